Background: an optimization exercise with open tools, aiming at small area. Do not read the settings as production practice.
RTL that was checked went through simulation tests only; none was proved equivalent to the original.
Runs are listed by start time; runs that overlapped did not see each other's results, and the first one shown may already differ from the original design.
Not every run is shown, and edits may drop behaviour that the tests do not exercise.
The RTL of run 3 was laid out without a check of its function.
In runs 8 to 10 the design's own scripts or RTL, not TritonCTS, make the clock network.
The flow treats the clock pin as an ideal source. Dropping or thinning the clock tree relies on that and would not hold on a real chip.
Power is estimated from default activity; no workload was simulated.

[design/flow/run.sh]
#!/bin/bash
# synth_recipe.tcl (not shown) runs the flow's synth.tcl, then flattens the netlist and writes it again
# the make line also repeats each setting of config.mk as NAME=value (left out here)
make -C /OpenROAD-flow-scripts/flow DESIGN_CONFIG=/design/flow/config.mk WORK_HOME=/design/flow/orfs CLKGATE_MAP_FILE= SYNTH_SCRIPT=/design/flow/synth_recipe.tcl finish
[design/flow/config.mk]
export PLATFORM = sky130hd
export DESIGN_NAME = BBqM
export DESIGN_NICKNAME = BBqM
export VERILOG_FILES = /design/flow/design.v
export SDC_FILE = /design/flow/constraint.sdc
export NUM_CORES = 4
export LEC_CHECK = 0
export CAP_MARGIN = 20
export CORE_MARGIN = 2
export CORE_UTILIZATION = 40
export SLEW_MARGIN = 20
[design/flow/constraint.sdc]
create_clock -name core_clock -period 20.0 [get_ports {CLK}]
set_input_delay 4.0000 -clock core_clock [delete_from_list [all_inputs] [get_ports {CLK}]]
set_output_delay 4.0000 -clock core_clock [all_outputs]
set_load 0.01 [all_outputs]
[design/flow/design.v]
module sevenSegments (bcd,dec);
input [3:0]bcd;
output reg [6:0] dec;
always@(bcd)
		begin 
			case(bcd)
				4'b0000 : dec = ~7'b1111110 ;  
				4'b0001 : dec = ~7'b0110000 ;  
				4'b0010 : dec = ~7'b1101101 ;  
				4'b0011 : dec = ~7'b1111001 ;  
				4'b0100 : dec = ~7'b0110011 ;  
				4'b0101 : dec = ~7'b1011011 ;  
				4'b0110 : dec = ~7'b1011111 ;  
				4'b0111 : dec = ~7'b1110000 ;  
				4'b1000 : dec = ~7'b1111111 ;  
				4'b1001 : dec = ~7'b1111011 ;  
			default : dec = ~7'b1111110 ;  
			endcase 
		end
endmodule
module Display( Pcount , Wtime , led0_Pcount , led1_Pcount , led0_Wtime , led1_Wtime ) ;
input [2:0]Pcount ;
input [4:0]Wtime ;
output [6:0]led0_Pcount , led1_Pcount ;
output [6:0]led0_Wtime , led1_Wtime ;
wire [3:0]Digit0_Wtime = Wtime % 10 ;
wire [3:0]Digit1_Wtime = Wtime / 10 ;
sevenSegments Digit0_Pcount ( { 1'b0 , Pcount } , led0_Pcount ) ;
sevenSegments Digit1_Pcount ( 4'b0000 , led1_Pcount ) ;
sevenSegments Digit0_wtime ( Digit0_Wtime , led0_Wtime ) ;
sevenSegments Digit1_wtime ( Digit1_Wtime , led1_Wtime ) ;
endmodule
module ROM ( address , Wtime ) ;
input [4:0] address;
output reg [4:0] Wtime ;
always @*
	begin
		case( address )
			5'b00_000 : Wtime = 5'b00_000 ; 
			5'b00_001 : Wtime = 5'b00_000 ; 
			5'b00_010 : Wtime = 5'b00_000 ; 
			5'b00_011 : Wtime = 5'b00_000 ; 
			5'b00_100 : Wtime = 5'b00_000 ; 
			5'b00_101 : Wtime = 5'b00_000 ; 
			5'b00_110 : Wtime = 5'b00_000 ; 
			5'b00_111 : Wtime = 5'b00_000 ; 
			5'b01_000 : Wtime = 5'b00_000 ; 
			5'b01_001 : Wtime = 5'b00_011 ; 
			5'b01_010 : Wtime = 5'b00_110 ; 
			5'b01_011 : Wtime = 5'b01_001 ; 
			5'b01_100 : Wtime = 5'b01_100 ; 
			5'b01_101 : Wtime = 5'b01_111 ; 
			5'b01_110 : Wtime = 5'b10_010 ; 
			5'b01_111 : Wtime = 5'b10_101 ; 
			5'b10_000 : Wtime = 5'b00_000 ; 
			5'b10_001 : Wtime = 5'b00_011 ; 
			5'b10_010 : Wtime = 5'b00_100 ; 
			5'b10_011 : Wtime = 5'b00_110 ; 
			5'b10_100 : Wtime = 5'b00_111 ; 
			5'b10_101 : Wtime = 5'b01_001 ; 
			5'b10_110 : Wtime = 5'b01_010 ; 
			5'b10_111 : Wtime = 5'b01_100 ; 
			5'b11_000 : Wtime = 5'b00_000 ; 
			5'b11_001 : Wtime = 5'b00_011 ; 
			5'b11_010 : Wtime = 5'b00_100 ; 
			5'b11_011 : Wtime = 5'b00_101 ; 
			5'b11_100 : Wtime = 5'b00_110 ; 
			5'b11_101 : Wtime = 5'b00_111 ; 
			5'b11_110 : Wtime = 5'b01_000 ; 
			5'b11_111 : Wtime = 5'b01_001 ; 
		endcase  
	end
endmodule
module FF ( clk , en , reset , D , Q ) ;
input clk , en , D, reset ;
output Q ;
reg Q ;
always @( posedge clk or posedge reset)
begin
  if(reset)
	  Q <= 0 ;
  else if(en)
	  Q <= ~D ;
end
endmodule
module clock_divider ( clk , reset , Tick5Hz ) ;
input clk, reset ;
output Tick5Hz ;
reg CLK5Hz ;
reg [15:0] count ; 
assign Tick5Hz = !( count < 50_000 ) && !CLK5Hz ;
always @( posedge clk or posedge reset )
	begin
		if( reset )  
			begin
				count <= 0;
				CLK5Hz <= 0;
			end
		else
			begin
				if( count < 50_000 )
					count <= count + 1 ;  
				else 
					begin
						CLK5Hz <= ~CLK5Hz ;  
						count <= 0 ;
					end
			end
	end		
endmodule
module UpDown_Counter_FSM ( clk , en , reset , up , down ,Pcount , Full_Flag , Empty_Flag , Alarm_Flag ) ;
input clk , en , reset , up , down;
output [2:0] Pcount ;
output Full_Flag , Empty_Flag , Alarm_Flag ;
parameter 
      S0 = 3'b000 ,  
		S1 = 3'b001 , 
		S2 = 3'b010 , 
		S3 = 3'b011 , 
      S4 = 3'b100 , 
      S5 = 3'b101 , 
      S6 = 3'b110 , 
      S7 = 3'b111 ;  
reg [2:0] Pcount;
reg [2:0] State;
reg Full_Flag , Empty_Flag , Alarm_Flag ;
always @( posedge clk or posedge reset )
	begin
		 if( reset )  
			 begin
				State <= S0 ;
				Pcount <= 3'b000 ;
				Full_Flag  <= 1'b0 ;
				Empty_Flag <= 1'b1 ;
				Alarm_Flag <= 1'b0 ;
			 end
		 else if( en )
		   begin
			   case(State)  
				  S0:  
				      if( up )
				       begin
				        State <= S1 ;
				        Pcount <= 3'b001 ;
				        Full_Flag  <= 1'b0 ;
				        Empty_Flag <= 1'b0 ;
				        Alarm_Flag <= 1'b0 ;  
				       end
				      else if( down )
				       begin
				        State <= S0 ;
				        Pcount <= 3'b000 ;
				        Full_Flag  <= 1'b0 ;
				        Empty_Flag <= 1'b1 ;
				        Alarm_Flag <= 1'b1 ;  
				       end
				  S1:  
				      if( up )
				       begin
				        State <= S2 ;
				        Pcount <= 3'b010 ;
				        Full_Flag  <= 1'b0 ;
				        Empty_Flag <= 1'b0 ;
				        Alarm_Flag <= 1'b0 ;  
				       end
				      else if( down )
				       begin
				        State <= S0 ;
				        Pcount <= 3'b000 ;
				        Full_Flag  <= 1'b0 ;
				        Empty_Flag <= 1'b1 ;
				        Alarm_Flag <= 1'b0 ;  
				       end
				  S2:   
				      if( up )
				       begin
				        State <= S3 ;
				        Pcount <= 3'b011 ;
				        Full_Flag  <= 1'b0 ;
				        Empty_Flag <= 1'b0 ;
				        Alarm_Flag <= 1'b0 ;  
				       end
				      else if( down )
				       begin
				        State <= S1 ;
				        Pcount <= 3'b001 ;
				        Full_Flag  <= 1'b0 ;
				        Empty_Flag <= 1'b0 ;
				        Alarm_Flag <= 1'b0 ;  
				       end
				  S3:  
				      if( up )
				       begin
				        State <= S4 ;
				        Pcount <= 3'b100 ;
				        Full_Flag  <= 1'b0 ;
				        Empty_Flag <= 1'b0 ;
				        Alarm_Flag <= 1'b0 ;  
				       end
				      else if( down )
				       begin
				        State <= S2 ;
				        Pcount <= 3'b010 ;
				        Full_Flag  <= 1'b0 ;
				        Empty_Flag <= 1'b0 ;
				        Alarm_Flag <= 1'b0 ;  
			         end
			    S4:   
			       if( up )
				      begin
				        State <= S5 ;
				        Pcount <= 3'b101 ;
				        Full_Flag  <= 1'b0 ;
				        Empty_Flag <= 1'b0 ;
				        Alarm_Flag <= 1'b0 ;  
				      end
				      else if( down )
				       begin
				        State <= S3 ;
				        Pcount <= 3'b011 ;
				        Full_Flag  <= 1'b0 ;
				        Empty_Flag <= 1'b0 ;
				        Alarm_Flag <= 1'b0 ;
				       end   
		      S5:   
			        if( up )
				       begin
				        State <= S6 ;
				        Pcount <= 3'b110 ;
				        Full_Flag  <= 1'b0 ;
				        Empty_Flag <= 1'b0 ;
				        Alarm_Flag <= 1'b0 ;  
				       end
				      else if( down )
				       begin
				        State <= S4 ;
				        Pcount <= 3'b100 ;
				        Full_Flag  <= 1'b0 ;
				        Empty_Flag <= 1'b0 ;
				        Alarm_Flag <= 1'b0 ; 
				       end 
		      S6:    
			        if( up )
				       begin
				        State <= S7 ;
				        Pcount <= 3'b111 ;
				        Full_Flag  <= 1'b1 ;
				        Empty_Flag <= 1'b0 ;
				        Alarm_Flag <= 1'b0 ;  
				       end
				      else if( down )
				       begin
				        State <= S5 ;
				        Pcount <= 3'b101 ;
				        Full_Flag  <= 1'b0 ;
				        Empty_Flag <= 1'b0 ;
				        Alarm_Flag <= 1'b0 ;  
				       end
		      S7:     
			        if( up )
				       begin
				        State <= S7 ;
				        Pcount <= 3'b111 ;
				        Full_Flag  <= 1'b1 ;
				        Empty_Flag <= 1'b0 ;
				        Alarm_Flag <= 1'b1 ;  
				       end
				      else if( down )
				       begin
				        State <= S6 ;
				        Pcount <= 3'b110 ;
				        Full_Flag  <= 1'b0 ;
				        Empty_Flag <= 1'b0 ;
				        Alarm_Flag <= 1'b0 ;  
				       end 
			endcase
		 end 
	end
endmodule
module Counter ( Up , Down , CLK , reset  , Pcount , Empty_Flag , Full_Flag , Alarm_Flag ) ;
input CLK , reset , Up , Down ;
output  [2:0]Pcount ;
output  Full_Flag , Empty_Flag , Alarm_Flag ; 
wire [2:0]Pcount ;
wire Tick5Hz ;  
wire Q_UP , Q_DOWN ;
clock_divider clk ( CLK , reset , Tick5Hz ) ;
FF FF_UP ( CLK , Tick5Hz , reset , Up , Q_UP ) ;  
FF FF_DOWN ( CLK , Tick5Hz , reset , Down , Q_DOWN ) ;  
UpDown_Counter_FSM UpDown( CLK , Tick5Hz , reset , Q_UP , Q_DOWN ,Pcount , Full_Flag , Empty_Flag , Alarm_Flag ) ;
endmodule
module BBqM ( Up , Down , CLK , reset , Tcount , Empty_Flag , Full_Flag , Alarm_Flag , led0_Pcount , led1_Pcount , led0_Wtime , led1_Wtime ) ;
input Up , Down , CLK , reset ;
input [1:0] Tcount ; 
output Empty_Flag , Full_Flag , Alarm_Flag ;
output [6:0] led0_Pcount , led1_Pcount ;
output [6:0] led0_Wtime , led1_Wtime ;
wire [2:0] Pcount ;
wire [4:0] address ;
wire [4:0] wtime ;
Counter COUNTER ( Up , Down , CLK , reset , Pcount , Empty_Flag , Full_Flag , Alarm_Flag ) ;
assign address = { Tcount , Pcount};
ROM Rom (  address  , wtime ) ;
Display DISPLAY ( Pcount , wtime , led0_Pcount , led1_Pcount , led0_Wtime , led1_Wtime ) ;
endmodule
==> results.ini, run 1 <==
[job]
drv_cap=0

[critical_path]
cp_data_required_time_ns=16.00
r2r_cells=8
ff2ff_setup_slack_ns=18.13
r2r_end=COUNTER.UpDown.State[0]$_DFFE_PP0P_
end_kind=output pin
path_class=primary input to output pin
cp.arrival_ns=8.52
r2r-start=COUNTER.clk.count[4]$_DFF_PP0_
cp-start-kind=primary input
startpoint=Tcount[0]
cp_max_fo=12

[pwr]
p_leak_nw=1.17
p_per_area_mw_per_mm2=37.0
worst_ir_drop_vdd_v=0.0000416

[finish]
stdcell_area_sq_mm=0.00268
drive_gt1_share_pct=8.33
area_growth_pct=13.6
diodes=0
stdcell_count=372
fin_nets=322

[global_routing]
grt_max_degree=29
grt_pass1_wl_um=8160
grt_pass1_vias=1836
grt_usage_pct=15.3
antenna_found_initial=0
grt-ovfl-total=0

[clocking]
clk_pin_slew_worst_paths_ns=0.09
clock_sinks=28
cts_buffer_depth=2
cts_tree=built
clk_latency_ns=0.28
cts-resized-gates=0
cts_setup_buffers=0
root_buffer=clkbuf_8
hold_buffers=0
cts_buffers=3
h-tree-depth=1

[sta]
layout_setup_ws_ns=7.48
period_share_pct=62.6
maxSlewHeadroom_pct=37.0
worst_pin_slew_ns=0.941
setup_viol=0
grt_setup_unrepaired=no
final.setup.tns_ns=0
finalHoldViolations=0
finClkSkew_ns=0.00271
period_minus_slack_ns=12.52
finalMaxSlewViolations=0
hold_ws_ns=0.467
fmaxAchievable_mhz=79.9

[floorplan]
die_w_um=80.9
dieArea_sq_mm=0.00654
core_area_sq_mm=0.00561
rows=27
die_h_um=80.9
ios=37
initial_utilization_pct=42.1

[routing]
drt-initial-drc-count=45
vias_per_cell=5.17
first_pass_iters=4
num_vias=1922
postRouteAntennaNets=0
wirelength_um=4610
wl_per_cell_um=12.4
drc=0

[min_path]
hp-class=flip-flop to flip-flop
holdPathStages=1
min-delay-start=COUNTER.clk.count[0]$_DFF_PP0_
holdPathEnd=COUNTER.clk.count[0]$_DFF_PP0_

[synthesis]
ys.flop_type=dfrtp_1
synth_common_cells=29 x nor2_1, 27 x dfrtp_1, 25 x nand2_1
netlist_instances=282
ys_types=64
synth_area_leaders=dfrtp_1 29%, ha_1 7.9%, nor2_1 4.6%
ys_warn_count=5
synth-async-reset-ratio_pct=100
synth_top_area_cell=dfrtp_1
synth_area_per_cell_sq_um=8.38
yosysSeqAreaShare_pct=29.7
synth_top_area_share_pct=28.6
yosysMostFrequentCell=nor2_1
synthesis.area_sq_mm=0.00236
synth_edf_count=0
ys_ff_latch=28

[placement]
hpwl_um=3390
placed_area_sq_mm=0.00263
dp_cells=368
preCtsSetupSlack_ns=7.50
port_buffers=28
routabilityCongestion=0.782

[status]
status=finished clean

## layout by cell type (no fill, tap or decap), types with 2 or more instances in the layout
cell type	count
a211oi_1	2
a211oi_2	2
a21boi_0	2
a21o_1	3
a21oi_1	12
a22oi_1	2
a31oi_1	2
and2_1	3
and2b_1	2
and3_1	4
clkbuf_8	4
clkdlybuf4s50_1	28
conb_1	8
dfrtp_1	27
ha_1	15
inv_1	16
mux2_2	2
mux2i_1	4
nand2_1	25
nand2b_1	2
nand3_1	9
nand4_1	2
nor2_1	29
nor2b_1	8
nor3_1	9
o211ai_1	4
o21a_1	2
o21ai_0	17
o22ai_1	2
o31ai_1	2
or4_1	2
xnor2_1	7
xor2_1	10
## critical path, stage by stage
cell,delay [ns]
clkdlybuf4s50_1,0.77
nor2b_2,0.30
o211ai_1,0.19
nand2_1,0.14
inv_1,0.05
ha_1,0.16
inv_1,0.05
ha_1,0.21
nand2b_1,0.15
a21oi_1,0.26
a21oi_1,0.18
a21oi_1,0.27
xor2_1,0.26
inv_1,0.10
ha_1,0.23
or4_1,0.53
o211ai_1,0.11
o2bb2ai_1,0.09
clkdlybuf4s50_1,0.47
## metal layers
metal,vias up,wire (um),global-route usage (%)
li1,993,-,-
met4,0,50,4.41
met5,-,0,0
met1,901,2290,20.9
met2,23,2180,25.8
met3,5,93,1.44
## area by class of cell
type	count	area (sq um)
fill	574	2930
multi-input combinational	221	1480
sequential	28	702
timing repair buffer	29	288
tap	72	90.1
inverter	18	68.8
clock buffer	4	55.1
## worst max-delay path by stage
| stage | slack (ns) | cells past startpoint | end |
|---|---|---|---|
| CTS | 7.48 | 19 | led0_Wtime[2] |
| global placement | 7.62 | 19 | led0_Wtime[2] |
| detailed placement | 7.50 | 19 | led0_Wtime[2] |
| global route | 7.00 | 19 | led0_Wtime[2] |
| finish | 7.48 | 19 | led0_Wtime[2] |
| floorplan | 8.95 | 18 | led0_Wtime[2] |
## through the flow
step	total power, mW	util (%)
floorplan	0.0637	-
global placement	0.0650	46.9
detailed placement	0.0650	46.9
CTS	0.101	47.8
global route	0.104	47.8
finish	0.0994	47.8
## cell families after synthesis
| kind of cell | count (synthesis) | synth area share (%) |
|---|---|---|
| xor+xnor | 17 | 6.30 |
| flops | 28 | 29.7 |
| simple gates | 106 | 22.4 |
| buf+inv | 39 | 8.63 |
| other cells | 2 | 0.318 |
| mux | 8 | 3.87 |
| fa+ha+maj | 15 | 7.94 |
| compound gates | 67 | 20.8 |
## registers in the layout, summed over array words and instances (netlist names)
name	cells
COUNTER.clk.CLK5Hz	1
COUNTER.clk.count	16
COUNTER.UpDown.Pcount	3
COUNTER.FF_UP.Q	1
COUNTER.UpDown.Alarm_Flag	1
COUNTER.UpDown.Full_Flag	1
COUNTER.UpDown.Empty_Flag	1
COUNTER.FF_DOWN.Q	1
COUNTER.UpDown.State	3
## report_power, final
part	internal, mW	switching, mW	leakage [nW]
combinational	0.00289	0.00440	0.774
clock	0.0177	0.0179	0.0288
sequential	0.0566	0	0.363
total	0.0771	0.0223	1.17
==> run 2: changes to the inputs <==
==> design/flow/design.v (replaced) <==
module Display ( Tcount , Pcode , led0_Pcount , led1_Pcount , led0_Wtime , led1_Wtime ) ;
input [1:0] Tcount ;
input [2:0] Pcode ;
output [6:0] led0_Pcount , led1_Pcount , led0_Wtime , led1_Wtime ;
wire [4:0] a = { Tcount , Pcode } ;
localparam [7:0] PSEG_0 = 8'b10000011 ;
localparam [7:0] PSEG_1 = 8'b10001110 ;
localparam [7:0] PSEG_2 = 8'b10111010 ;
localparam [7:0] PSEG_3 = 8'b10010010 ;
localparam [7:0] PSEG_4 = 8'b00000100 ;
localparam [7:0] PSEG_5 = 8'b01100000 ;
localparam [7:0] PSEG_6 = 8'b00010010 ;
localparam [31:0] W0_0 = 32'b00100001010100011000000111111111 ;
localparam [31:0] W0_1 = 32'b00100010100100101001001000000000 ;
localparam [31:0] W0_2 = 32'b10101110001101101010101000000000 ;
localparam [31:0] W0_3 = 32'b00100100000101001000000000000000 ;
localparam [31:0] W0_4 = 32'b00000000100000000001000000000000 ;
localparam [31:0] W0_5 = 32'b00011000000010000010010000000000 ;
localparam [31:0] W0_6 = 32'b00000100000001001000000000000000 ;
localparam [31:0] W1_0 = 32'b11111111111111110111111111111111 ;
localparam [31:0] W1_1 = 32'b00000000110000001111000000000000 ;
localparam [31:0] W1_2 = 32'b00000000110000000111000000000000 ;
localparam [31:0] W1_3 = 32'b00000000110000000111000000000000 ;
localparam [31:0] W1_4 = 32'b00000000000000001000000000000000 ;
localparam [31:0] W1_5 = 32'b00000000000000000000000000000000 ;
localparam [31:0] W1_6 = 32'b00000000110000000111000000000000 ;
assign led0_Pcount[0] = PSEG_0[Pcode] ;
assign led0_Pcount[1] = PSEG_1[Pcode] ;
assign led0_Pcount[2] = PSEG_2[Pcode] ;
assign led0_Pcount[3] = PSEG_3[Pcode] ;
assign led0_Pcount[4] = PSEG_4[Pcode] ;
assign led0_Pcount[5] = PSEG_5[Pcode] ;
assign led0_Pcount[6] = PSEG_6[Pcode] ;
assign led0_Wtime[0] = W0_0[a] ;
assign led0_Wtime[1] = W0_1[a] ;
assign led0_Wtime[2] = W0_2[a] ;
assign led0_Wtime[3] = W0_3[a] ;
assign led0_Wtime[4] = W0_4[a] ;
assign led0_Wtime[5] = W0_5[a] ;
assign led0_Wtime[6] = W0_6[a] ;
assign led1_Wtime[0] = W1_0[a] ;
assign led1_Wtime[1] = W1_1[a] ;
assign led1_Wtime[2] = W1_2[a] ;
assign led1_Wtime[3] = W1_3[a] ;
assign led1_Wtime[4] = W1_4[a] ;
assign led1_Wtime[5] = W1_5[a] ;
assign led1_Wtime[6] = W1_6[a] ;
assign led1_Pcount = 7'b0000001 ;
endmodule
module FF ( clk , en , reset , D , Q ) ;
input clk , en , D , reset ;
output reg Q ;
always @( posedge clk or posedge reset )
  if ( reset )
    Q <= 1'b0 ;
  else if ( en )
    Q <= ~D ;
endmodule
module clock_divider ( clk , reset , Tick5Hz ) ;
input clk , reset ;
output Tick5Hz ;
localparam [16:0] SEED = 17'h0484c ;
localparam [16:0] TERM = 17'h01f90 ;
localparam [16:0] MASK = 17'h1f7df ;
reg [16:0] s ;
assign Tick5Hz = ( ( s ^ TERM ) & MASK ) == 17'd0 ;
wire fb = ~( s[16] ^ s[4] ) ;
always @( posedge clk or posedge reset )
  if ( reset )
    s <= SEED ;
  else
    s <= { s[15:6] , s[5] ^ Tick5Hz , s[4:0] , fb } ;
endmodule
module UpDown_Counter_FSM ( clk , en , reset , up , down , Pcode , Full_Flag , Empty_Flag , Alarm_Flag ) ;
input clk , en , reset , up , down ;
output reg [2:0] Pcode ;
output Full_Flag , Empty_Flag ;
output reg Alarm_Flag ;
assign Empty_Flag = ( Pcode == 3'd0 ) ;
assign Full_Flag  = ( Pcode == 3'd7 ) ;
wire [4:0] a = { up , down , Pcode } ;
localparam [31:0] NXT_0 = 32'b11010101110101010101010010101010 ;
localparam [31:0] NXT_1 = 32'b11100110111001101001100011001100 ;
localparam [31:0] NXT_2 = 32'b11111000111110001110000011110000 ;
wire [2:0] Pnext = { NXT_2[a] , NXT_1[a] , NXT_0[a] } ;
always @( posedge clk or posedge reset )
  if ( reset ) begin
    Pcode <= 3'd0 ;
    Alarm_Flag <= 1'b0 ;
  end else if ( en ) begin
    Pcode <= Pnext ;
    if ( up ) Alarm_Flag <= Full_Flag ;
    else if ( down ) Alarm_Flag <= Empty_Flag ;
  end
endmodule
module Counter ( Up , Down , CLK , reset , Pcode , Empty_Flag , Full_Flag , Alarm_Flag ) ;
input CLK , reset , Up , Down ;
output [2:0] Pcode ;
output Full_Flag , Empty_Flag , Alarm_Flag ;
wire Tick5Hz ;  
wire Q_UP , Q_DOWN ;
clock_divider clk ( CLK , reset , Tick5Hz ) ;
FF FF_UP ( CLK , Tick5Hz , reset , Up , Q_UP ) ;
FF FF_DOWN ( CLK , Tick5Hz , reset , Down , Q_DOWN ) ;
UpDown_Counter_FSM UpDown ( CLK , Tick5Hz , reset , Q_UP , Q_DOWN , Pcode , Full_Flag , Empty_Flag , Alarm_Flag ) ;
endmodule
module BBqM ( Up , Down , CLK , reset , Tcount , Empty_Flag , Full_Flag , Alarm_Flag , led0_Pcount , led1_Pcount , led0_Wtime , led1_Wtime ) ;
input Up , Down , CLK , reset ;
input [1:0] Tcount ;
output Empty_Flag , Full_Flag , Alarm_Flag ;
output [6:0] led0_Pcount , led1_Pcount ;
output [6:0] led0_Wtime , led1_Wtime ;
wire [2:0] Pcode ;
Counter COUNTER ( Up , Down , CLK , reset , Pcode , Empty_Flag , Full_Flag , Alarm_Flag ) ;
Display DISPLAY ( Tcount , Pcode , led0_Pcount , led1_Pcount , led0_Wtime , led1_Wtime ) ;
endmodule
--- a/design/flow/config.mk
+++ b/design/flow/config.mk
@@ -8,4 +8,5 @@
 export CAP_MARGIN = 20
 export CORE_MARGIN = 2
 export CORE_UTILIZATION = 40
+export CTS_BUF_LIST = sky130_fd_sc_hd__clkbuf_4
 export SLEW_MARGIN = 20
==> run 2 against run 1 <==
  * First-iteration DRC count shrank 11%
  * Sequential power decreased by 18%
  * Largest cell class unchanged
  * Clock power is 36% lower
  * Worst setup slack better by 2.5 ns
  * Clock skew rose by 0.0013 ns
  * Die area down 42%
  * Area after synthesis shrank 44%
  * Sequential share of layout area grew 10 points
  * Synthesized cell count is 51% lower
  * Combinational power down 38%
  * Final area down 40%
==> results.ini, run 2 <==
[clocking]
cts_tree=built  ; unchanged
root_buffer=clkbuf_4  ; was clkbuf_8
h-tree-depth=1  ; unchanged
cts_setup_buffers=0  ; unchanged
cts-resized-gates=0  ; unchanged
clk_pin_slew_worst_paths_ns=0.12  ; was 0.09 ns
hold_buffers=0  ; unchanged
cts_buffers=3  ; unchanged
clock_sinks=23  ; was 28
cts_buffer_depth=2  ; unchanged
clk_latency_ns=0.31  ; was 0.28 ns

[finish]
diodes=0  ; unchanged
seq_area_sq_um=582  ; was 702 sq um
fillers=320  ; was 574
area_growth_pct=20.9  ; was 13.6%
drive_gt1_share_pct=10.8  ; was 8.33%
most-common-layout-cells=28 x clkdlybuf4s50_1, 18 x dfrtp_1, 16 x nand2_1, 9 x nor2_1  ; was 29 x nor2_1, 28 x clkdlybuf4s50_1, 27 x dfrtp_1, 25 x nand2_1, 17 x o21ai_0
multi_input_area_sq_um=632  ; was 0.00148 sq mm
layout_commonest_cell=clkdlybuf4s50_1  ; was nor2_1
fin_nets=172  ; was 322
stdcell_area_sq_mm=0.00160  ; was 0.00268 sq mm

[pwr]
p_per_area_mw_per_mm2=46.1  ; was 37.0 mW/mm^2
p_leak_nw=0.679  ; was 1.17 nW
worst_ir_drop_vdd_v=0.0000448  ; was 0.0000416 V

[critical_path]
end_kind=output pin  ; unchanged
cp.arrival_ns=6.05  ; was 8.52 ns
startpoint=Tcount[0]  ; unchanged
cp_max_fo=14  ; was 12
cp_data_required_time_ns=16.00  ; about the same
path_class=primary input to output pin  ; unchanged
ff2ff_setup_slack_ns=18.13  ; about the same
r2r_cells=4  ; was 8
cp-start-kind=primary input  ; unchanged
r2r-start=COUNTER.clk.s[1]$_DFF_PP0_  ; was COUNTER.clk.count[4]$_DFF_PP0_

[status]
status=finished clean  ; unchanged

[placement]
placed_area_sq_mm=0.00157  ; was 0.00263 sq mm
preCtsSetupSlack_ns=9.94  ; was 7.50 ns
hpwl_um=1930  ; was 3390 um
routabilityCongestion=0.775  ; was 0.782
port_buffers=28  ; unchanged

[synthesis]
synth_top_area_share_pct=34.0  ; was 28.6%
synth_area_per_cell_sq_um=9.67  ; was 8.38 sq um
synth_edf_count=0  ; unchanged
netlist_instances=137  ; was 282
yosysMostFrequentCell=dfrtp_1  ; was nor2_1
ys_warn_count=3  ; was 5
synthesis.area_sq_mm=0.00133  ; was 0.00236 sq mm
synth-async-reset-ratio_pct=100  ; unchanged
ys.flop_type=dfrtp_1  ; unchanged
ys_ff_latch=23  ; was 28
ys_types=36  ; was 64
synth_common_cells=18 x dfrtp_1, 16 x nand2_1, 11 x buf_4  ; was 29 x nor2_1, 27 x dfrtp_1, 25 x nand2_1
synth_area_leaders=dfrtp_1 34%, dfstp_2 9.9%, ha_1 6.6%  ; was dfrtp_1 29%, ha_1 7.9%, nor2_1 4.6%
yosysSeqAreaShare_pct=43.9  ; was 29.7%
synth_top_area_cell=dfrtp_1  ; unchanged

[floorplan]
rows=20  ; was 27
initial_utilization_pct=42.7  ; was 42.1%
die_w_um=61.6  ; was 80.9 um
ios=37  ; unchanged
die_h_um=61.6  ; was 80.9 um
dieArea_sq_mm=0.00379  ; was 0.00654 sq mm
core_area_sq_mm=0.00310  ; was 0.00561 sq mm

[sta]
period_minus_slack_ns=10.05  ; was 12.52 ns
setup_viol=0  ; unchanged
grt_setup_unrepaired=no  ; unchanged
finalMaxSlewViolations=0  ; unchanged
layout_setup_ws_ns=9.95  ; was 7.48 ns
fmaxAchievable_mhz=99.5  ; was 79.9 MHz
finClkSkew_ns=0.00403  ; was 0.00271 ns
final.setup.tns_ns=0  ; unchanged
period_share_pct=50.2  ; was 62.6%
worst_pin_slew_ns=0.815  ; was 0.941 ns
maxSlewHeadroom_pct=45.6  ; was 37.0%
finalHoldViolations=0  ; unchanged

[routing]
wl_per_cell_um=12.9  ; was 12.4 um
num_vias=1006  ; was 1922
drt-initial-drc-count=40  ; was 45
vias_per_cell=4.98  ; was 5.17
postRouteAntennaNets=0  ; unchanged
first_pass_iters=4  ; unchanged
drc=0  ; unchanged
wirelength_um=2600  ; was 4610 um

[global_routing]
grt_max_degree=24  ; was 29
grt_pass1_vias=896  ; was 1836
grt_usage_pct=15.2  ; was 15.3%
grt-ovfl-total=0  ; unchanged
grt_pass1_wl_um=4170  ; was 8160 um
antenna_found_initial=0  ; unchanged

[min_path]
min-delay-start=COUNTER.clk.s[2]$_DFF_PP1_  ; was COUNTER.clk.count[0]$_DFF_PP0_
holdPathEnd=COUNTER.clk.s[3]$_DFF_PP1_  ; was COUNTER.clk.count[0]$_DFF_PP0_
hp-class=flip-flop to flip-flop  ; unchanged
holdPathStages=0  ; was 1

[job]
drv_cap=0  ; unchanged

[run 2: worst max-delay path by stage]
stage                     to  slack [ns]  depth (start not counted)
2_1_floorplan  led1_Wtime[3]       11.10                          4
3_3_place_gp   led1_Wtime[2]       10.03                          5
3_5_place_dp   led1_Wtime[3]        9.94                          5
4_1_cts        led1_Wtime[3]        9.94                          5
5_1_grt        led1_Wtime[2]        9.83                          5
6_report       led1_Wtime[3]        9.95                          5
[run 2: final cells by class]
cell class	count	area share, %
Clock buffer	4	1.87
Tap cell	44	3.44
Multi-Input combinational cell	97	39.5
Timing Repair Buffer	28	17.5
Sequential cell	23	36.3
Inverter	6	1.41
[run 2: cells by family (layout without fill, tap and decap cells)]
kind of cell               count (synthesis)  count (layout)  synth area share (%)
and+or+nand+nor                           43              43                  17.8
xor gates and xnor gates                   2               2                  1.32
muxes                                      7               7                  5.57
other                                      2               8                 0.567
AOI/OAI and AO/OA                         30              30                  14.1
buffers and inverters                     23              38                  10.1
adders and majority gates                  7               7                  6.61
DFF                                       23              23                  43.9
[run 2: report_power, final]
part           internal [mW]  leakage (nW)  switching, mW
Sequential            0.0465         0.270              0
Combinational        0.00163         0.390        0.00290
Clock                0.00916        0.0184         0.0136
[run 2: critical path: stages]
cell,delay (ns)
clkdlybuf4s50_1,0.76
nand2b_1,0.17
or2_2,0.30
a21oi_1,0.22
clkdlybuf4s50_1,0.59
[run 2: stage by stage]
step | hold slack [ns] | utilization (%) | instances | power [mW]
finish | 0.378 | 51.6 | 202 | 0.0738
global placement | 0.362 | 50.6 | 198 | 0.0518
global route | 0.374 | 51.6 | 202 | 0.0773
CTS | 0.373 | 51.6 | 202 | 0.0751
detailed placement | 0.355 | 50.6 | 198 | 0.0520
floorplan | 0.346 | - | 143 | 0.0513
[run 2: routing by layer]
layer | up-vias | GRT usage (%) | wire length [um]
li1 | 489 | - | -
met1 | 482 | 21.4 | 1230
met2 | 30 | 22.3 | 1220
met3 | 5 | 4.41 | 119
met4 | 0 | 5.47 | 32
met5 | - | 0 | 0
==> run 3: changes to the inputs <==
==> design/flow/design.v (replaced) <==
module BBqM ( Up , Down , CLK , reset , Tcount , Empty_Flag , Full_Flag , Alarm_Flag , led0_Pcount , led1_Pcount , led0_Wtime , led1_Wtime ) ;
input Up , Down , CLK , reset ;
input [1:0] Tcount ;
output Empty_Flag , Full_Flag , Alarm_Flag ;
output [6:0] led0_Pcount , led1_Pcount ;
output [6:0] led0_Wtime , led1_Wtime ;
localparam [16:0] SEED = 17'h0484c ;
localparam [16:0] TERM = 17'h01f90 ;
localparam [16:0] MASK = 17'h1f7df ;
reg [16:0] s ;
wire Tick5Hz = ( ( s ^ TERM ) & MASK ) == 17'd0 ;
always @( posedge CLK or posedge reset )
  if ( reset )
    s <= SEED ;
  else
    s <= { s[15:6] , s[5] ^ Tick5Hz , s[4:0] , ~( s[16] ^ s[4] ) } ;
reg Q_UP , Q_DOWN ;
always @( posedge CLK or posedge reset )
  if ( reset ) begin
    Q_UP <= 1'b0 ;
    Q_DOWN <= 1'b0 ;
  end else if ( Tick5Hz ) begin
    Q_UP <= ~Up ;
    Q_DOWN <= ~Down ;
  end
reg [2:0] Pcode ;
reg Alarm_q ;
assign Empty_Flag = ( Pcode == 3'd0 ) ;
assign Full_Flag  = ( Pcode == 3'd7 ) ;
assign Alarm_Flag = Alarm_q ;
wire [4:0] na = { Q_UP , Q_DOWN , Pcode } ;
reg [2:0] Pnext ;
always @*
  case ( na )
    5'd0 : Pnext = 3'b000 ;
    5'd1 : Pnext = 3'b001 ;
    5'd2 : Pnext = 3'b010 ;
    5'd3 : Pnext = 3'b011 ;
    5'd4 : Pnext = 3'b100 ;
    5'd5 : Pnext = 3'b101 ;
    5'd6 : Pnext = 3'b110 ;
    5'd7 : Pnext = 3'b111 ;
    5'd8 : Pnext = 3'b000 ;
    5'd9 : Pnext = 3'b000 ;
    5'd10 : Pnext = 3'b001 ;
    5'd11 : Pnext = 3'b010 ;
    5'd12 : Pnext = 3'b011 ;
    5'd13 : Pnext = 3'b100 ;
    5'd14 : Pnext = 3'b101 ;
    5'd15 : Pnext = 3'b110 ;
    5'd16 : Pnext = 3'b001 ;
    5'd17 : Pnext = 3'b010 ;
    5'd18 : Pnext = 3'b011 ;
    5'd19 : Pnext = 3'b100 ;
    5'd20 : Pnext = 3'b101 ;
    5'd21 : Pnext = 3'b110 ;
    5'd22 : Pnext = 3'b111 ;
    5'd23 : Pnext = 3'b111 ;
    5'd24 : Pnext = 3'b001 ;
    5'd25 : Pnext = 3'b010 ;
    5'd26 : Pnext = 3'b011 ;
    5'd27 : Pnext = 3'b100 ;
    5'd28 : Pnext = 3'b101 ;
    5'd29 : Pnext = 3'b110 ;
    5'd30 : Pnext = 3'b111 ;
    5'd31 : Pnext = 3'b111 ;
    default : Pnext = 3'b0 ;
  endcase
always @( posedge CLK or posedge reset )
  if ( reset ) begin
    Pcode <= 3'd0 ;
    Alarm_q <= 1'b0 ;
  end else if ( Tick5Hz ) begin
    Pcode <= Pnext ;
    if ( Q_UP ) Alarm_q <= Full_Flag ;
    else if ( Q_DOWN ) Alarm_q <= Empty_Flag ;
  end
wire [4:0] da = { Tcount , Pcode } ;
reg [6:0] PSEG ;
always @*
  case ( Pcode )
    3'd0 : PSEG = 7'b0000001 ;
    3'd1 : PSEG = 7'b1001111 ;
    3'd2 : PSEG = 7'b0010010 ;
    3'd3 : PSEG = 7'b0000110 ;
    3'd4 : PSEG = 7'b1001100 ;
    3'd5 : PSEG = 7'b0100100 ;
    3'd6 : PSEG = 7'b0100000 ;
    3'd7 : PSEG = 7'b0001111 ;
    default : PSEG = 7'b0 ;
  endcase
reg [6:0] W0 ;
always @*
  case ( da )
    5'd0 : W0 = 7'b0000001 ;
    5'd1 : W0 = 7'b0000001 ;
    5'd2 : W0 = 7'b0000001 ;
    5'd3 : W0 = 7'b0000001 ;
    5'd4 : W0 = 7'b0000001 ;
    5'd5 : W0 = 7'b0000001 ;
    5'd6 : W0 = 7'b0000001 ;
    5'd7 : W0 = 7'b0000001 ;
    5'd8 : W0 = 7'b0000001 ;
    5'd9 : W0 = 7'b0000110 ;
    5'd10 : W0 = 7'b0100000 ;
    5'd11 : W0 = 7'b0000100 ;
    5'd12 : W0 = 7'b0010010 ;
    5'd13 : W0 = 7'b0100100 ;
    5'd14 : W0 = 7'b0000000 ;
    5'd15 : W0 = 7'b1001111 ;
    5'd16 : W0 = 7'b0000001 ;
    5'd17 : W0 = 7'b0000110 ;
    5'd18 : W0 = 7'b1001100 ;
    5'd19 : W0 = 7'b0100000 ;
    5'd20 : W0 = 7'b0001111 ;
    5'd21 : W0 = 7'b0000100 ;
    5'd22 : W0 = 7'b0000001 ;
    5'd23 : W0 = 7'b0010010 ;
    5'd24 : W0 = 7'b0000001 ;
    5'd25 : W0 = 7'b0000110 ;
    5'd26 : W0 = 7'b1001100 ;
    5'd27 : W0 = 7'b0100100 ;
    5'd28 : W0 = 7'b0100000 ;
    5'd29 : W0 = 7'b0001111 ;
    5'd30 : W0 = 7'b0000000 ;
    5'd31 : W0 = 7'b0000100 ;
    default : W0 = 7'b0 ;
  endcase
reg [6:0] W1 ;
always @*
  case ( da )
    5'd0 : W1 = 7'b0000001 ;
    5'd1 : W1 = 7'b0000001 ;
    5'd2 : W1 = 7'b0000001 ;
    5'd3 : W1 = 7'b0000001 ;
    5'd4 : W1 = 7'b0000001 ;
    5'd5 : W1 = 7'b0000001 ;
    5'd6 : W1 = 7'b0000001 ;
    5'd7 : W1 = 7'b0000001 ;
    5'd8 : W1 = 7'b0000001 ;
    5'd9 : W1 = 7'b0000001 ;
    5'd10 : W1 = 7'b0000001 ;
    5'd11 : W1 = 7'b0000001 ;
    5'd12 : W1 = 7'b1001111 ;
    5'd13 : W1 = 7'b1001111 ;
    5'd14 : W1 = 7'b1001111 ;
    5'd15 : W1 = 7'b0010010 ;
    5'd16 : W1 = 7'b0000001 ;
    5'd17 : W1 = 7'b0000001 ;
    5'd18 : W1 = 7'b0000001 ;
    5'd19 : W1 = 7'b0000001 ;
    5'd20 : W1 = 7'b0000001 ;
    5'd21 : W1 = 7'b0000001 ;
    5'd22 : W1 = 7'b1001111 ;
    5'd23 : W1 = 7'b1001111 ;
    5'd24 : W1 = 7'b0000001 ;
    5'd25 : W1 = 7'b0000001 ;
    5'd26 : W1 = 7'b0000001 ;
    5'd27 : W1 = 7'b0000001 ;
    5'd28 : W1 = 7'b0000001 ;
    5'd29 : W1 = 7'b0000001 ;
    5'd30 : W1 = 7'b0000001 ;
    5'd31 : W1 = 7'b0000001 ;
    default : W1 = 7'b0 ;
  endcase
assign led0_Pcount = PSEG ;
assign led1_Pcount = 7'b0000001 ;
assign led0_Wtime = W0 ;
assign led1_Wtime = W1 ;
endmodule
==> design/flow/flow/run.sh (new file) <==
#!/bin/bash
# Own layout flow: the standard flow (standard.sh), with three changes:
#  - synthesis maps the logic with an area-oriented ABC script (flow/area.abc)
#    and without ORFS's half/full-adder extraction; everything else in the
#    synthesis (synth_recipe.tcl: -nofsm -noshare, flatten, renaming) is unchanged,
#    so the registers keep the standard synthesis's names and cells;
#  - the port buffers are sky130_fd_sc_hd__buf_1;
#  - the constant outputs share the synthesis's tie cells (no per-pin tie cells);
#  - CTS inserts no dummy loads;
#  - the rest of the layout is ORFS's, as standard.sh runs it.
# Each tool's output goes to a log file in this folder (and ORFS's logs in orfs/logs).
set -euo pipefail
W=$(pwd)
F=$W/flow

# synthesis script: synth_recipe.tcl, sourcing an edited copy of ORFS's synth.tcl
python3 - "$FLOW_HOME/scripts/synth.tcl" "$W/synth_area.tcl" "$F/area.abc" > edit_synth.log 2>&1 <<'PY'
import sys
src, dst, abc = sys.argv[1:]
t = open(src).read()
old = "log_cmd abc {*}$abc_args"
assert t.count(old) == 1, "abc call not found"
t = t.replace(old, "log_cmd abc -script " + abc + " {*}$lib_args {*}$lib_dont_use_args")
open(dst, "w").write(t)
print("wrote", dst)
PY
python3 - "$W/synth_recipe.tcl" "$W/my_synth.tcl" "$W/synth_area.tcl" >> edit_synth.log 2>&1 <<'PY'
import sys
src, dst, core = sys.argv[1:]
t = open(src).read()
old = "source $::env(SCRIPTS_DIR)/synth.tcl"
assert t.count(old) == 1, "synth.tcl source line not found"
open(dst, "w").write(t.replace(old, "source " + core))
print("wrote", dst)
PY

ARGS=(SYNTH_SCRIPT="$W/my_synth.tcl" ADDER_MAP_FILE= "BUFFER_PORTS_ARGS=-buffer_cell sky130_fd_sc_hd__buf_1"
      SKIP_REPAIR_TIE_FANOUT=1
      "CTS_ARGS=-sink_clustering_enable -repair_clock_nets -buf_list sky130_fd_sc_hd__clkbuf_4 sky130_fd_sc_hd__clkbuf_8 -dont_use_dummy_load")
bash standard.sh "${ARGS[@]}" finish > standard_finish.log 2>&1
==> design/flow/flow/area.abc (new file) <==
collapse
sop
fx
strash
&get -n
&deepsyn -T 20
&put
dch -f
amap
topo
==> design/flow/standard.sh (new file) <==
#!/bin/bash
# synth_recipe.tcl (not shown) runs the flow's synth.tcl, then flattens the netlist and writes it again
# the make line also repeats each setting of config.mk as NAME=value (left out here)
make -C /OpenROAD-flow-scripts/flow DESIGN_CONFIG=/design/flow/config.mk WORK_HOME=/design/flow/orfs CLKGATE_MAP_FILE= SYNTH_SCRIPT=/design/flow/synth_recipe.tcl "${@:-finish}"
removed: design/flow/run.sh
==> run 3 against run 2 <==
  * The run now fails in clock tree synthesis
  * Synthesized cell count down 21%
  * Area after synthesis fell by 24%
==> results.ini, run 3 <==
[status]
status=aborted with a tool error  ; was finished clean
stop_stage=clock tree synthesis
error_line=[ERROR STA-0564] clock_tree_synthesis positional arguments not supported.

[synthesis]
yosysMostFrequentCell=nor2_1  ; was dfrtp_1
synth_area_per_cell_sq_um=9.36  ; was 9.67 sq um
synth_edf_count=0  ; unchanged
synth_area_leaders=dfrtp_1 45%, dfstp_2 13%, nor2_1 8.2%  ; was dfrtp_1 34%, dfstp_2 9.9%, ha_1 6.6%
yosysSeqAreaShare_pct=57.5  ; was 43.9%
ys_ff_latch=23  ; unchanged
synth_top_area_cell=dfrtp_1  ; unchanged
synth_top_area_share_pct=44.6  ; was 34.0%
ys_types=20  ; was 36
synth-async-reset-ratio_pct=100  ; unchanged
synth_common_cells=22 x nor2_1, 18 x dfrtp_1, 11 x clkinv_1  ; was 18 x dfrtp_1, 16 x nand2_1, 11 x buf_4
synthesis.area_sq_mm=0.00101  ; was 0.00133 sq mm
netlist_instances=108  ; was 137
ys_warn_count=1  ; was 3
ys.flop_type=dfrtp_1  ; unchanged

[placement]
port_buffers=28  ; unchanged
routabilityCongestion=0.667  ; was 0.775
hpwl_um=1380  ; was 1930 um

[floorplan]
ios=37  ; unchanged
initial_utilization_pct=41.6  ; was 42.7%
die_w_um=54.3  ; was 61.6 um
rows=18  ; was 20
die_h_um=54.3  ; was 61.6 um

## run 3: cell types whose count changed after synthesis, moves of 5 or more
cell	change
nor2_1	+13
clkinv_1	+11
nand2_1	-9
ha_1	-7
buf_2	-5
inv_1	-5
nor2b_1	-5
## run 3: stage by stage
| step | area, sq um | cells | worst slack [ns] |
|---|---|---|---|
| detailed placement | 1080 | 156 | 10.18 |
| floorplan | 1010 | 108 | 10.18 |
| global placement | 1080 | 156 | 10.31 |
## run 3: logic make-up after synthesis
| kind of cell | Yosys count | synth area share (%) |
|---|---|---|
| AND/OR/NAND/NOR | 43 | 19.7 |
| AO/OA/AOI/OAI | 19 | 10.5 |
| buffers and inverters | 21 | 11.5 |
| flip-flops | 23 | 57.5 |
| other | 2 | 0.743 |
## run 3: how the worst max path moves through the flow
stage                     to
2_1_floorplan  led1_Wtime[3]
3_3_place_gp   led1_Wtime[2]
3_5_place_dp   led1_Wtime[2]
## run 3: power groups by stage
stage / clock [mW] / combinational (mW) / sequential (mW)
after detailed placement: 0 / 0.00263 / 0.0474
after global placement: 0 / 0.00257 / 0.0474
after floorplan: 0 / 0.00300 / 0.0474
==> run 4: changes to the inputs <==
--- a/design/flow/design.v
+++ b/design/flow/design.v
@@ -23,12 +23,13 @@
     Q_UP <= ~Up ;
     Q_DOWN <= ~Down ;
   end
+wire up = Q_UP , down = Q_DOWN ;
 reg [2:0] Pcode ;
 reg Alarm_q ;
 assign Empty_Flag = ( Pcode == 3'd0 ) ;
 assign Full_Flag  = ( Pcode == 3'd7 ) ;
 assign Alarm_Flag = Alarm_q ;
-wire [4:0] na = { Q_UP , Q_DOWN , Pcode } ;
+wire [4:0] na = { up , down , Pcode } ;
 reg [2:0] Pnext ;
 always @*
   case ( na )
@@ -72,8 +73,8 @@
     Alarm_q <= 1'b0 ;
   end else if ( Tick5Hz ) begin
     Pcode <= Pnext ;
-    if ( Q_UP ) Alarm_q <= Full_Flag ;
-    else if ( Q_DOWN ) Alarm_q <= Empty_Flag ;
+    if ( up ) Alarm_q <= Full_Flag ;
+    else if ( down ) Alarm_q <= Empty_Flag ;
   end
 wire [4:0] da = { Tcount , Pcode } ;
 reg [6:0] PSEG ;
--- a/design/flow/flow/run.sh
+++ b/design/flow/flow/run.sh
@@ -36,5 +36,5 @@
 
 ARGS=(SYNTH_SCRIPT="$W/my_synth.tcl" ADDER_MAP_FILE= "BUFFER_PORTS_ARGS=-buffer_cell sky130_fd_sc_hd__buf_1"
       SKIP_REPAIR_TIE_FANOUT=1
-      "CTS_ARGS=-sink_clustering_enable -repair_clock_nets -buf_list sky130_fd_sc_hd__clkbuf_4 sky130_fd_sc_hd__clkbuf_8 -dont_use_dummy_load")
+      "CTS_ARGS=-sink_clustering_enable -repair_clock_nets -buf_list sky130_fd_sc_hd__clkbuf_4 -dont_use_dummy_load")
 bash standard.sh "${ARGS[@]}" finish > standard_finish.log 2>&1
--- a/design/flow/config.mk
+++ b/design/flow/config.mk
@@ -9,4 +9,5 @@
 export CORE_MARGIN = 2
 export CORE_UTILIZATION = 40
 export CTS_BUF_LIST = sky130_fd_sc_hd__clkbuf_4
+export PLACE_DENSITY = 0.85
 export SLEW_MARGIN = 20
==> run 4 against run 3 <==
  * The run now finishes clean
  * Synthesized cell count unchanged
  * Area after synthesis unchanged
==> results.ini, run 4 <==
[status]
status=finished clean  ; was aborted with a tool error

[pwr]
p_comb_share_pct=4.1
worst_ir_drop_vdd_v=0.0000377
p_per_area_mw_per_mm2=61.5
p_clk_share_pct=27.1
p_int_uw=54.0
netSwitchingFraction_pct=20.3
power_frac_seq_pct=68.8
p_leak_nw=0.430
switching_power_uw=13.7

[clocking]
clock_sinks=23
cts_setup_buffers=0
root_buffer=clkbuf_4
cts_buffers=3
clk_latency_ns=0.30
cts-resized-gates=0
h-tree-depth=1
clk_pin_slew_worst_paths_ns=0.11
cts_tree=built
hold_buffers=0
cts_buffer_depth=2

[floorplan]
ios=37  ; unchanged
dieArea_sq_mm=0.00295
initial_utilization_pct=41.6  ; unchanged
rows=18  ; unchanged
die_w_um=54.3  ; unchanged
die_h_um=54.3  ; unchanged
core_area_sq_mm=0.00243

[routing]
wl_per_cell_um=12.4
drt-initial-drc-count=13
first_pass_iters=4
vias_per_cell=5.26
postRouteAntennaNets=0
num_vias=837
wirelength_um=1970
drc=0

[finish]
reg_top3=s x17, Pcode x3
area_growth_pct=8.91
seq_area_sq_um=582
most-common-layout-cells=28 x buf_1, 22 x nor2_1, 18 x dfrtp_1, 11 x clkinv_1
multi_input_area_sq_um=313
layout_commonest_cell=buf_1
largest-register=s
drive_gt1_share_pct=6.20
fin_nets=137
fillers=228
largest_reg_flops=17
diodes=0

[critical_path]
path_class=primary input to output pin
cp_max_fo=4
path_common_cell=nor2_1
critical_path.cell_chain=buf_1 > clkinv_1 > nor2_1 > nor2_1 > nor2_1 > nand3_1 > o221ai_1 > nand2_1 > nor2_1 > or2_0 > nor3_1 > buf_1
cp_data_required_time_ns=16.00
end_kind=output pin
cp-start-kind=primary input
critPathMaxStageDelay_ns=0.28
cp.arrival_ns=6.01
crit_path_top_delay_cell=nor2_1

[global_routing]
antenna_found_initial=0
grt-ovfl-total=0
grt_usage_pct=14.9
grt_max_degree=24
grt_pass1_wl_um=2990
grt_pass1_vias=710

[placement]
hpwl_um=1510  ; was 1380 um
preCtsSetupSlack_ns=10.08  ; was 10.18 ns
port_buffers=28  ; unchanged
routabilityCongestion=0.743  ; was 0.667

[synthesis]
synth_common_cells=22 x nor2_1, 18 x dfrtp_1, 11 x clkinv_1  ; unchanged
synth_edf_count=0  ; unchanged
synth_top_area_cell=dfrtp_1  ; unchanged
yosysMostFrequentCell=nor2_1  ; unchanged
synth_area_per_cell_sq_um=9.36  ; unchanged
netlist_instances=108  ; unchanged
synth_top_area_share_pct=44.6  ; unchanged
yosysSeqAreaShare_pct=57.5  ; unchanged
ys_warn_count=1  ; unchanged
synth-async-reset-ratio_pct=100  ; unchanged
synth_area_leaders=dfrtp_1 45%, dfstp_2 13%, nor2_1 8.2%  ; unchanged
ys.flop_type=dfrtp_1  ; unchanged
ys_types=20  ; unchanged
synthesis.area_sq_mm=0.00101  ; unchanged
ys_ff_latch=23  ; unchanged

[sta]
finalHoldViolations=0
fmaxAchievable_mhz=99.9
period_share_pct=50.0
finalMaxSlewViolations=0
period_minus_slack_ns=10.01
setup_viol=0
worst_pin_slew_ns=0.836
maxSlewHeadroom_pct=43.8
final.setup.tns_ns=0
finClkSkew_ns=0.00755
layout_setup_ws_ns=9.99
grt_setup_unrepaired=no

[min_path]
hp-class=flip-flop to flip-flop

[job]
drv_cap=0

## run 4: cell counts after synthesis
Identical to the previous run, type by type.
## run 4: path summary, 6_finish.rpt
kind | from | end | slack [ns] | depth (start not counted)
max | Tcount[1] | led1_Wtime[2] | 9.99 | 12
min | s[2]$_DFF_PP1_ | s[3]$_DFF_PP1_ | 0.37 | 0
max reg2reg | s[1]$_DFF_PP0_ | Pcode[1]$_DFFE_PP0P_ | 17.44 | 7
min reg2reg | s[2]$_DFF_PP1_ | s[3]$_DFF_PP1_ | 0.37 | 0
max in group asynchronous | reset | s[14]$_DFF_PP1_ | 15.93 | 2
min in group asynchronous | reset | s[16]$_DFF_PP0_ | 3.70 | 2
## run 4: worst max-delay path: cells and delay by family
kind,cells,cell delay [ns]
compound gates,1,0.26
simple gates,8,1.24
buf+inv,3,0.51
## run 4: logic make-up after synthesis
family / after synthesis / share of synthesized area, %
AO/OA/AOI/OAI: 19 / 10.5
buffers and inverters: 21 / 11.5
flip-flops: 23 / 57.5
other: 2 / 0.743
AND/OR/NAND/NOR: 43 / 19.7
## run 4: per-stage QoR
step	total power [mW]	hold slack (ns)	std cells	area (sq um)	util, %
floorplan	0.0504	0.346	108	1010	-
global placement	0.0499	0.354	156	1080	44.3
detailed placement	0.0501	0.355	156	1080	44.3
CTS	0.0689	0.375	159	1100	45.3
global route	0.0716	0.382	159	1100	45.3
finish	0.0677	0.371	159	1100	45.3
## run 4: area by class of cell
class                      instances  area share (%)
clock buffer                       3            2.05
inverter                          11            3.75
multi-input combinational         64            28.4
sequential                        23            52.8
tap                               30            3.41
timing repair buffer              28            9.55
## run 4: power groups by stage
stage / logic, mW / registers (mW) / clock network (mW)
after floorplan: 0.00300 / 0.0474 / 0
after global placement: 0.00250 / 0.0474 / 0
after detailed placement: 0.00273 / 0.0474 / 0
after CTS: 0.00272 / 0.0465 / 0.0196
after global routing: 0.00314 / 0.0466 / 0.0219
final: 0.00278 / 0.0465 / 0.0184
## run 4: routing by layer
layer / vias to the layer above / track usage (%) / wire length [um]
met5: - / 0 / 0
li1: 391 / - / -
met2: 56 / 26.9 / 954
met3: 6 / 1.64 / 204
met4: 0 / 10.4 / 45
met1: 384 / 16.2 / 767
==> run 5: changes to the inputs <==
--- a/design/flow/config.mk
+++ b/design/flow/config.mk
@@ -6,8 +6,8 @@
 export NUM_CORES = 4
 export LEC_CHECK = 0
 export CAP_MARGIN = 20
-export CORE_MARGIN = 2
-export CORE_UTILIZATION = 40
+export CORE_AREA = 2 2 60 60
 export CTS_BUF_LIST = sky130_fd_sc_hd__clkbuf_4
+export DIE_AREA = 0 0 62 62
 export PLACE_DENSITY = 0.85
 export SLEW_MARGIN = 20
==> run 5 against run 4 <==
  * Die area increased by 30%
  * First-iteration DRC count increased to 2.5 times the previous value
  * Sequential share of layout area decreased by 0.94 points
  * Via count decreased by 5.9%
  * Core utilization decreased by 11 points
  * Sequential cell count unchanged
  * Sequential power about the same
  * Area after synthesis unchanged
  * Clock power increased by 7%
  * Hold slack improved by 0.0058 ns
  * Global-route usage decreased by 4.8 points
  * Synthesized cell count unchanged
  * Largest cell class unchanged
==> results.ini, run 5 <==
[critical_path]
crit_family=simple AND/OR/NAND/NOR gates  ; unchanged
cp_max_fo=5  ; was 4
path_buf_inv=3  ; unchanged
worst-path-stages=11  ; was 12
r2r-start=s[1]$_DFF_PP0_  ; unchanged
critPathMaxStageDelay_ns=0.44  ; was 0.28 ns
end_kind=output pin  ; unchanged
cp-start-kind=primary input  ; unchanged
path_class=primary input to output pin  ; unchanged
crit_path_top_delay_cell=o21ai_0  ; was nor2_1
r2r_end=Pcode[1]$_DFFE_PP0P_  ; unchanged
r2r_cells=7  ; unchanged
critical_path.cell_chain=buf_1 > clkinv_1 > nor2_1 > o21ai_0 > nand3_1 > o221ai_1 > nand2_1 > nor2_1 > or2_0 > nor3_1 > buf_1  ; was buf_1 > clkinv_1 > nor2_1 > nor2_1 > nor2_1 > nand3_1 > o221ai_1 > nand2_1 > nor2_1 > or2_0 > nor3_1 > buf_1
cp.arrival_ns=5.82  ; was 6.01 ns
cp_data_required_time_ns=16.00  ; about the same
ff2ff_setup_slack_ns=17.44  ; about the same

[finish]
diodes=0  ; unchanged
drive_gt1_share_pct=6.20  ; unchanged
largest_reg_flops=17  ; unchanged
stdcell_count=175  ; was 159
stdcell_area_sq_mm=0.00112  ; was 0.00110 sq mm
reg_top3=s x17, Pcode x3  ; unchanged
fillers=338  ; was 228
fin_nets=137  ; unchanged
seq_area_sq_um=582  ; unchanged
most-common-layout-cells=28 x buf_1, 22 x nor2_1, 18 x dfrtp_1, 11 x clkinv_1  ; unchanged
area_growth_pct=10.9  ; was 8.91%
largest-register=s  ; unchanged
multi_input_area_sq_um=313  ; unchanged
layout_commonest_cell=buf_1  ; unchanged

[global_routing]
grt_max_degree=24  ; unchanged
grt_pass1_wl_um=2810  ; was 2990 um
grt-ovfl-total=0  ; unchanged
antenna_found_initial=0  ; unchanged
grt_usage_pct=10.1  ; was 14.9%
grt_pass1_vias=633  ; was 710

[clocking]
cts_setup_buffers=0  ; unchanged
cts_buffers=3  ; unchanged
cts-resized-gates=0  ; unchanged
clock_sinks=23  ; unchanged
hold_buffers=0  ; unchanged
cts_tree=built  ; unchanged
h-tree-depth=1  ; unchanged
cts_buffer_depth=2  ; unchanged
clk_pin_slew_worst_paths_ns=0.11  ; about the same
root_buffer=clkbuf_4  ; unchanged
clk_latency_ns=0.30  ; about the same

[pwr]
p_comb_share_pct=3.8  ; was 4.1%
worst_ir_drop_vdd_v=0.0000450  ; was 0.0000377 V
p_leak_nw=0.430  ; unchanged
power_frac_seq_pct=67.7  ; was 68.8%
netSwitchingFraction_pct=21.4  ; was 20.3%
p_per_area_mw_per_mm2=61.3  ; was 61.5 mW/mm^2
p_int_uw=54.0  ; about the same
p_clk_share_pct=28.5  ; was 27.1%
switching_power_uw=14.7  ; was 13.7 uW

[synthesis]
ys_warn_count=1  ; unchanged
synth_edf_count=0  ; unchanged
yosysMostFrequentCell=nor2_1  ; unchanged
ys.flop_type=dfrtp_1  ; unchanged
synth_common_cells=22 x nor2_1, 18 x dfrtp_1, 11 x clkinv_1  ; unchanged
synth_top_area_cell=dfrtp_1  ; unchanged
ys_types=20  ; unchanged
synth_top_area_share_pct=44.6  ; unchanged
synth_area_per_cell_sq_um=9.36  ; unchanged
netlist_instances=108  ; unchanged
yosysSeqAreaShare_pct=57.5  ; unchanged
ys_ff_latch=23  ; unchanged
synth_area_leaders=dfrtp_1 45%, dfstp_2 13%, nor2_1 8.2%  ; unchanged
synthesis.area_sq_mm=0.00101  ; unchanged
synth-async-reset-ratio_pct=100  ; unchanged

[min_path]
holdPathStages=0  ; unchanged
hp-class=flip-flop to flip-flop  ; unchanged
holdPathEnd=s[3]$_DFF_PP1_  ; unchanged
min-delay-start=s[2]$_DFF_PP1_  ; unchanged

[routing]
postRouteAntennaNets=0  ; unchanged
drt-initial-drc-count=33  ; was 13
wl_per_cell_um=10.4  ; was 12.4 um
vias_per_cell=4.50  ; was 5.26
wirelength_um=1820  ; was 1970 um
drc=0  ; unchanged
num_vias=788  ; was 837
first_pass_iters=4  ; unchanged

[sta]
finalMaxSlewViolations=0  ; unchanged
finClkSkew_ns=0.00151  ; was 0.00755 ns
worst_pin_slew_ns=0.845  ; was 0.836 ns
final.setup.tns_ns=0  ; unchanged
finalHoldViolations=0  ; unchanged
maxSlewHeadroom_pct=43.2  ; was 43.8%
fmaxAchievable_mhz=102  ; was 99.9 MHz
setup_viol=0  ; unchanged
period_share_pct=49.1  ; was 50.0%
period_minus_slack_ns=9.82  ; was 10.01 ns
grt_setup_unrepaired=no  ; unchanged

[placement]
placed_area_sq_mm=0.00110  ; was 0.00108 sq mm
hpwl_um=1400  ; was 1510 um
routabilityCongestion=0.776  ; was 0.743
dp_cells=172  ; was 156
port_buffers=28  ; unchanged

[floorplan]
dieArea_sq_mm=0.00384  ; was 0.00295 sq mm
initial_utilization_pct=30.8  ; was 41.6%
rows=21  ; was 18
core_area_sq_mm=0.00328  ; was 0.00243 sq mm
die_w_um=62  ; was 54.3 um
die_h_um=62  ; was 54.3 um
ios=37  ; unchanged

[job]
drv_cap=0  ; unchanged

[status]
status=finished clean  ; unchanged

[run 5: kinds of logic after synthesis]
kind of cell / share of synthesized area, %
other cells: 0.743
compound gates: 10.5
flops: 57.5
simple gates: 19.7
buf+inv: 11.5
[run 5: power groups by stage]
stage | combinational, mW | sequential (mW) | clock (mW)
2_1_floorplan | 0.00300 | 0.0474 | 0
3_3_place_gp | 0.00260 | 0.0474 | 0
3_5_place_dp | 0.00261 | 0.0474 | 0
4_1_cts | 0.00262 | 0.0465 | 0.0201
5_1_grt | 0.00309 | 0.0466 | 0.0222
6_report | 0.00259 | 0.0465 | 0.0196
[run 5: how the worst max path moves through the flow]
stage	startpoint	to	slack (ns)
after global routing	Tcount[0]	led1_Wtime[6]	9.89
after CTS	Tcount[0]	led1_Wtime[2]	10.22
after global placement	Tcount[0]	led1_Wtime[3]	10.31
after detailed placement	Tcount[0]	led1_Wtime[2]	10.23
after floorplan	Tcount[0]	led1_Wtime[3]	10.18
final	Tcount[0]	led1_Wtime[2]	10.18
[run 5: metal layers]
layer  share of wire (%)  global-route usage (%)  vias up
met5                   0                       0        -
met4                 1.2                    3.95        0
met3                 7.1                    3.93        5
met2                  44                    12.9       24
met1                  48                    15.2      368
li1                    -                       -      391
[run 5: cell type report]
type / instances / share of cell area, %
multi-input cells: 64 / 27.9
repair buffers: 28 / 9.37
flip-flops and latches: 23 / 51.9
well taps: 46 / 5.13
inverters: 11 / 3.68
clock buffers: 3 / 2.01
[run 5: stage by stage]
| step | worst slack [ns] | power [mW] | util (%) | hold WS [ns] |
|---|---|---|---|---|
| after floorplan | 10.18 | 0.0504 | - | 0.346 |
| after global placement | 10.31 | 0.0500 | 33.4 | 0.350 |
| after detailed placement | 10.23 | 0.0500 | 33.4 | 0.356 |
| after CTS | 10.22 | 0.0692 | 34.1 | 0.378 |
| after global routing | 9.89 | 0.0719 | 34.1 | 0.383 |
| final | 10.18 | 0.0687 | 34.1 | 0.377 |
==> run 6: changes to the inputs <==
==> design/flow/flow/run.sh (replaced) <==
#!/bin/bash
# Own layout flow: the standard flow (standard.sh) with these changes:
#  - synthesis: synth_recipe.tcl unchanged (-nofsm -noshare, flatten, renaming), but the
#    ORFS synth.tcl it sources is an edited copy (flow/mk_core.py) that maps the logic
#    with several area-oriented ABC scripts (deepsyn seeds x two mappers) and keeps the
#    smallest; ORFS's half/full-adder extraction is off (ADDER_MAP_FILE empty). The
#    registers are mapped before ABC, so they keep the standard synthesis's names/cells;
#  - the port buffers are sky130_fd_sc_hd__buf_1;
#  - the constant outputs share the synthesis's tie cells (no per-pin tie cells);
#  - CTS inserts no dummy loads.
# Each tool's output goes to a log file in this folder (and ORFS's logs in orfs/logs).
set -euo pipefail
W=$(pwd)
F=$W/flow
mkdir -p $W/abc
SCRIPTS=()
for S in 0 1 2 3 4 5; do
  for M in amap "map -a"; do
    n=$W/abc/s${S}_$(echo "$M" | tr -d ' -').abc
    printf 'collapse\nsop\nfx\nstrash\n&get -n\n&deepsyn -T 15 -S %s\n&put\ndch -f\n%s\ntopo\n' "$S" "$M" > "$n"
    SCRIPTS+=("$n")
  done
done
python3 $F/mk_core.py "$FLOW_HOME/scripts/synth.tcl" "$W/synth_area.tcl" "${SCRIPTS[@]}" > edit_synth.log 2>&1
python3 - "$W/synth_recipe.tcl" "$W/my_synth.tcl" "$W/synth_area.tcl" >> edit_synth.log 2>&1 <<'PY'
import sys
src, dst, core = sys.argv[1:]
t = open(src).read()
old = "source $::env(SCRIPTS_DIR)/synth.tcl"
assert t.count(old) == 1, "synth.tcl source line not found"
open(dst, "w").write(t.replace(old, "source " + core))
print("wrote", dst)
PY

ARGS=(SYNTH_SCRIPT="$W/my_synth.tcl" ADDER_MAP_FILE= "BUFFER_PORTS_ARGS=-buffer_cell sky130_fd_sc_hd__buf_1"
      SKIP_REPAIR_TIE_FANOUT=1
      "CTS_ARGS=-sink_clustering_enable -repair_clock_nets -buf_list sky130_fd_sc_hd__clkbuf_4 -dont_use_dummy_load")
bash standard.sh "${ARGS[@]}" finish > standard_finish.log 2>&1
==> design/flow/flow/mk_core.py (new file) <==
import sys
# usage: mk_core.py ORFS_synth.tcl OUT_core.tcl ABC_SCRIPT_1 [ABC_SCRIPT_2 ...]
src, dst, scripts = sys.argv[1], sys.argv[2], sys.argv[3:]
t = open(src).read()
old = "log_cmd abc {*}$abc_args"
assert t.count(old) == 1, "abc call not found"
new = """design -save my_pre_abc
set my_best_area 1e30
set my_best -1
set my_i 0
foreach my_scr {%s} {
  design -load my_pre_abc
  log_cmd abc -script $my_scr {*}$lib_args {*}$lib_dont_use_args
  set my_st [tee -q -s result.string stat {*}$lib_args]
  if { [regexp {Chip area for module [^:]*: ([0-9.]+)} $my_st -> my_area] } {
    puts "flow: abc script $my_scr gives area $my_area"
    if { $my_area < $my_best_area } {
      set my_best_area $my_area
      set my_best $my_i
    }
  }
  design -save my_abc_$my_i
  incr my_i
}
puts "flow: keeping abc result $my_best (area $my_best_area)"
design -load my_abc_$my_best""" % " ".join(scripts)
open(dst, "w").write(t.replace(old, new))
removed: design/flow/flow/area.abc
==> run 6 against run 5 <==
  * Clock power about the same
  * Count of clock-buffer cells in the layout unchanged
  * Die area is the same
  * Hold slack better by 0.0040 ns
  * Synthesized cell count rose by 4.6%
  * Critical endpoint is now led1_Wtime[3]
  * Largest cell class unchanged
==> results.ini, run 6 <==
[status]
status=finished clean  ; unchanged

[critical_path]
crit_path_top_delay_cell=o221ai_1  ; was o21ai_0
critPathMaxStageDelay_ns=0.22  ; was 0.44 ns
cp_data_required_time_ns=16.00  ; about the same
path_common_cell=clkinv_1
end_kind=output pin  ; unchanged
startpoint=Tcount[1]  ; was Tcount[0]
r2r-start=s[1]$_DFF_PP0_  ; unchanged
path_class=primary input to output pin  ; unchanged
cp.arrival_ns=5.58  ; was 5.82 ns
cp_max_fo=6  ; was 5
cp-start-kind=primary input  ; unchanged
path_buf_inv=5  ; was 3
crit_family=simple AND/OR/NAND/NOR gates  ; unchanged
critical_path.cell_chain=buf_1 > clkinv_1 > nor2_1 > o22ai_1 > nand3b_1 > o221ai_1 > nand2_1 > nor2_1 > clkinv_1 > nand2_1 > clkinv_1 > buf_1  ; was buf_1 > clkinv_1 > nor2_1 > o21ai_0 > nand3_1 > o221ai_1 > nand2_1 > nor2_1 > or2_0 > nor3_1 > buf_1

[synthesis]
yosysMostFrequentCell=nor2_1  ; unchanged
ys_warn_count=1  ; unchanged
synth_area_leaders=dfrtp_1 44%, dfstp_2 13%, nor2_1 9.6%  ; was dfrtp_1 45%, dfstp_2 13%, nor2_1 8.2%
ys_types=20  ; unchanged
synth_edf_count=0  ; unchanged
netlist_instances=113  ; was 108
synthesis.area_sq_mm=0.00102  ; was 0.00101 sq mm
synth_common_cells=26 x nor2_1, 18 x dfrtp_1, 13 x clkinv_1  ; was 22 x nor2_1, 18 x dfrtp_1, 11 x clkinv_1
synth_top_area_share_pct=44.2  ; was 44.6%
synth-async-reset-ratio_pct=100  ; unchanged
yosysSeqAreaShare_pct=57.1  ; was 57.5%
ys_ff_latch=23  ; unchanged
synth_area_per_cell_sq_um=9.01  ; was 9.36 sq um
synth_top_area_cell=dfrtp_1  ; unchanged
ys.flop_type=dfrtp_1  ; unchanged

[finish]
drive_gt1_share_pct=5.97  ; was 6.20%
layout_commonest_cell=buf_1  ; unchanged
fillers=333  ; was 338
largest-register=s  ; unchanged
most-common-layout-cells=28 x buf_1, 26 x nor2_1, 18 x dfrtp_1, 13 x clkinv_1, 9 x o21ai_0  ; was 28 x buf_1, 22 x nor2_1, 18 x dfrtp_1, 11 x clkinv_1
diodes=0  ; unchanged
area_growth_pct=10.8  ; was 10.9%
final_util_pct=34.4  ; was 34.1%
fin_nets=142  ; was 137
reg_top3=s x17, Pcode x3  ; unchanged
largest_reg_flops=17  ; unchanged

[routing]
num_vias=786  ; was 788
postRouteAntennaNets=0  ; unchanged
wirelength_um=1760  ; was 1820 um
wl_per_cell_um=9.78  ; was 10.4 um
vias_per_cell=4.37  ; was 4.50
first_pass_iters=4  ; unchanged
drc=0  ; unchanged
drt-initial-drc-count=30  ; was 33

[clocking]
root_buffer=clkbuf_4  ; unchanged
clk_latency_ns=0.31  ; was 0.30 ns
cts_tree=built  ; unchanged
hold_buffers=0  ; unchanged
cts_buffers=3  ; unchanged
cts-resized-gates=0  ; unchanged
cts_buffer_depth=2  ; unchanged
clk_pin_slew_worst_paths_ns=0.10  ; was 0.11 ns
cts_setup_buffers=0  ; unchanged
clock_sinks=23  ; unchanged
h-tree-depth=1  ; unchanged

[pwr]
worst_ir_drop_vdd_v=0.0000453  ; was 0.0000450 V
p_leak_nw=0.448  ; was 0.430 nW
p_per_area_mw_per_mm2=60.8  ; was 61.3 mW/mm^2

[floorplan]
dieArea_sq_mm=0.00384  ; unchanged
rows=21  ; unchanged
die_h_um=62  ; unchanged
ios=37  ; unchanged
die_w_um=62  ; unchanged
initial_utilization_pct=31.0  ; was 30.8%
core_area_sq_mm=0.00328  ; unchanged

[global_routing]
grt_max_degree=24  ; unchanged
grt-ovfl-total=0  ; unchanged
antenna_found_initial=0  ; unchanged
grt_pass1_wl_um=2730  ; was 2810 um
grt_pass1_vias=609  ; was 633
grt_usage_pct=9.73  ; was 10.1%

[sta]
setup_viol=0  ; unchanged
finClkSkew_ns=0.0185  ; was 0.00151 ns
worst_pin_slew_ns=0.753  ; was 0.845 ns
final.setup.tns_ns=0  ; unchanged
finalMaxSlewViolations=0  ; unchanged
period_minus_slack_ns=9.58  ; was 9.82 ns
period_share_pct=47.9  ; was 49.1%
maxSlewHeadroom_pct=49.5  ; was 43.2%
grt_setup_unrepaired=no  ; unchanged
layout_setup_ws_ns=10.42  ; was 10.18 ns
fmaxAchievable_mhz=104  ; was 102 MHz
finalHoldViolations=0  ; unchanged

[min_path]
hp-class=flip-flop to flip-flop  ; unchanged
min-delay-start=s[12]$_DFF_PP0_  ; was s[2]$_DFF_PP1_

[job]
drv_cap=0  ; unchanged

[placement]
port_buffers=28  ; unchanged
hpwl_um=1370  ; was 1400 um
routabilityCongestion=0.698  ; was 0.776
preCtsSetupSlack_ns=10.44  ; was 10.23 ns

-- run 6: power by group --
group          switching (mW)  total (mW)  internal (mW)
sequential                  0      0.0465         0.0465
combinational         0.00208     0.00248       0.000399
clock                  0.0126      0.0196        0.00702
-- run 6: layer usage --
metal / GRT usage, % / vias to the layer above / routed length (um) / share of wire (%)
met5: 0 / - / 0 / 0
met4: 2.43 / 0 / 0 / 0
met2: 12.5 / 20 / 791 / 45
met1: 14.9 / 360 / 856 / 49
li1: - / 406 / - / -
met3: 4.14 / 0 / 112 / 6.4
-- run 6: through the flow --
step / total power, mW / cells / hold WS (ns) / cell area, sq um
global placement: 0.0499 / 177 / 0.349 / 1110
detailed placement: 0.0500 / 177 / 0.359 / 1110
global route: 0.0712 / 180 / 0.386 / 1130
CTS: 0.0695 / 180 / 0.385 / 1130
floorplan: 0.0503 / 113 / 0.347 / 1020
finish: 0.0687 / 180 / 0.381 / 1130
-- run 6: area by class of cell --
class	count	area [sq um]	share of cell area (%)
timing repair buffer	28	105	9.31
multi-input combinational	67	313	27.7
tap	46	57.6	5.10
clock buffer	3	22.5	2.00
inverter	13	48.8	4.32
sequential	23	582	51.6
-- run 6: worst register-to-register path, delay by kind of cell (launching register included) --
family | cells | cell delay, ns
and+or+nand+nor | 7 | 1.80
DFF | 1 | 0.40
AOI/OAI and AO/OA | 2 | 0.29
-- run 6: logic make-up after synthesis --
| logic type | count (synthesis) | synth area share, % |
|---|---|---|
| and+or+nand+nor | 45 | 18.8 |
| other | 2 | 0.737 |
| AOI/OAI and AO/OA | 20 | 11.2 |
| buffers and inverters | 23 | 12.2 |
| DFF | 23 | 57.1 |
-- run 6: worst paths after layout --
kind / to / slack, ns / cells after the start
min in group asynchronous: s[1]$_DFF_PP0_ / 3.70 / 2
max: led1_Wtime[3] / 10.42 / 12
min: s[13]$_DFF_PP0_ / 0.38 / 0
min reg2reg: s[13]$_DFF_PP0_ / 0.38 / 0
max in group asynchronous: s[3]$_DFF_PP1_ / 15.91 / 2
max reg2reg: Pcode[0]$_DFFE_PP0P_ / 17.40 / 9
==> run 7: changes to the inputs <==
--- a/design/flow/flow/run.sh
+++ b/design/flow/flow/run.sh
@@ -7,7 +7,8 @@
 #    registers are mapped before ABC, so they keep the standard synthesis's names/cells;
 #  - the port buffers are sky130_fd_sc_hd__buf_1;
 #  - the constant outputs share the synthesis's tie cells (no per-pin tie cells);
-#  - CTS inserts no dummy loads.
+#  - no CTS tool: flow/cts_manual.tcl (PRE_CTS_TCL) puts two clock buffers on the clock
+#    port, each driving half of the flip-flops; the rest of ORFS's CTS step is unchanged.
 # Each tool's output goes to a log file in this folder (and ORFS's logs in orfs/logs).
 set -euo pipefail
 W=$(pwd)
@@ -34,5 +35,5 @@
 
 ARGS=(SYNTH_SCRIPT="$W/my_synth.tcl" ADDER_MAP_FILE= "BUFFER_PORTS_ARGS=-buffer_cell sky130_fd_sc_hd__buf_1"
       SKIP_REPAIR_TIE_FANOUT=1
-      "CTS_ARGS=-sink_clustering_enable -repair_clock_nets -buf_list sky130_fd_sc_hd__clkbuf_4 -dont_use_dummy_load")
+      PRE_CTS_TCL="$F/cts_manual.tcl")
 bash standard.sh "${ARGS[@]}" finish > standard_finish.log 2>&1
==> design/flow/flow/cts_manual.tcl (new file) <==
rename clock_tree_synthesis my_unused_clock_tree_synthesis
proc clock_tree_synthesis { args } {
  set nbuf 2
  set cell sky130_fd_sc_hd__clkbuf_4
  set block [ord::get_db_block]
  set sinks {}
  foreach pin [get_pins -of_objects [get_nets CLK]] {
    if { [get_property $pin direction] != "input" } { continue }
    set inst [$block findInst [get_full_name [get_cells -of_objects $pin]]]
    set bb [$inst getBBox]
    lappend sinks [list $pin [expr { [$bb xMin] / 1000.0 }] [expr { [$bb yMin] / 1000.0 }]]
  }
  set sinks [lsort -real -index 1 $sinks]
  set n [llength $sinks]
  puts "manual clock buffering: $n clock sinks, $nbuf x $cell"
  for { set k 0 } { $k < $nbuf } { incr k } {
    set lo [expr { $k * $n / $nbuf }]
    set hi [expr { ($k + 1) * $n / $nbuf - 1 }]
    set pins {}
    set xs 0.0
    set ys 0.0
    foreach f [lrange $sinks $lo $hi] {
      lappend pins [lindex $f 0]
      set xs [expr { $xs + [lindex $f 1] }]
      set ys [expr { $ys + [lindex $f 2] }]
    }
    set m [llength $pins]
    insert_buffer -buffer_cell $cell -net CLK -load_pins $pins \
      -location [list [expr { $xs / $m }] [expr { $ys / $m }]] \
      -buffer_name clkbuf_man_$k -net_name clk_man_$k
    puts "  clkbuf_man_$k drives $m clock pins"
  }
  set_propagated_clock [all_clocks]
}
==> run 7 against run 6 <==
  * The run now fails in clock tree synthesis
  * Synthesized cell count is 4.4% lower
  * Area after synthesis fell by 0.74%
==> results.ini, run 7 <==
[status]
status=aborted with a tool error  ; was finished clean
stop_stage=clock tree synthesis
error_line=Error: cts.tcl, 36 invalid command name "NULL"

[synthesis]
synth-async-reset-ratio_pct=100  ; unchanged
synth_area_per_cell_sq_um=9.36  ; was 9.01 sq um
yosysSeqAreaShare_pct=57.5  ; was 57.1%
ys_ff_latch=23  ; unchanged
ys.flop_type=dfrtp_1  ; unchanged
synth_common_cells=22 x nor2_1, 18 x dfrtp_1, 11 x clkinv_1  ; was 26 x nor2_1, 18 x dfrtp_1, 13 x clkinv_1
yosysMostFrequentCell=nor2_1  ; unchanged
ys_warn_count=1  ; unchanged
synthesis.area_sq_mm=0.00101  ; was 0.00102 sq mm
synth_area_leaders=dfrtp_1 45%, dfstp_2 13%, nor2_1 8.2%  ; was dfrtp_1 44%, dfstp_2 13%, nor2_1 9.6%
synth_edf_count=0  ; unchanged
synth_top_area_cell=dfrtp_1  ; unchanged
synth_top_area_share_pct=44.6  ; was 44.2%
netlist_instances=108  ; was 113
ys_types=20  ; unchanged

[floorplan]
die_w_um=62  ; unchanged
die_h_um=62  ; unchanged
rows=21  ; unchanged
initial_utilization_pct=30.8  ; was 31.0%
ios=37  ; unchanged

[placement]
hpwl_um=1400  ; was 1370 um
routabilityCongestion=0.776  ; was 0.698
placed_area_sq_mm=0.00110  ; was 0.00111 sq mm
port_buffers=28  ; unchanged

run 7: cell types whose count changed after synthesis, sizes merged, moves of 2 or more:
cell / change
nand4b: +2
clkinv: -2
o21ai: -2
o22ai: +3
nor2: -4
or2: +2
a31oi: +2
nor3: -3
run 7: through the flow:
stage                     std cells  util (%)  setup slack (ns)
after global placement          172      33.4             10.31
after floorplan                 108         -             10.18
after detailed placement        172      33.4             10.23
run 7: worst max-delay path by stage:
stage	from	end	slack (ns)	cells past startpoint
after floorplan	Tcount[0]	led1_Wtime[3]	10.18	10
after global placement	Tcount[0]	led1_Wtime[3]	10.31	11
after detailed placement	Tcount[0]	led1_Wtime[2]	10.23	11
run 7: power by group through the flow:
stage / logic [mW] / clock network (mW) / registers, mW
after floorplan: 0.00300 / 0 / 0.0474
after global placement: 0.00260 / 0 / 0.0474
after detailed placement: 0.00261 / 0 / 0.0474
run 7: logic make-up after synthesis:
| family | synth area share (%) |
|---|---|
| other | 0.743 |
| and+or+nand+nor | 19.7 |
| AOI/OAI and AO/OA | 10.5 |
| DFF | 57.5 |
| buffers and inverters | 11.5 |
==> run 8: changes to the inputs <==
--- a/design/flow/flow/run.sh
+++ b/design/flow/flow/run.sh
@@ -6,7 +6,8 @@
 #    smallest; ORFS's half/full-adder extraction is off (ADDER_MAP_FILE empty). The
 #    registers are mapped before ABC, so they keep the standard synthesis's names/cells;
 #  - the port buffers are sky130_fd_sc_hd__buf_1;
-#  - the constant outputs share the synthesis's tie cells (no per-pin tie cells);
+#  - the constant outputs share one tie cell (flow/merge_ties.py joins the synthesis's HI
+#    and LO cells; no per-pin tie cells);
 #  - no CTS tool: flow/cts_manual.tcl (PRE_CTS_TCL) puts two clock buffers on the clock
 #    port, each driving half of the flip-flops; the rest of ORFS's CTS step is unchanged.
 # Each tool's output goes to a log file in this folder (and ORFS's logs in orfs/logs).
@@ -15,10 +16,10 @@
 F=$W/flow
 mkdir -p $W/abc
 SCRIPTS=()
-for S in 0 1 2 3 4 5; do
-  for M in amap "map -a"; do
+for S in 0 3; do
+  for M in amap; do
     n=$W/abc/s${S}_$(echo "$M" | tr -d ' -').abc
-    printf 'collapse\nsop\nfx\nstrash\n&get -n\n&deepsyn -T 15 -S %s\n&put\ndch -f\n%s\ntopo\n' "$S" "$M" > "$n"
+    printf 'collapse\nsop\nfx\nstrash\n&get -n\n&deepsyn -T 40 -S %s\n&put\ndch -f\n%s\ntopo\n' "$S" "$M" > "$n"
     SCRIPTS+=("$n")
   done
 done
@@ -36,4 +37,6 @@
 ARGS=(SYNTH_SCRIPT="$W/my_synth.tcl" ADDER_MAP_FILE= "BUFFER_PORTS_ARGS=-buffer_cell sky130_fd_sc_hd__buf_1"
       SKIP_REPAIR_TIE_FANOUT=1
       PRE_CTS_TCL="$F/cts_manual.tcl")
+bash standard.sh "${ARGS[@]}" synth > standard_synth.log 2>&1
+python3 $F/merge_ties.py $W/orfs/results/sky130hd/BBqM/base/1_2_yosys.v > merge_ties.log 2>&1
 bash standard.sh "${ARGS[@]}" finish > standard_finish.log 2>&1
--- a/design/flow/flow/cts_manual.tcl
+++ b/design/flow/flow/cts_manual.tcl
@@ -6,7 +6,7 @@
   set sinks {}
   foreach pin [get_pins -of_objects [get_nets CLK]] {
     if { [get_property $pin direction] != "input" } { continue }
-    set inst [$block findInst [get_full_name [get_cells -of_objects $pin]]]
+    set inst [sta::sta_to_db_inst [get_cells -of_objects $pin]]
     set bb [$inst getBBox]
     lappend sinks [list $pin [expr { [$bb xMin] / 1000.0 }] [expr { [$bb yMin] / 1000.0 }]]
   }
==> design/flow/flow/merge_ties.py (new file) <==
#!/usr/bin/env python3
"""Merges the synthesis's two tie cells (one conb_1 for HI, one for LO) into one conb_1 that
drives both nets from its two outputs. Leaves the netlist as it is unless it has exactly one
HI-only and one LO-only conb_1."""
import re, sys
path = sys.argv[1]
t = open(path).read()
cells = list(re.finditer(r"  sky130_fd_sc_hd__conb_1 (\S+) \(\n    \.(HI|LO)\(([^)]*)\)\n  \);\n", t))
if len(cells) != 2 or {c.group(2) for c in cells} != {"HI", "LO"}:
    print("merge_ties: left unchanged (%d tie cells)" % len(cells))
    sys.exit(0)
hi = next(c for c in cells if c.group(2) == "HI")
lo = next(c for c in cells if c.group(2) == "LO")
merged = "  sky130_fd_sc_hd__conb_1 %s (\n    .HI(%s),\n    .LO(%s)\n  );\n" % (hi.group(1), hi.group(3), lo.group(3))
out = t.replace(hi.group(0), merged).replace(lo.group(0), "")
open(path, "w").write(out)
print("merge_ties: %s now drives %s and %s; removed %s" % (hi.group(1), hi.group(3), lo.group(3), lo.group(1)))
==> run 8 against run 7 <==
  * Now clean on timing, DRC and antenna
  * Area after synthesis fell by 0.50%
  * Synthesized cell count rose by 1.9%
==> results.ini, run 8 <==
[routing]
wl_per_cell_um=9.40
first_pass_iters=4
vias_per_cell=4.35
wirelength_um=1660
postRouteAntennaNets=0
drc=0
num_vias=766
drt-initial-drc-count=35

[synthesis]
ys_warn_count=1  ; unchanged
synth_area_per_cell_sq_um=9.15  ; was 9.36 sq um
synthesis.area_sq_mm=0.00101  ; about the same
netlist_instances=110  ; was 108

[finish]
layout_commonest_cell=buf_1
reg_top3=s x17, Pcode x3
largest-register=s
stdcell_area_sq_mm=0.00111
fillers=331
largest_reg_flops=17
diodes=0
most-common-layout-cells=28 x buf_1, 24 x nor2_1, 18 x dfrtp_1, 12 x clkinv_1, 9 x a21oi_1
area_growth_pct=10.2
drive_gt1_share_pct=5.38
fin_nets=139

[global_routing]
grt_max_degree=24
grt_usage_pct=8.44
antenna_found_initial=0
grt_pass1_vias=609
grt-ovfl-total=0
grt_pass1_wl_um=2590

[floorplan]
die_w_um=62  ; unchanged
ios=37  ; unchanged
dieArea_sq_mm=0.00384
core_area_sq_mm=0.00328
initial_utilization_pct=30.6  ; was 30.8%
rows=21  ; unchanged
die_h_um=62  ; unchanged

[clocking]
clk_latency_ns=0.17
cts_setup_buffers=0
hold_buffers=0
cts-resized-gates=0
clk_pin_slew_worst_paths_ns=0.11

[sta]
worst_pin_slew_ns=0.749
fmaxAchievable_mhz=108
period_share_pct=46.3
hold_ws_ns=0.367
finalMaxSlewViolations=0
grt_setup_unrepaired=no
final.setup.tns_ns=0
setup_viol=0
maxSlewHeadroom_pct=49.7
period_minus_slack_ns=9.26
finalHoldViolations=0
finClkSkew_ns=0.0133

[pwr]
netSwitchingFraction_pct=18.8
p_clk_share_pct=22.8
p_comb_share_pct=4.4
p_int_uw=51.9
p_per_area_mw_per_mm2=57.6
p_leak_nw=0.449
power_frac_seq_pct=72.9
worst_ir_drop_vdd_v=0.0000546
switching_power_uw=12.0

[placement]
port_buffers=28  ; unchanged
placed_area_sq_mm=0.00109  ; was 0.00110 sq mm
routabilityCongestion=0.790  ; was 0.776
hpwl_um=1350  ; was 1400 um

[min_path]
hp-class=flip-flop to flip-flop
min-delay-start=s[7]$_DFF_PP0_

[critical_path]
r2r-start=s[13]$_DFF_PP0_
crit_path_top_delay_cell=nor2_1
crit_family=simple AND/OR/NAND/NOR gates
path_class=primary input to output pin
startpoint=Tcount[1]
critPathMaxStageDelay_ns=0.18
cp_data_required_time_ns=16.00
crit_path_end=led0_Wtime[2]
cp.arrival_ns=5.26
ff2ff_setup_slack_ns=17.35
r2r_end=Pcode[0]$_DFFE_PP0P_
cp-start-kind=primary input
cp_max_fo=5
worst-path-stages=10
end_kind=output pin
r2r_cells=10
path_buf_inv=3
critical_path.cell_chain=buf_1 > clkinv_1 > nor2_1 > nand3_1 > o21a_1 > o21ai_0 > nand2_1 > nand2_1 > o21bai_1 > buf_1

[status]
status=finished clean  ; was aborted with a tool error

[job]
drv_cap=0

run 8: worst reg2reg max path, delay by kind of cell (launching register included):
kind	cells	cell delay, ns
simple gates	8	1.84
compound gates	2	0.30
flops	1	0.41
run 8: layout make-up, clock buffers not listed:
type	instances	area (sq um)	share of cell area [%]
sequential	23	582	52.5
multi-input combinational	65	304	27.4
timing repair buffer	28	105	9.48
tap	46	57.6	5.19
inverter	12	45.0	4.06
run 8: stage by stage:
step	total power, mW	std cells	util [%]	worst slack [ns]
finish	0.0639	176	33.8	10.74
global route	0.0664	176	33.8	10.53
CTS	0.0647	176	33.8	10.74
detailed placement	0.0502	174	33.3	10.75
global placement	0.0502	174	33.3	10.79
floorplan	0.0506	110	-	10.82
run 8: worst min path at each step:
| stage | endpoint | cells past startpoint |
|---|---|---|
| after floorplan | s[16]$_DFF_PP0_ | 0 |
| after global placement | s[3]$_DFF_PP1_ | 0 |
| after detailed placement | s[3]$_DFF_PP1_ | 0 |
| after CTS | s[3]$_DFF_PP1_ | 0 |
| after global routing | s[3]$_DFF_PP1_ | 0 |
| final | s[8]$_DFF_PP0_ | 0 |
run 8: power groups by stage:
stage / registers [mW] / clock network, mW / logic [mW]
after CTS: 0.0465 / 0.0153 / 0.00285
final: 0.0465 / 0.0145 / 0.00281
after detailed placement: 0.0474 / 0 / 0.00283
after floorplan: 0.0474 / 0 / 0.00318
after global placement: 0.0474 / 0 / 0.00278
after global routing: 0.0466 / 0.0165 / 0.00334
run 8: layer usage:
| layer | part of all wire, % | GRT usage, % | routed length (um) |
|---|---|---|---|
| met1 | 49 | 14.8 | 811 |
| met2 | 46 | 11.5 | 767 |
| met3 | 4.6 | 0.828 | 76 |
| met4 | 0 | 0.608 | 0 |
| met5 | 0 | 0 | 0 |
==> run 9: changes to the inputs <==
==> design/flow/design.v (replaced) <==
module BBqM ( Up , Down , CLK , reset , Tcount , Empty_Flag , Full_Flag , Alarm_Flag , led0_Pcount , led1_Pcount , led0_Wtime , led1_Wtime ) ;
input Up , Down , CLK , reset ;
input [1:0] Tcount ;
output Empty_Flag , Full_Flag , Alarm_Flag ;
output [6:0] led0_Pcount , led1_Pcount ;
output [6:0] led0_Wtime , led1_Wtime ;
localparam [16:0] SEED = 17'h06264 ;
localparam [16:0] TERM = 17'h12018 ;
localparam [16:0] MASK = 17'h1ffed ;
reg [16:0] s ;
wire Tick5Hz = ( ( s ^ TERM ) & MASK ) == 17'd0 ;
always @( posedge CLK or posedge reset )
  if ( reset )
    s <= SEED ;
  else
    s <= { s[15] , s[14] , s[13] , s[12] , s[11] , s[10] , s[9] , s[8] , s[7] , s[6] , s[5] , s[4] , s[3] ^ Tick5Hz , s[2] , s[1] , s[0] , ( s[16] ^ s[13] ) } ;
reg Q_UP , Q_DOWN ;
always @( posedge CLK or posedge reset )
  if ( reset ) begin
    Q_UP <= 1'b0 ;
    Q_DOWN <= 1'b0 ;
  end else if ( Tick5Hz ) begin
    Q_UP <= ~Up ;
    Q_DOWN <= ~Down ;
  end
wire up = Q_UP , down = Q_DOWN ;
reg [2:0] Pcode ;
reg Alarm_q ;
assign Empty_Flag = ( Pcode == 3'd0 ) ;
assign Full_Flag  = ( Pcode == 3'd2 ) ;
assign Alarm_Flag = Alarm_q ;
wire [4:0] na = { up , down , Pcode } ;
reg [2:0] Pnext ;
always @*
  case ( na )
    5'd0 : Pnext = 3'b000 ;
    5'd1 : Pnext = 3'b001 ;
    5'd2 : Pnext = 3'b010 ;
    5'd3 : Pnext = 3'b011 ;
    5'd4 : Pnext = 3'b100 ;
    5'd5 : Pnext = 3'b101 ;
    5'd6 : Pnext = 3'b110 ;
    5'd7 : Pnext = 3'b111 ;
    5'd8 : Pnext = 3'b000 ;
    5'd9 : Pnext = 3'b111 ;
    5'd10 : Pnext = 3'b001 ;
    5'd11 : Pnext = 3'b000 ;
    5'd12 : Pnext = 3'b110 ;
    5'd13 : Pnext = 3'b011 ;
    5'd14 : Pnext = 3'b101 ;
    5'd15 : Pnext = 3'b100 ;
    5'd16 : Pnext = 3'b011 ;
    5'd17 : Pnext = 3'b010 ;
    5'd18 : Pnext = 3'b010 ;
    5'd19 : Pnext = 3'b101 ;
    5'd20 : Pnext = 3'b111 ;
    5'd21 : Pnext = 3'b110 ;
    5'd22 : Pnext = 3'b100 ;
    5'd23 : Pnext = 3'b001 ;
    5'd24 : Pnext = 3'b011 ;
    5'd25 : Pnext = 3'b010 ;
    5'd26 : Pnext = 3'b010 ;
    5'd27 : Pnext = 3'b101 ;
    5'd28 : Pnext = 3'b111 ;
    5'd29 : Pnext = 3'b110 ;
    5'd30 : Pnext = 3'b100 ;
    5'd31 : Pnext = 3'b001 ;
    default : Pnext = 3'b0 ;
  endcase
always @( posedge CLK or posedge reset )
  if ( reset ) begin
    Pcode <= 3'd0 ;
    Alarm_q <= 1'b0 ;
  end else if ( Tick5Hz ) begin
    Pcode <= Pnext ;
    if ( up ) Alarm_q <= Full_Flag ;
    else if ( down ) Alarm_q <= Empty_Flag ;
  end
wire [4:0] da = { Tcount , Pcode } ;
reg [6:0] PSEG ;
always @*
  case ( Pcode )
    3'd0 : PSEG = 7'b0000001 ;
    3'd1 : PSEG = 7'b0100000 ;
    3'd2 : PSEG = 7'b0001111 ;
    3'd3 : PSEG = 7'b1001111 ;
    3'd4 : PSEG = 7'b1001100 ;
    3'd5 : PSEG = 7'b0010010 ;
    3'd6 : PSEG = 7'b0000110 ;
    3'd7 : PSEG = 7'b0100100 ;
    default : PSEG = 7'b0 ;
  endcase
reg [6:0] W0 ;
always @*
  case ( da )
    5'd0 : W0 = 7'b0000001 ;
    5'd1 : W0 = 7'b0000001 ;
    5'd2 : W0 = 7'b0000001 ;
    5'd3 : W0 = 7'b0000001 ;
    5'd4 : W0 = 7'b0000001 ;
    5'd5 : W0 = 7'b0000001 ;
    5'd6 : W0 = 7'b0000001 ;
    5'd7 : W0 = 7'b0000001 ;
    5'd8 : W0 = 7'b0000001 ;
    5'd9 : W0 = 7'b0000000 ;
    5'd10 : W0 = 7'b1001111 ;
    5'd11 : W0 = 7'b0000110 ;
    5'd12 : W0 = 7'b0010010 ;
    5'd13 : W0 = 7'b0100000 ;
    5'd14 : W0 = 7'b0000100 ;
    5'd15 : W0 = 7'b0100100 ;
    5'd16 : W0 = 7'b0000001 ;
    5'd17 : W0 = 7'b0000001 ;
    5'd18 : W0 = 7'b0010010 ;
    5'd19 : W0 = 7'b0000110 ;
    5'd20 : W0 = 7'b0001111 ;
    5'd21 : W0 = 7'b1001100 ;
    5'd22 : W0 = 7'b0100000 ;
    5'd23 : W0 = 7'b0000100 ;
    5'd24 : W0 = 7'b0000001 ;
    5'd25 : W0 = 7'b0000000 ;
    5'd26 : W0 = 7'b0000100 ;
    5'd27 : W0 = 7'b0000110 ;
    5'd28 : W0 = 7'b0100000 ;
    5'd29 : W0 = 7'b1001100 ;
    5'd30 : W0 = 7'b0100100 ;
    5'd31 : W0 = 7'b0001111 ;
    default : W0 = 7'b0 ;
  endcase
reg [6:0] W1 ;
always @*
  case ( da )
    5'd0 : W1 = 7'b0000001 ;
    5'd1 : W1 = 7'b0000001 ;
    5'd2 : W1 = 7'b0000001 ;
    5'd3 : W1 = 7'b0000001 ;
    5'd4 : W1 = 7'b0000001 ;
    5'd5 : W1 = 7'b0000001 ;
    5'd6 : W1 = 7'b0000001 ;
    5'd7 : W1 = 7'b0000001 ;
    5'd8 : W1 = 7'b0000001 ;
    5'd9 : W1 = 7'b1001111 ;
    5'd10 : W1 = 7'b0010010 ;
    5'd11 : W1 = 7'b0000001 ;
    5'd12 : W1 = 7'b1001111 ;
    5'd13 : W1 = 7'b0000001 ;
    5'd14 : W1 = 7'b0000001 ;
    5'd15 : W1 = 7'b1001111 ;
    5'd16 : W1 = 7'b0000001 ;
    5'd17 : W1 = 7'b1001111 ;
    5'd18 : W1 = 7'b1001111 ;
    5'd19 : W1 = 7'b0000001 ;
    5'd20 : W1 = 7'b0000001 ;
    5'd21 : W1 = 7'b0000001 ;
    5'd22 : W1 = 7'b0000001 ;
    5'd23 : W1 = 7'b0000001 ;
    5'd24 : W1 = 7'b0000001 ;
    5'd25 : W1 = 7'b0000001 ;
    5'd26 : W1 = 7'b0000001 ;
    5'd27 : W1 = 7'b0000001 ;
    5'd28 : W1 = 7'b0000001 ;
    5'd29 : W1 = 7'b0000001 ;
    5'd30 : W1 = 7'b0000001 ;
    5'd31 : W1 = 7'b0000001 ;
    default : W1 = 7'b0 ;
  endcase
assign led0_Pcount = PSEG ;
assign led1_Pcount = 7'b0000001 ;
assign led0_Wtime = W0 ;
assign led1_Wtime = W1 ;
endmodule
--- a/design/flow/flow/run.sh
+++ b/design/flow/flow/run.sh
@@ -16,10 +16,10 @@
 F=$W/flow
 mkdir -p $W/abc
 SCRIPTS=()
-for S in 0 3; do
+for S in 0 1 2 3 4 5; do
   for M in amap; do
     n=$W/abc/s${S}_$(echo "$M" | tr -d ' -').abc
-    printf 'collapse\nsop\nfx\nstrash\n&get -n\n&deepsyn -T 40 -S %s\n&put\ndch -f\n%s\ntopo\n' "$S" "$M" > "$n"
+    printf 'collapse\nsop\nfx\nstrash\n&get -n\n&deepsyn -T 30 -S %s\n&put\ndch -f\n%s\ntopo\n' "$S" "$M" > "$n"
     SCRIPTS+=("$n")
   done
 done
==> run 9 against run 8 <==
  * Still clean
  * Critical path depth rose by 3
  * Synthesized cell count fell by 8.2%
  * Fmax fell by 5.9%
  * Core utilization fell by 0.76 points
  * Register-to-register slack got worse by 0.20 ns
  * Global-route usage barely moved
  * Clock power barely moved
  * Final area fell by 2.3%
  * Final cell count fell by 5.1%
  * Sequential cell count did not move
  * Critical endpoint is now led1_Wtime[1]
  * Largest power group unchanged
  * Highest routed layer unchanged
==> results.ini, run 9 <==
[sta]
finClkSkew_ns=0.0171  ; was 0.0133 ns
finalMaxSlewViolations=0  ; unchanged
grt_setup_unrepaired=no  ; unchanged
period_share_pct=49.2  ; was 46.3%
setup_viol=0  ; unchanged
period_minus_slack_ns=9.84  ; was 9.26 ns
final.setup.tns_ns=0  ; unchanged
worst_pin_slew_ns=0.738  ; was 0.749 ns
finalHoldViolations=0  ; unchanged
maxSlewHeadroom_pct=50.5  ; was 49.7%
fmaxAchievable_mhz=102  ; was 108 MHz

[global_routing]
met2_usage_pct=12.6  ; was 11.5%
grt_pass1_wl_um=2540  ; was 2590 um
grt_usage_pct=8.40  ; was 8.44%
grt_util_met1_pct=13.8  ; was 14.8%
grt-busiest-layer=met1  ; unchanged
antenna_found_initial=0  ; unchanged
grt_pass1_vias=587  ; was 609
grt-ovfl-total=0  ; unchanged
grt_max_degree=24  ; unchanged
use_met3_pct=0.828  ; unchanged

[floorplan]
die_h_um=62  ; unchanged
initial_utilization_pct=29.9  ; was 30.6%
core_area_sq_mm=0.00328  ; unchanged
rows=21  ; unchanged
ios=37  ; unchanged
dieArea_sq_mm=0.00384  ; unchanged
die_w_um=62  ; unchanged

[routing]
wirelength_um=1550  ; was 1660 um
postRouteAntennaNets=0  ; unchanged
num_vias=695  ; was 766
first_pass_iters=5  ; was 4
vias_per_cell=4.16  ; was 4.35
drt-initial-drc-count=34  ; was 35
wl_per_cell_um=9.31  ; was 9.40 um
drc=0  ; unchanged

[finish]
most-common-layout-cells=28 x buf_1, 17 x dfrtp_1, 15 x clkinv_1, 15 x nor2_1, 9 x o21ai_0  ; was 28 x buf_1, 24 x nor2_1, 18 x dfrtp_1, 12 x clkinv_1, 9 x a21oi_1
reg_top3=s x17, Pcode x3  ; unchanged
seq_area_sq_um=583  ; was 582 sq um
fillers=336  ; was 331
layout_commonest_cell=buf_1  ; unchanged
multi_input_area_sq_um=267  ; was 304 sq um
area_growth_pct=10.5  ; was 10.2%
largest-register=s  ; unchanged
fin_nets=130  ; was 139
stdcell_count=167  ; was 176
largest_reg_flops=17  ; unchanged
drive_gt1_share_pct=6.61  ; was 5.38%
diodes=0  ; unchanged
stdcell_area_sq_mm=0.00108  ; was 0.00111 sq mm

[synthesis]
ys_warn_count=1  ; unchanged
synthesis.area_sq_um=981  ; was 0.00101 sq mm
synth_area_per_cell_sq_um=9.71  ; was 9.15 sq um
netlist_instances=101  ; was 110

[critical_path]
ff2ff_setup_slack_ns=17.15  ; was 17.35 ns
critPathMaxStageDelay_ns=0.32  ; was 0.18 ns
crit_path_top_delay_cell=nor3_1  ; was nor2_1
r2r_cells=9  ; was 10
cp-start-kind=primary input  ; unchanged
path_buf_inv=4  ; was 3
r2r_end=Pcode[1]$_DFFE_PP0P_  ; was Pcode[0]$_DFFE_PP0P_
end_kind=output pin  ; unchanged
path_class=primary input to output pin  ; unchanged
cp_max_fo=6  ; was 5
crit_family=simple AND/OR/NAND/NOR gates  ; unchanged
cp_data_required_time_ns=16.00  ; about the same
critical_path.cell_chain=buf_1 > clkinv_1 > nor3_1 > nand2_1 > nand2_1 > clkinv_1 > o21bai_1 > nor2_1 > o21ai_0 > nor2_1 > a31o_1 > or2_0 > buf_1  ; was buf_1 > clkinv_1 > nor2_1 > nand3_1 > o21a_1 > o21ai_0 > nand2_1 > nand2_1 > o21bai_1 > buf_1
cp.arrival_ns=5.84  ; was 5.26 ns
r2r-start=s[2]$_DFF_PP1_  ; was s[13]$_DFF_PP0_

[min_path]
holdPathStages=0  ; unchanged
min-delay-start=s[12]$_DFF_PP0_  ; was s[7]$_DFF_PP0_
hp-class=flip-flop to flip-flop  ; unchanged
holdPathEnd=s[13]$_DFF_PP1_  ; was s[8]$_DFF_PP0_

[pwr]
power_frac_seq_pct=73.2  ; was 72.9%
p_clk_share_pct=23.0  ; was 22.8%
worst_ir_drop_vdd_v=0.0000453  ; was 0.0000546 V
p_leak_nw=0.451  ; was 0.449 nW
netSwitchingFraction_pct=18.6  ; was 18.8%
p_per_area_mw_per_mm2=58.7  ; was 57.6 mW/mm^2
p_comb_share_pct=3.8  ; was 4.4%
p_int_uw=51.7  ; was 51.9 uW
switching_power_uw=11.8  ; was 12.0 uW
power_uw=63.6  ; was 63.9 uW

[status]
status=finished clean  ; unchanged

[placement]
dp_cells=165  ; was 174
hpwl_um=1280  ; was 1350 um
placed_area_sq_mm=0.00107  ; was 0.00109 sq mm
routabilityCongestion=0.726  ; was 0.790
port_buffers=28  ; unchanged

[clocking]
cts_setup_buffers=0  ; unchanged
clk_latency_ns=0.17  ; about the same
cts-resized-gates=0  ; unchanged
hold_buffers=0  ; unchanged
clk_pin_slew_worst_paths_ns=0.11  ; about the same

[job]
drv_cap=0  ; unchanged

==> run 9: worst max path at each step <==
stage | from | end | slack, ns | cells past startpoint
after floorplan | Tcount[1] | led1_Wtime[1] | 10.13 | 11
after global placement | Tcount[0] | led1_Wtime[1] | 10.28 | 13
after detailed placement | Tcount[1] | led1_Wtime[1] | 10.18 | 13
after CTS | Tcount[1] | led1_Wtime[1] | 10.17 | 13
after global routing | Tcount[0] | led1_Wtime[1] | 9.91 | 13
final | Tcount[1] | led1_Wtime[1] | 10.16 | 13
==> run 9: power by group through the flow <==
stage                     combinational (mW)  sequential, mW  clock [mW]
after floorplan                      0.00286          0.0474           0
after global placement               0.00240          0.0474           0
after detailed placement             0.00242          0.0474           0
after CTS                            0.00244          0.0466      0.0151
after global routing                 0.00290          0.0466      0.0180
final                                0.00240          0.0465      0.0146
==> run 9: metrics by stage <==
step / hold WS [ns] / util, % / setup WS, ns
detailed placement: 0.337 / 32.5 / 10.18
CTS: 0.363 / 33.0 / 10.17
global route: 0.376 / 33.0 / 9.91
global placement: 0.334 / 32.5 / 10.28
finish: 0.357 / 33.0 / 10.16
floorplan: 0.333 / - / 10.13
==> run 9: cell type report, clock buffers not listed <==
class                      count  area share [%]
timing repair buffer          28            9.70
sequential                    23            53.8
inverter                      15            5.20
multi-input combinational     53            24.6
tap                           46            5.31
==> run 9: per-layer routing <==
layer  part of all wire (%)  vias up
li1                       -      370
met1                     47      308
met2                     48       17
met3                    5.3        0
met4                      0        0
met5                      0        -
==> run 10: changes to the inputs <==
--- a/design/flow/flow/run.sh
+++ b/design/flow/flow/run.sh
@@ -2,7 +2,7 @@
 # Own layout flow: the standard flow (standard.sh) with these changes:
 #  - synthesis: synth_recipe.tcl unchanged (-nofsm -noshare, flatten, renaming), but the
 #    ORFS synth.tcl it sources is an edited copy (flow/mk_core.py) that maps the logic
-#    with several area-oriented ABC scripts (deepsyn seeds x two mappers) and keeps the
+#    with several area-oriented ABC scripts (deepsyn with six seeds, then amap) and keeps the
 #    smallest; ORFS's half/full-adder extraction is off (ADDER_MAP_FILE empty). The
 #    registers are mapped before ABC, so they keep the standard synthesis's names/cells;
 #  - the port buffers are sky130_fd_sc_hd__buf_1;
==> run 10 against run 9 <==
  * Final cell count is the same
  * Synthesized cell count unchanged
  * Critical path depth unchanged
  * Final area did not move
  * Highest routed layer unchanged
  * Sequential power about the same
  * Fmax stayed put
  * Critical endpoint unchanged
  * Clock power is essentially flat
  * Core utilization did not move
  * Register-to-register slack is essentially flat
  * Sequential cell count unchanged
  * Largest cell class unchanged
  * Area after synthesis is the same
  * Die area unchanged
==> results.ini, run 10 <==
[routing]
drt-initial-drc-count=34  ; unchanged
drc=0  ; unchanged
wl_per_cell_um=9.31  ; unchanged
num_vias=695  ; unchanged
first_pass_iters=5  ; unchanged
wirelength_um=1550  ; unchanged
vias_per_cell=4.16  ; unchanged
postRouteAntennaNets=0  ; unchanged

[min_path]
hp-class=flip-flop to flip-flop  ; unchanged
min-delay-start=s[12]$_DFF_PP0_  ; unchanged
holdPathEnd=s[13]$_DFF_PP1_  ; unchanged
holdPathStages=0  ; unchanged

[pwr]
worst_ir_drop_vdd_v=0.0000453  ; unchanged
p_leak_nw=0.451  ; unchanged
p_int_uw=51.7  ; unchanged
p_per_area_mw_per_mm2=58.7  ; unchanged
netSwitchingFraction_pct=18.6  ; unchanged
power_uw=63.6  ; unchanged
p_comb_share_pct=3.8  ; about the same
switching_power_uw=11.8  ; unchanged
p_clk_share_pct=23.0  ; about the same
power_frac_seq_pct=73.2  ; about the same

[finish]
fin_nets=130  ; unchanged
reg_top3=s x17, Pcode x3  ; unchanged
largest-register=s  ; unchanged
drive_gt1_share_pct=6.61  ; unchanged
final_util_pct=33.0  ; unchanged
diodes=0  ; unchanged
most-common-layout-cells=28 x buf_1, 17 x dfrtp_1, 15 x clkinv_1, 15 x nor2_1, 9 x o21ai_0  ; unchanged
area_growth_pct=10.5  ; unchanged
largest_reg_flops=17  ; unchanged
layout_commonest_cell=buf_1  ; unchanged

[critical_path]
path_class=primary input to output pin  ; unchanged
critPathMaxStageDelay_ns=0.32  ; about the same
cp.arrival_ns=5.84  ; about the same
cp_data_required_time_ns=16.00  ; about the same
r2r_end=Pcode[1]$_DFFE_PP0P_  ; unchanged
path_buf_inv=4  ; unchanged
crit_family=simple AND/OR/NAND/NOR gates  ; unchanged
crit_path_top_delay_cell=nor3_1  ; unchanged
r2r_cells=9  ; unchanged
cp-start-kind=primary input  ; unchanged
cp_max_fo=6  ; unchanged
end_kind=output pin  ; unchanged
critical_path.cell_chain=buf_1 > clkinv_1 > nor3_1 > nand2_1 > nand2_1 > clkinv_1 > o21bai_1 > nor2_1 > o21ai_0 > nor2_1 > a31o_1 > or2_0 > buf_1  ; unchanged
ff2ff_setup_slack_ns=17.15  ; about the same
r2r-start=s[2]$_DFF_PP1_  ; unchanged

[global_routing]
grt_pass1_vias=587  ; unchanged
grt_pass1_wl_um=2540  ; unchanged
grt-ovfl-total=0  ; unchanged
grt_usage_pct=8.40  ; unchanged
grt_max_degree=24  ; unchanged
antenna_found_initial=0  ; unchanged

[clocking]
clk_pin_slew_worst_paths_ns=0.11  ; about the same
cts-resized-gates=0  ; unchanged
cts_setup_buffers=0  ; unchanged
hold_buffers=0  ; unchanged
clk_latency_ns=0.17  ; about the same

[sta]
setup_viol=0  ; unchanged
final.setup.tns_ns=0  ; unchanged
period_minus_slack_ns=9.84  ; unchanged
finalHoldViolations=0  ; unchanged
maxSlewHeadroom_pct=50.5  ; unchanged
period_share_pct=49.2  ; unchanged
fmaxAchievable_mhz=102  ; unchanged
finClkSkew_ns=0.0171  ; unchanged
finalMaxSlewViolations=0  ; unchanged
worst_pin_slew_ns=0.738  ; unchanged
grt_setup_unrepaired=no  ; unchanged

[synthesis]
ys_warn_count=1  ; unchanged
netlist_instances=101  ; unchanged
synthesis.area_sq_um=981  ; unchanged
synth_area_per_cell_sq_um=9.71  ; unchanged

[floorplan]
initial_utilization_pct=29.9  ; unchanged
die_h_um=62  ; unchanged
ios=37  ; unchanged
core_area_sq_mm=0.00328  ; unchanged
rows=21  ; unchanged
die_w_um=62  ; unchanged
dieArea_sq_mm=0.00384  ; unchanged

[status]
status=finished clean  ; unchanged

[job]
drv_cap=0  ; unchanged

[placement]
port_buffers=28  ; unchanged
routabilityCongestion=0.726  ; unchanged
hpwl_um=1280  ; unchanged

==> run 10: cell counts in the layout (fill, tap and decap cells not counted) <==
Identical to the previous run, type by type.
==> run 10: layout make-up, clock buffers not listed <==
type	instances	area [sq um]
Inverter	15	56.3
Tap cell	46	57.6
Fill cell	336	2200
Timing Repair Buffer	28	105
Multi-Input combinational cell	53	267
Sequential cell	23	583
==> run 10: worst max path at each step <==
stage	cells past startpoint	slack [ns]	endpoint	startpoint
2_1_floorplan	11	10.13	led1_Wtime[1]	Tcount[1]
3_3_place_gp	13	10.28	led1_Wtime[1]	Tcount[0]
3_5_place_dp	13	10.18	led1_Wtime[1]	Tcount[1]
4_1_cts	13	10.17	led1_Wtime[1]	Tcount[1]
5_1_grt	13	9.91	led1_Wtime[1]	Tcount[0]
6_report	13	10.16	led1_Wtime[1]	Tcount[1]
==> run 10: power groups by stage <==
stage	Combinational (mW)	Sequential [mW]	Clock, mW
floorplan	0.00286	0.0474	0
global placement	0.00240	0.0474	0
detailed placement	0.00242	0.0474	0
CTS	0.00244	0.0466	0.0151
global route	0.00290	0.0466	0.0180
finish	0.00240	0.0465	0.0146
==> run 10: per-layer routing <==
metal / track usage (%) / share of wire, %
met2: 12.6 / 48
met4: 0.304 / 0
met1: 13.8 / 47
met3: 0.828 / 5.3
met5: 0 / 0
==> run 10: stage by stage <==
step / cell area (sq um) / cells / worst slack [ns] / hold slack, ns
after floorplan: 981 / 101 / 10.13 / 0.333
after global placement: 1070 / 165 / 10.28 / 0.334
after detailed placement: 1070 / 165 / 10.18 / 0.337
after CTS: 1080 / 167 / 10.17 / 0.363
after global routing: 1080 / 167 / 9.91 / 0.376
final: 1080 / 167 / 10.16 / 0.357

==> afterwards: timing with drivers on the ports <==
In the flow no input, the clock included, has a driving cell. The finished layouts below were timed again as built, in two steps.
Step 1 sets driving cells, clkbuf_16 on the clock port and buf_2 on the other inputs (assumed; they add their load-dependent delay and slew).
Step 2 adds t to the input delays and takes it off the output delays; t is the mean of the earliest and latest rising clock arrival at the registers after step 1. Input paths then give back, and output paths get back, about the clock's delay inside the block.
a / b / c = ideal ports / drivers / drivers and shift; a / b = the first two.
run	shift t [ns]	setup WS [ns]	worst hold slack (ns)
run 1	0.300	7.482 / 7.458 / 7.458	0.467 / 0.467 / 0.467
run 2	0.333	9.954 / 9.931 / 9.931	0.378 / 0.378 / 0.378
run 4	0.313	9.991 / 9.969 / 9.969	0.371 / 0.371 / 0.371
run 5	0.324	10.181 / 10.157 / 10.157	0.377 / 0.377 / 0.377
run 6	0.316	10.419 / 10.386 / 10.386	0.381 / 0.381 / 0.381
run 8	0.182	10.736 / 10.711 / 10.711	0.367 / 0.367 / 0.367
run 9	0.183	10.158 / 10.136 / 10.136	0.357 / 0.357 / 0.357
run 10	0.183	10.158 / 10.136 / 10.136	0.357 / 0.357 / 0.357
After both steps every run listed still meets setup and hold. For run 6, which loses most, drivers alone change the setup slack by -0.033 ns; drivers and shift together by -0.033 ns.
